Background: an optimization exercise with open tools, aiming at small area. Do not read the settings as production practice. Where RTL was checked, it was by simulation tests only, not by an equivalence proof against the original. The runs stand in the order in which they began. Some may have run side by side, so a run need not build on the results above it, and the first need not be the original design. Some runs may be left out. An edit can pass the tests and still lose a function that they never use. No functional check of the RTL was part of run 1. The clock cells of runs 14 to 18 and 21 to 23 come from the design's own scripts or RTL, not from TritonCTS. The clock port is modelled as an ideal driver, which makes a skipped or thinned clock tree look cheaper than it is; a real chip needs a root buffer or a tree. Power is estimated from default activity; no workload was simulated.

==> flow/design.v <==
module cardinal_nic(
  input             clk, 
  input             reset, 
  input [1:0]       addr, 
  input [63:0]      d_in,
  input             nicEn, 
  input             nicWrEn, 
  input             net_ro, 
  input             net_polarity, 
  input             net_si, 
  input [63:0]      net_di, 
  output reg        net_ri, 
  output reg        net_so, 
  output reg [63:0] net_do,
  output reg [63:0] d_out
);
parameter INPUT_CHANNEL_BUFFER             = 2'b00;
parameter INPUT_CHANNEL_STATUE_REGISTER    = 2'b01;
parameter OUTPUT_CHANNEL_BUFFER            = 2'b10;
parameter OUTPUT_CHANNEL_STATUE_REGISTER   = 2'b11;
reg input_statue_reg;
reg output_statue_reg;
reg[63:0] input_buffer;
reg[63:0] output_buffer;
always @(posedge clk) begin
  if(reset) begin
    net_do <= 64'b0;
    net_so <= 1'b0;
  end 
  else begin
    if(output_statue_reg == 1'b1 && net_ro == 1'b1 && net_polarity == output_buffer[63]) begin
       net_do <= output_buffer;
       net_so            <= 1'b1;
    end 
    else begin
       net_do <= net_do;
       net_so            <= 1'b0;
    end
  end
end
always @(posedge clk) begin 
  if(reset) begin
    output_buffer <= 64'b0;
  end 
  else begin
    if(nicEn && nicWrEn && addr == OUTPUT_CHANNEL_BUFFER) begin
      output_buffer <= d_in;
    end 
    else begin
      output_buffer <= output_buffer;
    end
  end 
end
always @(posedge clk) begin
  if(reset) begin
    output_statue_reg <= 1'b0;
  end 
  else begin
    if(output_statue_reg == 1'b1 && net_ro == 1'b1 && net_polarity == output_buffer[63]) begin
      output_statue_reg <= 1'b0;
    end 
    else if(nicEn && nicWrEn && addr == OUTPUT_CHANNEL_BUFFER) begin
      output_statue_reg <= 1'b1;
    end 
    else begin
      output_statue_reg <= output_statue_reg;
    end
  end
end 
always @(posedge clk) begin
  if(reset) begin
    input_buffer <= 64'b0;
  end 
  else begin
    if(net_ri == 1'b1 && net_si == 1'b1) begin
      input_buffer <= net_di;
    end 
    else begin
      input_buffer <= input_buffer;
    end 
  end
end
always @(posedge clk) begin
  if(reset) begin
    d_out <= 64'b0;
  end 
  else begin
    if(nicEn && !nicWrEn) begin
      case(addr)
        INPUT_CHANNEL_BUFFER:            d_out <= input_buffer;        
        INPUT_CHANNEL_STATUE_REGISTER:   d_out <= {input_statue_reg, 63'b0};  
        OUTPUT_CHANNEL_STATUE_REGISTER:  d_out <= {output_statue_reg, 63'b0};  
        default:                         d_out <= 64'b0;
      endcase
    end 
    else begin
      d_out <= d_out;
    end
  end
end
always @(posedge clk) begin
  if(reset) begin
    input_statue_reg <= 1'b0;
    net_ri           <= 1'b1;
  end 
  else begin
    if(nicEn && !nicWrEn && addr == INPUT_CHANNEL_BUFFER) begin
      input_statue_reg <= 1'b0;
      net_ri           <= 1'b1;
    end 
    else if(net_ri == 1'b1 && net_si == 1'b1) begin
      input_statue_reg <= 1'b1;
      net_ri           <= 1'b0;
    end 
    else begin
      input_statue_reg <= input_statue_reg;
      net_ri           <= net_ri;
    end
  end
end
endmodule
==> flow/run.sh <==
#!/bin/bash
# synth_recipe.tcl (not shown) runs the flow's synth.tcl, then flattens the netlist and writes it again
# the make line also repeats each setting of config.mk as NAME=value (left out here)
make -C /OpenROAD-flow-scripts/flow DESIGN_CONFIG=/design/flow/config.mk WORK_HOME=/design/flow/orfs CLKGATE_MAP_FILE= SYNTH_SCRIPT=/design/flow/synth_recipe.tcl finish
==> flow/config.mk <==
export PLATFORM = sky130hd
export DESIGN_NAME = cardinal_nic
export DESIGN_NICKNAME = cardinal_nic
export VERILOG_FILES = /design/flow/design.v
export SDC_FILE = /design/flow/constraint.sdc
export NUM_CORES = 4
export LEC_CHECK = 0
export CAP_MARGIN = 20
export CORE_MARGIN = 2
export CORE_UTILIZATION = 40
export SLEW_MARGIN = 20
==> flow/constraint.sdc <==
create_clock -name core_clock -period 3.0 [get_ports {clk}]
set_input_delay 0.6000 -clock core_clock [delete_from_list [all_inputs] [get_ports {clk}]]
set_output_delay 0.6000 -clock core_clock [all_outputs]
set_load 0.01 [all_outputs]
==> flow_summary.toml, run 1 <==
[synthesis]
syn_inst = 931
synth.avg_cell_area_um2 = 9.59
synth.distinct_cells = 27
yosysTopAreaCell = "dfxtp_1"
synth_nets = 1068
ys_ff_latch = 260
yosys_warnings = 1
netlist_area_um2 = 8930
synthFlopType = "dfxtp_1"
synth_top_area_share_pct = 58.3
synthArstFlopShare_pct = 0
synth_area_leaders = "dfxtp_1 58%, nand2_1 11%, a21oi_1 7.2%"
seq_area_frac_synth_pct = 58.3
synth_edf_count = 0

[power]
p_leak_nw = 4.50
p_per_area_nw_per_um2 = 589
vdd_drop_max_mv = 0.419

[job]
drv_cap = 0

[global_route]
grt_pass1_wl_um = 37900
grt_pass1_vias = 7095
overflow = 0
track_usage_pct = 19.5
antenna_found_initial = 1
grt_max_degree = 115

[die]
core_um2 = 21900
dieHeight_um = 153
dieArea_um2 = 23500
initial_core_util_pct = 40.8
ios = 267
core.rowCount = 54
die_w_um = 153

[sta]
fin_crit_sh_pct = 70.0
hold_viol = 0
fin_tns_setup_ps = 0
max_slew.worst_pin.slew_ps = 583
slew_headroom_pct = 61.0
setup_viol = 0
slew_violations = 0
setup_ws_ps = 899
min_period_ps = 2100
worst_clock_skew_ps = 10.9
timing.fmax_ghz = 0.476
rsz0062_at_grt = "false"

[worst_setup_path]
reg2reg_to = "net_do[8]"
path_cells = "clkdlybuf4s50_1"
cp.arrival_ps = 1500
critical_path_depth = 1
slowest_stage = "clkdlybuf4s50_1"
path_buf_inv = 1
crit_type = "reg2out"
start_kind = "flop"
required_ps = 2400
r2r-start = "output_buffer[63]"
cp_top_family = "buffers and inverters"
cp_slowest_stage_delay_ps = 620
ff2ff_path_depth = 4
crit_path_start = "d_out[61]"
endpoint_kind = "output pin"
endpoint = "d_out[61]"
worst-path-max-fanout = 2
regToRegSetupSlack_ps = 1410

[detailed_routing]
first_iter_violations = 346
drt.antenna.violating_nets = 0
dr_total_vias = 7248
drc_errors = 0
finalWirelength_um = 23800
drt_pre_antenna_iters = 5
wl_per_cell_um = 16.2
vias_per_cell = 4.95

[finish]
final_cell_mix = "265 x clkdlybuf4s50_1, 260 x dfxtp_1, 257 x nand2_1"
final_common_cell = "clkdlybuf4s50_1"
instances_no_fill = 1465
drive_gt1_share_pct = 8.70
syn2layout_area_growth_pct = 41.5
final_nets = 1302

[clock_network]
clockBufferDepth = 3
cts_tree = "yes"
cts_buffers = 28
holdBufCountCts = 0
cts_setup_buffers = 0
cts.sinks = 260
path_clk_slew_ps = 60
cts-htree-levels = 1
clk_latency_ps = 520
cts_root_buf = "clkbuf_16"
cts_resized = 0

[status]
status = "complete, no violations"

[placement]
dp_hpwl_um = 15300
preCtsSetupSlack_ps = 644
routabilityCongestion = 0.721
post-place-cells = 1415
portBuffers = 266

[worst_hold_path]
hold_path.class = "reg2reg"
[per-stage QoR]
stage / hold WS [ps] / util, % / power, W / instance area, um2
after floorplan: 436 / - / 0.00387 / 8930
after global placement: 441 / 53.5 / 0.00414 / 11700
after detailed placement: 446 / 53.5 / 0.00415 / 11700
after CTS: 454 / 57.7 / 0.00755 / 12600
after global routing: 468 / 57.7 / 0.00775 / 12600
final: 452 / 57.7 / 0.00744 / 12600
[power breakdown]
| group | switching [W] | internal [W] |
|---|---|---|
| sequential | 0.0000432 | 0.00353 |
| combinational | 0.000240 | 0.000253 |
| clock | 0.00130 | 0.00208 |
| total | 0.00158 | 0.00586 |
[logic make-up (layout without fill, tap and decap cells)]
| logic type | after synthesis | after routing | share of synthesized area [%] |
|---|---|---|---|
| AO/OA/AOI/OAI | 261 | 261 | 21.4 |
| flip-flops | 260 | 260 | 58.3 |
| AND/OR/NAND/NOR | 330 | 330 | 14.4 |
| buffers and inverters | 78 | 331 | 5.63 |
| multiplexers | 1 | 1 | 0.112 |
| other | 0 | 1 | 0 |
| XOR/XNOR | 1 | 1 | 0.0981 |
[worst register-to-register path, stage by stage, from the launching register on]
cell and delay (ps):
dfxtp_1 360, xor2_1 300, o21ba_2 340, buf_12 300, a22o_1 230
[layout make-up]
class / count / area [um2]
Clock inverter: 6 / 80.1
Timing Repair Buffer: 281 / 2910
Fill cell: 2012 / 9260
Sequential cell: 260 / 5200
Clock buffer: 43 / 838
Tap cell: 280 / 350
Multi-Input combinational cell: 593 / 3240
Inverter: 1 / 3.75
Antenna cell: 1 / 2.50
[worst min path at each step]
stage                     startpoint               end  slack, ps  cells after the start
detailed placement  input_buffer[20]  input_buffer[20]        450                      2
finish               input_buffer[9]   input_buffer[9]        450                      2
CTS                 input_buffer[20]  input_buffer[20]        450                      2
global route         input_buffer[1]   input_buffer[1]        470                      2
global placement    input_buffer[14]  input_buffer[14]        440                      2
floorplan            input_buffer[0]   input_buffer[0]        440                      2
[Yosys cell counts (2+ instances only)]
| master | n |
|---|---|
| a22o_1 | 64 |
| nor2_1 | 64 |
| buf_6 | 23 |
| nand3b_1 | 2 |
| a22oi_2 | 39 |
| o21a_1 | 2 |
| a21oi_1 | 128 |
| nand2_1 | 258 |
| buf_2 | 24 |
| buf_4 | 2 |
| dfxtp_1 | 260 |
| a22oi_1 | 24 |
| clkbuf_1 | 27 |
[metal layers]
layer | vias to the layer above | track usage (%) | wire [um]
li1 | 3632 | - | -
met1 | 3338 | 25.8 | 10300
met2 | 242 | 30.6 | 10500
met3 | 34 | 7.26 | 2480
met4 | 2 | 4.46 | 409
met5 | - | 0 | 11
==> run 2, diff against run 1 <==
==> flow/design.v (replaced) <==
module cardinal_nic(
  input             clk,
  input             reset,
  input [1:0]       addr,
  input [63:0]      d_in,
  input             nicEn,
  input             nicWrEn,
  input             net_ro,
  input             net_polarity,
  input             net_si,
  input [63:0]      net_di,
  output reg        net_ri,
  output reg        net_so,
  output [63:0]     net_do,
  output reg [63:0] d_out
);
reg        out_stat;
reg [63:0] out_buf;
reg        ib_valid;
reg [63:0] in_buf;
wire send = out_stat & net_ro & (net_polarity == out_buf[63]);
wire wr_ob = nicEn & nicWrEn & (addr == 2'b10);
wire rd_ib = nicEn & ~nicWrEn & (addr == 2'b00);
wire recv = net_ri & net_si;
assign net_do = out_buf;
always @(posedge clk) begin
  if (wr_ob & ~send)
    out_buf <= d_in;
end
always @(posedge clk) begin
  if (reset) begin
    out_stat <= 1'b0;
    net_so   <= 1'b0;
  end else begin
    net_so   <= send;
    out_stat <= send ? 1'b0 : (wr_ob | out_stat);
  end
end
always @(posedge clk) begin
  if (recv)
    in_buf <= net_di;
end
always @(posedge clk) begin
  if (reset) begin
    ib_valid <= 1'b0;
    net_ri   <= 1'b1;
  end else begin
    ib_valid <= ib_valid | recv;
    net_ri   <= rd_ib | (net_ri & ~net_si);
  end
end
wire sel_ib = (addr == 2'b00) & ib_valid;
always @(posedge clk) begin
  d_out[62:0] <= in_buf[62:0] & {63{sel_ib}};
  case (addr)
    2'b00: d_out[63] <= in_buf[63] & ib_valid;
    2'b01: d_out[63] <= ~net_ri;
    2'b10: d_out[63] <= 1'b0;
    2'b11: d_out[63] <= out_stat;
  endcase
end
endmodule
==> run 2 against run 1 <==
Utilization grew 7.2 points. Register-to-register slack improved by 40 ps. Setup slack gained 120 ps. Clock-buffer cell count fell by 19. Routed wire length down 44%. Die area shrank 34%. Maximum frequency grew 6.1%. Critical path depth unchanged. Highest routed layer is now met4.
==> flow_summary.toml, run 2 <==
[synthesis]
syn_inst = 283
seq_area_frac_synth_pct = 89.2
synthFlopType = "edfxtp_1"
synthArstFlopShare_pct = 0
synth.distinct_cells = 18
synth_top_area_share_pct = 65.9
synth_area_leaders = "edfxtp_1 66%, dfxtp_1 23%, and2_2 6.7%"
yosysTopAreaCell = "edfxtp_1"
synth.most_common_cell = "edfxtp_1"
synth_edf_count = 128
ys_ff_latch = 196
yosys-top-cells-count = "128 x edfxtp_1, 68 x dfxtp_1, 52 x and2_2"
synth_nets = 420
netlist_area_um2 = 5830
synth.avg_cell_area_um2 = 20.6
yosys_warnings = 1

[clock_network]
cts.sinks = 196
holdBufCountCts = 0
path_clk_slew_ps = 60
cts_tree = "yes"
cts_setup_buffers = 0
cts_root_buf = "clkbuf_16"
clk_latency_ps = 420
cts_buffers = 17
cts-htree-levels = 4
clockBufferDepth = 2
cts_resized = 0

[worst_hold_path]
hold_path.class = "reg2reg"

[power]
internal-power_w = 0.00442
p_leak_nw = 3.34
p_sw_share_pct = 19.0
combPwrFrac_pct = 6.3
p_per_area_nw_per_um2 = 585
seq_power_share_pct = 54.9
power.share.clock_pct = 38.8
p_switching_w = 0.00104
vdd_drop_max_mv = 0.386

[global_route]
grt_pass1_wl_um = 19600
grt_pass1_vias = 3376
track_usage_pct = 17.2
antenna_found_initial = 0
grt_max_degree = 65
overflow = 0

[worst_setup_path]
endpoint_kind = "output pin"
start_kind = "flop"
required_ps = 2400
crit_type = "reg2out"
cp_top_family = "buffers and inverters"
path_cells = "clkdlybuf4s50_1"
slowest_stage = "clkdlybuf4s50_1"
cp.arrival_ps = 1380
path_buf_inv = 1
cp_slowest_stage_delay_ps = 570
worst-path-max-fanout = 5

[die]
core.rowCount = 44
die_w_um = 125
initial_core_util_pct = 40.6
dieArea_um2 = 15600
dieHeight_um = 125
ios = 267
core_um2 = 14400

[sta]
timing.fmax_ghz = 0.505
whs_ps = 440
hold_viol = 0
fin_crit_sh_pct = 66.0
rsz0062_at_grt = "false"
max_slew.worst_pin.slew_ps = 509
setup_viol = 0
slew_violations = 0
fin_tns_setup_ps = 0
min_period_ps = 1980
setup_ws_ps = 1020
worst_clock_skew_ps = 9.69
slew_headroom_pct = 66.1

[finish]
insertedDiodeCount = 0
fillers = 1030
largestRegisters = "d_out: 64 flops, in_buf: 64 flops, out_buf: 64 flops"
drive_gt1_share_pct = 15.4
final_cell_mix = "266 x clkdlybuf4s50_1, 128 x edfxtp_1, 68 x dfxtp_1"
final_nets = 703
syn2layout_area_growth_pct = 59.8
final_common_cell = "clkdlybuf4s50_1"

[detailed_routing]
dr_total_vias = 3314
vias_per_cell = 4.34
wl_per_cell_um = 17.4
drt.antenna.violating_nets = 0
first_iter_violations = 165
drt_pre_antenna_iters = 4
finalWirelength_um = 13300
drc_errors = 0

[job]
drv_cap = 0

[placement]
preCtsSetupSlack_ps = 690
routabilityCongestion = 0.757
dp_hpwl_um = 9690
portBuffers = 266

[status]
status = "complete, no violations"
[run 2: cell count changes after synthesis, moves of 39 or more]
cell,delta
a21oi_1,-126
a22o_1,-64
edfxtp_1,+128
dfxtp_1,-192
and2_2,+52
nor2_1,-63
nand2_1,-258
a22oi_2,-39
[run 2: cell type report]
class                      count  area [um2]  area share, %
timing repair buffer         270        2720           29.2
sequential                   196        5200           55.8
clock inverter                 8        75.1          0.805
clock buffer                  24         482           5.17
tap                          184         230           2.47
inverter                       2        7.51         0.0805
multi-input combinational     79         603           6.47
[run 2: logic make-up (layout without fill, tap and decap cells)]
logic type | after synthesis | count (layout) | share of synthesized area (%)
AO/OA/AOI/OAI | 5 | 5 | 0.622
XOR/XNOR | 1 | 1 | 0.150
buffers and inverters | 8 | 304 | 0.644
flip-flops | 196 | 196 | 89.2
AND/OR/NAND/NOR | 73 | 73 | 9.35
[run 2: final timing paths]
path                            startpoint  slack (ps)  cells after the start          to
worst max-delay path                net_ri        1020                      1      net_ri
worst min-delay path            in_buf[38]         440                      1   d_out[38]
worst max register to register      net_ri        1450                      2  in_buf[63]
worst min register to register  in_buf[38]         440                      1   d_out[38]
[run 2: layer usage]
metal  up-vias  GRT usage (%)  routed length (um)
li1       1572              -                   -
met1      1552           19.4                5240
met2       180           28.2                6440
met3        10           8.76                1420
met4         0           6.15                 190
met5         -              0                   0
[run 2: per-stage QoR]
step	total power [W]	cells	instance area, um2	util (%)
3_5_place_dp	0.00340	731	8760	61.0
4_1_cts	0.00552	763	9320	64.9
6_report	0.00545	763	9320	64.9
5_1_grt	0.00564	763	9320	64.9
3_3_place_gp	0.00339	731	8760	61.0
2_1_floorplan	0.00312	283	5840	-
[run 2: power groups by stage]
stage                     Clock [W]  Combinational [W]  Sequential, W
after floorplan                   0          0.0000521        0.00307
after global placement            0           0.000339        0.00305
after detailed placement          0           0.000346        0.00305
after CTS                   0.00217           0.000348        0.00299
after global routing        0.00228           0.000365        0.00300
final                       0.00212           0.000343        0.00299
==> run 3, diff against run 2 <==
==> flow/flow/run.sh (new file) <==
#!/bin/bash
# Standard synthesis and layout; the only change is that the port buffers
# buffer_ports inserts are the smallest buffer (buf_1) instead of its default pick.
set -euo pipefail
bash standard.sh synth > synth.log 2>&1
bash standard.sh BUFFER_PORTS_ARGS="-buffer_cell sky130_fd_sc_hd__buf_1" finish > layout.log 2>&1
==> flow/standard.sh (new file) <==
#!/bin/bash
# synth_recipe.tcl (not shown) runs the flow's synth.tcl, then flattens the netlist and writes it again
# the make line also repeats each setting of config.mk as NAME=value (left out here)
make -C /OpenROAD-flow-scripts/flow DESIGN_CONFIG=/design/flow/config.mk WORK_HOME=/design/flow/orfs CLKGATE_MAP_FILE= SYNTH_SCRIPT=/design/flow/synth_recipe.tcl "${@:-finish}"
removed: flow/run.sh
==> run 3 against run 2 <==
Maximum frequency rose by 25%. Critical path depth did not move. Utilization fell by 11 points. Combinational power fell by 46%. Area after synthesis did not move. Critical path type unchanged. Highest routed layer unchanged.
==> flow_summary.toml, run 3 <==
[clock_network]
clk_latency_ps = 420
cts-htree-levels = 4
cts_resized = 0
cts_buffers = 17
path_clk_slew_ps = 70
cts.sinks = 196
cts_root_buf = "clkbuf_16"
cts_setup_buffers = 0
cts_tree = "yes"
holdBufCountCts = 0
clockBufferDepth = 2

[placement]
post-place-cells = 730
routabilityCongestion = 0.788
portBuffers = 266
dp_hpwl_um = 8300

[worst_setup_path]
endpoint_kind = "output pin"
required_ps = 2400
cp_slowest_stage_delay_ps = 400
path_cells = "buf_1"
cp.arrival_ps = 980
start_kind = "flop"
slowest_stage = "dfxtp_1"
cp_top_family = "flip-flops"
path_buf_inv = 1
crit_type = "reg2out"
worst-path-max-fanout = 5

[synthesis]
synthFlopType = "edfxtp_1"
synth.distinct_cells = 18
synth_edf_count = 128
netlist_area_um2 = 5830
syn_inst = 283
yosys-top-cells-count = "128 x edfxtp_1, 68 x dfxtp_1, 52 x and2_2"
synth_top_area_share_pct = 65.9
synth.most_common_cell = "edfxtp_1"
synth_nets = 420
synth_area_leaders = "edfxtp_1 66%, dfxtp_1 23%, and2_2 6.7%"
synth.avg_cell_area_um2 = 20.6
ys_ff_latch = 196
seq_area_frac_synth_pct = 89.2
yosys_warnings = 1
yosysTopAreaCell = "edfxtp_1"
synthArstFlopShare_pct = 0

[sta]
timing.fmax_ghz = 0.632
slew_headroom_pct = 68.1
rsz0062_at_grt = "false"
whs_ps = 345
max_slew.worst_pin.slew_ps = 479
fin_tns_setup_ps = 0
hold_viol = 0
slew_violations = 0
setup_viol = 0
fin_crit_sh_pct = 52.7
min_period_ps = 1580
worst_clock_skew_ps = 5.53

[detailed_routing]
drc_errors = 0
first_iter_violations = 143
vias_per_cell = 4.35
drt.antenna.violating_nets = 0
finalWirelength_um = 11800
dr_total_vias = 3316
drt_pre_antenna_iters = 4
wl_per_cell_um = 15.4

[power]
vdd_drop_max_mv = 0.363
p_leak_nw = 2.66
p_per_area_nw_per_um2 = 704

[die]
core_um2 = 14400
die_w_um = 125
core.rowCount = 44
dieHeight_um = 125
ios = 267
initial_core_util_pct = 40.6
dieArea_um2 = 15600

[finish]
final_cell_mix = "266 x buf_1, 128 x edfxtp_1, 68 x dfxtp_1"
drive_gt1_share_pct = 15.6
register_area_um2 = 5200
insertedDiodeCount = 0
fillers = 1249
multi_input_area_um2 = 603
final_common_cell = "buf_1"
largestRegisters = "d_out: 64 flops, in_buf: 64 flops, out_buf: 64 flops"
instances_no_fill = 762
syn2layout_area_growth_pct = 31.8
final_nets = 702

[global_route]
overflow = 0
grt_pass1_vias = 3271
grt_max_degree = 65
track_usage_pct = 15.3
grt_pass1_wl_um = 17900
antenna_found_initial = 0

[job]
drv_cap = 0

[worst_hold_path]
hold_path.class = "in2reg"

[status]
status = "complete, no violations"
==> run 3: final cells by class <==
class                           count  area share, %
Tap cell                          184           3.00
Clock buffer                       20           6.23
Multi-Input combinational cell     79           7.85
Timing Repair Buffer              269           13.6
Inverter                            2         0.0977
Clock inverter                     12           1.50
Sequential cell                   196           67.7
==> run 3: power breakdown <==
group          internal, W  leakage, nW  switching (W)  total [W]
clock              0.00126        0.292       0.000972    0.00223
combinational    0.0000769        0.622       0.000108   0.000185
sequential         0.00297         1.74      0.0000200    0.00299
total              0.00431         2.66        0.00110    0.00541
==> run 3: final timing paths <==
| kind | cells past startpoint | start | end | slack [ps] |
|---|---|---|---|---|
| min | 1 | net_di[15] | in_buf[15] | 350 |
| max reg2reg | 3 | out_buf[63] | out_buf[8] | 1530 |
| min reg2reg | 1 | in_buf[11] | d_out[11] | 450 |
| max | 1 | net_ri | net_ri | 1420 |
==> run 3: metrics by stage <==
| step | area [um2] | power [W] | util, % | setup WS [ps] |
|---|---|---|---|---|
| 2_1_floorplan | 5840 | 0.00312 | - | 468 |
| 3_3_place_gp | 7090 | 0.00323 | 49.4 | 1130 |
| 3_5_place_dp | 7090 | 0.00324 | 49.4 | 1060 |
| 4_1_cts | 7690 | 0.00549 | 53.5 | 1380 |
| 5_1_grt | 7690 | 0.00563 | 53.5 | 1350 |
| 6_report | 7690 | 0.00541 | 53.5 | 1420 |
==> run 3: logic make-up after synthesis <==
family / after synthesis / share of synthesized area, %
flops: 196 / 89.2
simple gates: 73 / 9.35
buf+inv: 8 / 0.644
compound gates: 5 / 0.622
xor+xnor: 1 / 0.150
==> run 3: routing by layer <==
layer | GRT usage [%] | vias up | share of wire, % | wire, um
met5 | 0 | - | 0 | 0
met4 | 6.35 | 0 | 1.4 | 170
met3 | 7.22 | 13 | 11 | 1280
met2 | 23.3 | 183 | 48 | 5630
met1 | 18.9 | 1549 | 40 | 4680
li1 | - | 1571 | - | -
==> run 4, diff against run 3 <==
--- a/flow/config.mk
+++ b/flow/config.mk
@@ -7,5 +7,6 @@
 export LEC_CHECK = 0
+export ABC_AREA = 1
 export CAP_MARGIN = 20
 export CORE_MARGIN = 2
-export CORE_UTILIZATION = 40
+export CORE_UTILIZATION = 60
 export SLEW_MARGIN = 20
==> run 4 against run 3 <==
Critical path depth rose by 5. First-iteration DRC count fell by 4.2%. Largest cell class unchanged. Flip-flop and latch count did not move. Power fell by 2.6%. Critical path type is now reg2reg. Cell area fell by 0.75%. Cell count rose by 3.5%.
==> flow_summary.toml, run 4 <==
[worst_setup_path]
reg2reg_to = "out_buf[47]"
worst-path-max-fanout = 21
required_ps = 3220
crit_type = "reg2reg"
regToRegSetupSlack_ps = 1270
ff2ff_path_depth = 6
start_kind = "flop"
cp.arrival_ps = 1950
r2r-start = "out_buf[63]"
endpoint_kind = "flop"

[sta]
whs_ps = 245
worst_clock_skew_ps = 5.04
slew_violations = 0
fin_tns_setup_ps = 0
setup_ws_ps = 1270
slew_headroom_pct = 49.2
rsz0062_at_grt = "false"
hold_viol = 0
min_period_ps = 1730
fin_crit_sh_pct = 57.7
timing.fmax_ghz = 0.577
setup_viol = 0
max_slew.worst_pin.slew_ps = 763

[synthesis]
syn_inst = 360
seq_area_frac_synth_pct = 87.8
yosys_warnings = 1
synth_nets = 497
synthFlopType = "edfxtp_1"
yosys-top-cells-count = "128 x edfxtp_1, 71 x inv_1, 68 x dfxtp_1"
netlist_area_um2 = 5930
synth_edf_count = 128
synth_top_area_share_pct = 64.9
synth.distinct_cells = 13
synth_area_leaders = "edfxtp_1 65%, dfxtp_1 23%, inv_1 4.5%"
ys_ff_latch = 196
synth.most_common_cell = "edfxtp_1"
synthArstFlopShare_pct = 0
yosysTopAreaCell = "edfxtp_1"
synth.avg_cell_area_um2 = 16.5

[clock_network]
cts_root_buf = "clkbuf_8"
cts_buffers = 17
cts_tree = "yes"
cts-htree-levels = 4
cts_setup_buffers = 0
holdBufCountCts = 0
clk_latency_ps = 510
cts_resized = 0
cts.sinks = 196
path_clk_slew_ps = 70
clockBufferDepth = 2

[finish]
final_cell_mix = "266 x buf_1, 128 x edfxtp_1, 69 x inv_1"
final_common_cell = "buf_1"
largestRegisters = "d_out: 64 flops, in_buf: 64 flops, out_buf: 64 flops"
final_util_pct = 78.8
drive_gt1_share_pct = 7.32
insertedDiodeCount = 0
fillers = 625
syn2layout_area_growth_pct = 28.7
final_nets = 780

[placement]
dp_hpwl_um = 8600
portBuffers = 266
preCtsSetupSlack_ps = 902
routabilityCongestion = 0.804

[die]
core.rowCount = 36
core_um2 = 9680
die_w_um = 103
dieHeight_um = 103
ios = 267
dieArea_um2 = 10700
initial_core_util_pct = 61.2

[power]
vdd_drop_max_mv = 0.404
p_per_area_nw_per_um2 = 691
p_leak_nw = 2.92

[worst_hold_path]
hold_path.class = "in2reg"
hold_depth = 1
hp-start = "net_di[57]"
hold_end = "in_buf[57]"

[global_route]
grt_pass1_wl_um = 16400
grt_max_degree = 66
track_usage_pct = 21.7
overflow = 0
antenna_found_initial = 0
grt_pass1_vias = 3316

[detailed_routing]
dr_total_vias = 3527
wl_per_cell_um = 15.1
drt.antenna.violating_nets = 0
vias_per_cell = 4.47
drc_errors = 0
drt_pre_antenna_iters = 4
first_iter_violations = 137
finalWirelength_um = 11900

[job]
drv_cap = 0

[status]
status = "complete, no violations"
## run 4: metal layers
layer / vias to the layer above / GRT usage (%) / routed length (um)
li1: 1722 / - / -
met2: 162 / 38.3 / 6360
met5: - / 0 / 0
met1: 1622 / 23.2 / 4160
met3: 21 / 9.48 / 1160
met4: 0 / 7.89 / 232
## run 4: through the flow
step | power, W | instance area [um2] | std cells
after floorplan | 0.00316 | 5930 | 360
after global placement | 0.00328 | 7080 | 757
after detailed placement | 0.00328 | 7080 | 757
after CTS | 0.00532 | 7630 | 789
after global routing | 0.00547 | 7630 | 789
final | 0.00527 | 7630 | 789
## run 4: worst max path at each step
stage | from | endpoint | slack, ps | cells after the start
after global placement | addr[1] | out_buf[20] | 940 | 6
after floorplan | addr[0] | out_buf[0] | 470 | 5
after CTS | out_buf[63] | out_buf[47] | 1250 | 6
final | out_buf[63] | out_buf[47] | 1270 | 6
after global routing | out_buf[63] | out_buf[47] | 1130 | 6
after detailed placement | addr[1] | out_buf[28] | 900 | 6
## run 4: cell families after synthesis
| logic type | Yosys count | synth area share (%) |
|---|---|---|
| AO/OA/AOI/OAI | 1 | 0.0844 |
| buffers and inverters | 77 | 5.64 |
| flip-flops | 196 | 87.8 |
| AND/OR/NAND/NOR | 86 | 6.46 |
## run 4: where the power goes
part	leakage (nW)	internal (W)	total (W)	switching, W
sequential	1.74	0.00298	0.00301	0.0000267
combinational	0.917	0.0000776	0.000211	0.000134
clock	0.259	0.00117	0.00205	0.000879
## run 4: worst max-delay path, cell delays in order, from the launching register on
cell,delay [ps]
edfxtp_1,420
inv_1,70
nand2_1,50
nand3_1,120
nand2_1,80
inv_2,380
buf_4,300
## run 4: layout make-up
| class | instances | area (um2) | share of cell area [%] |
|---|---|---|---|
| sequential | 196 | 5200 | 68.2 |
| timing repair buffer | 270 | 1050 | 13.8 |
| clock buffer | 24 | 470 | 6.17 |
| multi-input combinational | 87 | 388 | 5.08 |
| inverter | 71 | 267 | 3.49 |
| tap | 133 | 166 | 2.18 |
| clock inverter | 8 | 78.8 | 1.03 |
==> run 5, diff against run 4 <==
--- a/flow/config.mk
+++ b/flow/config.mk
@@ -7,6 +7,6 @@
 export LEC_CHECK = 0
-export ABC_AREA = 1
 export CAP_MARGIN = 20
 export CORE_MARGIN = 2
-export CORE_UTILIZATION = 60
+export CORE_UTILIZATION = 40
+export CTS_BUF_LIST = sky130_fd_sc_hd__clkbuf_8
 export SLEW_MARGIN = 20
==> run 5 against run 4 <==
First-iteration DRC count grew 10%. Sequential share of layout area up 1.1 points. Flip-flop and latch count did not move. Maximum frequency increased by 6.4%. Clock-buffer cell count down 7. Utilization shrank 27 points. Setup slack gained 100 ps. Sequential power is essentially flat.
==> flow_summary.toml, run 5 <==
[worst_setup_path]
critical_path_depth = 1
worst-path-max-fanout = 5
cp_slowest_stage_delay_ps = 410
reg2reg_to = "out_buf[8]"
cp.arrival_ps = 1030
crit_path_start = "net_ri"
path_cells = "buf_1"
crit_type = "reg2out"
endpoint = "net_ri"
slowest_stage = "dfxtp_1"
r2r-start = "out_buf[63]"
regToRegSetupSlack_ps = 1520
required_ps = 2400
endpoint_kind = "output pin"
cp_top_family = "flip-flops"
path_buf_inv = 1
start_kind = "flop"
ff2ff_path_depth = 3

[placement]
routabilityCongestion = 0.788
portBuffers = 266
dp_hpwl_um = 8300
preCtsSetupSlack_ps = 1060

[synthesis]
yosys_warnings = 1
yosys-top-cells-count = "128 x edfxtp_1, 68 x dfxtp_1, 52 x and2_2"
synth_nets = 420
synth.avg_cell_area_um2 = 20.6
synthFlopType = "edfxtp_1"
synth_top_area_share_pct = 65.9
yosysTopAreaCell = "edfxtp_1"
synth_edf_count = 128
netlist_area_um2 = 5830
seq_area_frac_synth_pct = 89.2
synth.most_common_cell = "edfxtp_1"
syn_inst = 283
synth_area_leaders = "edfxtp_1 66%, dfxtp_1 23%, and2_2 6.7%"
synth.distinct_cells = 18
ys_ff_latch = 196
synthArstFlopShare_pct = 0

[die]
die_w_um = 125
initial_core_util_pct = 40.6
dieHeight_um = 125
dieArea_um2 = 15600
core.rowCount = 44
core_um2 = 14400
ios = 267

[clock_network]
clk_latency_ps = 450
cts_root_buf = "clkbuf_8"
cts-htree-levels = 4
holdBufCountCts = 0
cts_resized = 0
cts_setup_buffers = 0
path_clk_slew_ps = 100
cts_tree = "yes"
cts.sinks = 196
cts_buffers = 17
clockBufferDepth = 2

[finish]
largestRegisters = "d_out: 64 flops, in_buf: 64 flops, out_buf: 64 flops"
insertedDiodeCount = 0
final_nets = 702
final_cell_mix = "266 x buf_1, 128 x edfxtp_1, 68 x dfxtp_1"
final_common_cell = "buf_1"
syn2layout_area_growth_pct = 28.7
final_util_pct = 52.2
drive_gt1_share_pct = 15.6

[power]
p_leak_nw = 2.58
p_per_area_nw_per_um2 = 656
vdd_drop_max_mv = 0.403

[sta]
setup_viol = 0
slew_headroom_pct = 67.7
worst_clock_skew_ps = 8.75
timing.fmax_ghz = 0.614
max_slew.worst_pin.slew_ps = 485
min_period_ps = 1630
hold_viol = 0
setup_ws_ps = 1370
slew_violations = 0
rsz0062_at_grt = "false"
fin_crit_sh_pct = 54.3
fin_tns_setup_ps = 0

[worst_hold_path]
hold_path.class = "in2reg"

[detailed_routing]
finalWirelength_um = 11800
first_iter_violations = 151
dr_total_vias = 3293
drt.antenna.violating_nets = 0
drt_pre_antenna_iters = 4
vias_per_cell = 4.32
wl_per_cell_um = 15.5
drc_errors = 0

[global_route]
track_usage_pct = 15.3
antenna_found_initial = 0
overflow = 0
grt_pass1_vias = 3272
grt_max_degree = 65
grt_pass1_wl_um = 17800

[status]
status = "complete, no violations"

[job]
drv_cap = 0
[run 5: cell count changes after synthesis, moves of 2 or more]
cell	change
inv_1	-69
nor2_1	-55
and2_2	+52
and2_1	+13
nor2_2	-13
nand2_1	-9
buf_6	-6
clkbuf_2	+6
nand3_1	-3
nand2b_1	+2
nand3b_1	-2
[run 5: cell families after synthesis]
group / synth area share (%)
DFF: 89.2
and+or+nand+nor: 9.35
AOI/OAI and AO/OA: 0.622
xor gates and xnor gates: 0.150
buffers and inverters: 0.644
[run 5: how the worst min path moves through the flow]
stage	cells after the start	start	end	slack, ps
6_report	1	net_di[29]	in_buf[29]	310
3_5_place_dp	1	in_buf[3]	d_out[3]	430
4_1_cts	1	net_di[21]	in_buf[21]	270
2_1_floorplan	1	in_buf[10]	d_out[10]	420
5_1_grt	1	net_di[14]	in_buf[14]	260
3_3_place_gp	1	in_buf[4]	d_out[4]	420
[run 5: routing by layer]
layer	GRT usage [%]	wire [um]	up-vias
met5	0	0	-
met1	18.7	4620	1521
li1	-	-	1565
met2	23.4	5510	191
met4	6.74	227	0
met3	7.09	1430	16
[run 5: cell type report]
type | count | area [um2]
Sequential cell | 196 | 5200
Tap cell | 184 | 230
Multi-Input combinational cell | 79 | 603
Inverter | 2 | 7.51
Clock buffer | 17 | 234
Timing Repair Buffer | 269 | 1050
Clock inverter | 15 | 179
Fill cell | 1272 | 6860
[run 5: per-stage QoR]
stage	cells	hold slack (ps)	instance area (um2)	total power (W)
floorplan	283	420	5840	0.00312
global placement	730	423	7090	0.00323
detailed placement	730	432	7090	0.00324
CTS	762	265	7500	0.00499
global route	762	260	7500	0.00513
finish	762	308	7500	0.00492
[run 5: report_power, final]
part / leakage (nW) / switching (W) / total (W) / internal (W)
Clock: 0.212 / 0.000911 / 0.00175 / 0.000836
Combinational: 0.622 / 0.000108 / 0.000185 / 0.0000769
Sequential: 1.74 / 0.0000202 / 0.00299 / 0.00297
Total: 2.58 / 0.00104 / 0.00492 / 0.00388
==> run 6, diff against run 5 <==
==> flow/flow/run.sh (replaced) <==
#!/bin/bash
# Standard synthesis and layout with smaller port buffers and a lighter clock tree.
set -euo pipefail
bash standard.sh synth > synth.log 2>&1
bash standard.sh BUFFER_PORTS_ARGS="-buffer_cell sky130_fd_sc_hd__buf_1" \
  CTS_ARGS="-sink_clustering_enable -repair_clock_nets -dont_use_dummy_load -buf_list sky130_fd_sc_hd__clkbuf_16 -sink_clustering_size 100 -sink_clustering_max_diameter 500" finish > layout.log 2>&1
--- a/flow/config.mk
+++ b/flow/config.mk
@@ -10,3 +10,2 @@
 export CORE_UTILIZATION = 40
-export CTS_BUF_LIST = sky130_fd_sc_hd__clkbuf_8
 export SLEW_MARGIN = 20
==> run 6 against run 5 <==
Worst hold slack better by 42 ps. Combinational power is essentially flat. Via count is 1.2% lower. Synthesized cell count is the same. Die area unchanged. Largest power group unchanged.
==> flow_summary.toml, run 6 <==
[placement]
postPlaceCellArea_um2 = 7090
routabilityCongestion = 0.788
portBuffers = 266
dp_hpwl_um = 8300

[global_route]
antenna_found_initial = 0
grt_max_degree = 65
overflow = 0
track_usage_pct = 15.2
grt_pass1_wl_um = 17700
grt_pass1_vias = 3222

[power]
p_leak_nw = 2.57
p_per_area_nw_per_um2 = 662
vdd_drop_max_mv = 0.332
total_power_w = 0.00498

[sta]
hold_viol = 0
min_period_ps = 1570
setup_viol = 0
fin_crit_sh_pct = 52.3
worst_clock_skew_ps = 14.0
max_slew.worst_pin.slew_ps = 487
slew_headroom_pct = 67.5
rsz0062_at_grt = "false"
fin_tns_setup_ps = 0
timing.fmax_ghz = 0.637
slew_violations = 0

[clock_network]
path_clk_slew_ps = 70
cts_buffers = 17
cts_root_buf = "clkbuf_16"
cts-htree-levels = 4
cts_tree = "yes"
holdBufCountCts = 0
clockBufferDepth = 2
cts_setup_buffers = 0
cts.sinks = 196
clk_latency_ps = 410
cts_resized = 0

[synthesis]
netlist_area_um2 = 5830
synth.most_common_cell = "edfxtp_1"
synth_top_area_share_pct = 65.9
synth_edf_count = 128
synthFlopType = "edfxtp_1"
synth_nets = 420
syn_inst = 283
synth.distinct_cells = 18
synthArstFlopShare_pct = 0
yosysTopAreaCell = "edfxtp_1"
synth_area_leaders = "edfxtp_1 66%, dfxtp_1 23%, and2_2 6.7%"
yosys-top-cells-count = "128 x edfxtp_1, 68 x dfxtp_1, 52 x and2_2"
synth.avg_cell_area_um2 = 20.6
ys_ff_latch = 196
seq_area_frac_synth_pct = 89.2
yosys_warnings = 1

[finish]
largestRegisters = "d_out: 64 flops, in_buf: 64 flops, out_buf: 64 flops"
final_common_cell = "buf_1"
postLayoutCellArea_um2 = 7520
drive_gt1_share_pct = 13.7
final_nets = 702
fillers = 1261
final_cell_mix = "266 x buf_1, 128 x edfxtp_1, 68 x dfxtp_1"
final_util_pct = 52.3
insertedDiodeCount = 0
syn2layout_area_growth_pct = 28.9

[die]
dieArea_um2 = 15600
initial_core_util_pct = 40.6
core.rowCount = 44
die_w_um = 125
core_um2 = 14400
dieHeight_um = 125
ios = 267

[worst_setup_path]
required_ps = 2400
cp_top_family = "flip-flops"
cp.arrival_ps = 970
start_kind = "flop"
worst-path-max-fanout = 2
regToRegSetupSlack_ps = 1520
crit_type = "reg2out"
cp_slowest_stage_delay_ps = 410
path_cells = "buf_1"
critical_path_depth = 1
reg2reg_to = "out_buf[9]"
path_buf_inv = 1
endpoint_kind = "output pin"
ff2ff_path_depth = 3
slowest_stage = "edfxtp_1"
r2r-start = "out_buf[63]"

[detailed_routing]
drt.antenna.violating_nets = 0
first_iter_violations = 189
wl_per_cell_um = 15.6
vias_per_cell = 4.36
drt_pre_antenna_iters = 4
dr_total_vias = 3254
drc_errors = 0
finalWirelength_um = 11700

[worst_hold_path]
hp-start = "net_di[29]"
hold_depth = 1
hold_end = "in_buf[29]"
hold_path.class = "in2reg"

[job]
drv_cap = 0

[status]
status = "complete, no violations"
run 6: where the power goes:
group | internal (W) | total [W] | switching, W
clock network | 0.000987 | 0.00180 | 0.000810
logic | 0.0000769 | 0.000185 | 0.000108
registers | 0.00297 | 0.00299 | 0.0000200
total | 0.00404 | 0.00498 | 0.000938
run 6: layout make-up:
class	count	area, um2	area share (%)
Clock buffer	17	425	5.66
Inverter	2	7.51	0.0999
Multi-Input combinational cell	79	603	8.02
Sequential cell	196	5200	69.2
Tap cell	184	230	3.06
Timing Repair Buffer	269	1050	13.9
run 6: kinds of logic (layout without fill, tap and decap cells):
kind of cell              count (synthesis)  in the layout  share of synthesized area, %
xor gates and xnor gates                  1              1                         0.150
AOI/OAI and AO/OA                         5              5                         0.622
buffers and inverters                     8            288                         0.644
DFF                                     196            196                          89.2
and+or+nand+nor                          73             73                          9.35
run 6: through the flow:
stage,hold WS (ps),instances,setup slack (ps)
floorplan,420,283,468
global placement,423,730,1130
detailed placement,432,730,1060
CTS,324,747,1400
global route,317,747,1370
finish,350,747,1430
run 6: how the worst max path moves through the flow:
stage             endpoint  slack (ps)        start
6_report        net_do[63]        1430  out_buf[63]
5_1_grt         net_do[63]        1370  out_buf[63]
4_1_cts             net_ri        1400       net_ri
3_5_place_dp   out_buf[55]        1060      addr[1]
3_3_place_gp   out_buf[52]        1130      addr[1]
2_1_floorplan    in_buf[0]         470       net_si
run 6: per-layer routing:
layer  part of all wire (%)  vias to the layer above  GRT usage, %
met1                     40                     1515          18.8
met2                     48                      176          23.2
li1                       -                     1552             -
met4                    1.4                        0          6.15
met5                      0                        -             0
met3                     11                       11          6.83
==> run 7, diff against run 6 <==
==> flow/flow/run.sh (replaced) <==
#!/bin/bash
# Standard synthesis and layout with smaller port buffers and a lighter clock tree.
set -euo pipefail
bash standard.sh synth > synth.log 2>&1
bash standard.sh BUFFER_PORTS_ARGS="-buffer_cell sky130_fd_sc_hd__buf_1" \
  CTS_ARGS="-sink_clustering_enable -repair_clock_nets -dont_use_dummy_load -buf_list sky130_fd_sc_hd__clkbuf_8 -sink_clustering_size 40" finish > layout.log 2>&1
==> run 7 against run 6 <==
Worst hold slack worse by 39 ps. Maximum frequency down 2.6%. Global-route usage is 0.10 points lower. Register-to-register slack hardly changed. Via count shrank 0.22%. Combinational power barely moved. Sequential share of layout area up 1.8 points. Flip-flop and latch count stayed put. Synthesized cell count did not move. Setup slack lost 42 ps. Cell area down 2.5%. Largest power group unchanged.
==> flow_summary.toml, run 7 <==
[worst_setup_path]
ff2ff_path_depth = 3
regToRegSetupSlack_ps = 1510
cp_top_family = "flip-flops"
endpoint_kind = "output pin"
cp.arrival_ps = 1010
path_cells = "buf_1"
slowest_stage = "edfxtp_1"
worst-path-max-fanout = 2
cp_slowest_stage_delay_ps = 420
reg2reg_to = "out_buf[9]"
path_buf_inv = 1
crit_type = "reg2out"
r2r-start = "out_buf[63]"
start_kind = "flop"
required_ps = 2400

[power]
p_leak_nw = 2.49
seq_power_share_pct = 67.5
internal-power_w = 0.00355
p_sw_share_pct = 19.8
p_per_area_nw_per_um2 = 604
power.share.clock_pct = 28.3
combPwrFrac_pct = 4.2
p_switching_w = 0.000877
vdd_drop_max_mv = 0.400

[worst_hold_path]
hold_end = "in_buf[29]"
hp-start = "net_di[29]"
hold_path.class = "in2reg"
hold_depth = 1

[detailed_routing]
finalWirelength_um = 11600
drt_pre_antenna_iters = 4
dr_total_vias = 3247
first_iter_violations = 141
drc_errors = 0
vias_per_cell = 4.35
wl_per_cell_um = 15.5
drt.antenna.violating_nets = 0

[global_route]
grt_pass1_wl_um = 17600
track_usage_pct = 15.1
antenna_found_initial = 0
grt_pass1_vias = 3228
grt_max_degree = 65
overflow = 0

[status]
status = "complete, no violations"

[synthesis]
synth.most_common_cell = "edfxtp_1"
synth_edf_count = 128
synth_top_area_share_pct = 65.9
yosysTopAreaCell = "edfxtp_1"
netlist_area_um2 = 5830
synth_area_leaders = "edfxtp_1 66%, dfxtp_1 23%, and2_2 6.7%"
synth.distinct_cells = 18
synthFlopType = "edfxtp_1"
synthArstFlopShare_pct = 0
seq_area_frac_synth_pct = 89.2
synth_nets = 420
syn_inst = 283
yosys_warnings = 1
synth.avg_cell_area_um2 = 20.6
ys_ff_latch = 196
yosys-top-cells-count = "128 x edfxtp_1, 68 x dfxtp_1, 52 x and2_2"

[job]
drv_cap = 0

[finish]
syn2layout_area_growth_pct = 25.6
drive_gt1_share_pct = 13.7
final_nets = 702
largestRegisters = "d_out: 64 flops, in_buf: 64 flops, out_buf: 64 flops"
insertedDiodeCount = 0
instances_no_fill = 747
final_cell_mix = "266 x buf_1, 128 x edfxtp_1, 68 x dfxtp_1"
final_common_cell = "buf_1"

[die]
core.rowCount = 44
dieArea_um2 = 15600
initial_core_util_pct = 40.6
core_um2 = 14400
ios = 267
die_w_um = 125
dieHeight_um = 125

[placement]
dp_hpwl_um = 8300
portBuffers = 266
routabilityCongestion = 0.788
post-place-cells = 730

[sta]
fin_tns_setup_ps = 0
rsz0062_at_grt = "false"
hold_viol = 0
max_slew.worst_pin.slew_ps = 478
timing.fmax_ghz = 0.620
min_period_ps = 1610
fin_crit_sh_pct = 53.8
slew_violations = 0
setup_viol = 0
slew_headroom_pct = 68.1
worst_clock_skew_ps = 22.5

[clock_network]
cts_tree = "yes"
cts_resized = 0
cts_root_buf = "clkbuf_8"
path_clk_slew_ps = 100
cts_buffers = 17
cts-htree-levels = 4
clockBufferDepth = 2
holdBufCountCts = 0
cts.sinks = 196
clk_latency_ps = 450
cts_setup_buffers = 0
==> run 7: kinds of logic (layout without fill, tap and decap cells) <==
kind of cell	count (synthesis)	in the layout	share of synthesized area, %
AO/OA/AOI/OAI	5	5	0.622
XOR/XNOR	1	1	0.150
buffers and inverters	8	288	0.644
flip-flops	196	196	89.2
AND/OR/NAND/NOR	73	73	9.35
==> run 7: cell type report <==
class | instances | area [um2]
sequential | 196 | 5200
multi-input combinational | 79 | 603
inverter | 2 | 7.51
tap | 184 | 230
timing repair buffer | 269 | 1050
clock buffer | 17 | 234
fill | 1282 | 7040
==> run 7: worst max-delay path by stage <==
stage,depth (start not counted),start,slack [ps],endpoint
after floorplan,1,net_si,470,in_buf[0]
after global placement,4,addr[1],1130,out_buf[52]
after detailed placement,4,addr[1],1060,out_buf[55]
after CTS,1,out_buf[63],1350,net_do[63]
after global routing,1,out_buf[63],1310,net_do[63]
final,1,out_buf[63],1390,net_do[63]
==> run 7: per-stage QoR <==
step	total power, W	worst slack [ps]	utilization, %	hold WS [ps]	cell area (um2)
after CTS	0.00448	1350	51.0	272	7330
after floorplan	0.00312	468	-	420	5840
after global placement	0.00323	1130	49.4	423	7090
after global routing	0.00461	1310	51.0	263	7330
final	0.00443	1390	51.0	311	7330
after detailed placement	0.00324	1060	49.4	432	7090
==> run 7: routing by layer <==
layer / GRT usage [%] / share of wire (%) / vias up
li1: - / - / 1547
met1: 18.2 / 40 / 1498
met2: 23.2 / 47 / 188
met3: 7.30 / 11 / 14
met4: 6.15 / 1.7 / 0
met5: 0 / 0 / -
==> run 7: power by group through the flow <==
stage / combinational, W / sequential [W] / clock [W]
floorplan: 0.0000521 / 0.00307 / 0
global placement: 0.000183 / 0.00305 / 0
detailed placement: 0.000189 / 0.00305 / 0
CTS: 0.000190 / 0.00299 / 0.00130
global route: 0.000205 / 0.00300 / 0.00141
finish: 0.000184 / 0.00299 / 0.00125
==> run 8, diff against run 7 <==
==> flow/flow/run.sh (replaced) <==
#!/bin/bash
# Standard synthesis and layout with smaller port buffers and a lighter clock tree.
set -euo pipefail
bash standard.sh synth > synth.log 2>&1
bash standard.sh BUFFER_PORTS_ARGS="-buffer_cell sky130_fd_sc_hd__buf_1" \
  CTS_ARGS="-sink_clustering_enable -repair_clock_nets -dont_use_dummy_load -buf_list sky130_fd_sc_hd__clkbuf_8" finish > layout.log 2>&1
==> run 8 against run 7 <==
Still clean. Register-to-register slack about the same. Sequential share of layout area unchanged. Routed wire length unchanged. Sequential power about the same. Via count unchanged. Setup slack unchanged. Non-clock buffer count unchanged. Flip-flop and latch count unchanged. Clock power about the same. Critical path depth unchanged. Die area unchanged. Clock-buffer cell count unchanged. Critical path type unchanged.
==> flow_summary.toml, run 8 <==
[detailed_routing]
wl_met2_um = 5430
finalWirelength_um = 11600
drt_pre_antenna_iters = 4
drc_errors = 0
route.layer.met1.wl_um = 4640
wl_met3_um = 1340
vias_per_cell = 4.35
first_iter_violations = 141
top_layer = "met4"
wl_per_cell_um = 15.5
drt.antenna.violating_nets = 0
dr_total_vias = 3247

[sta]
worst_clock_skew_ps = 22.5
min_period_ps = 1610
fin_tns_setup_ps = 0
max_slew.worst_pin.slew_ps = 478
hold_viol = 0
fin_crit_sh_pct = 53.8
rsz0062_at_grt = "false"
timing.fmax_ghz = 0.620
slew_violations = 0
setup_viol = 0
slew_headroom_pct = 68.1

[synthesis]
synth.most_common_cell = "edfxtp_1"
netlist_area_um2 = 5830
synth_edf_count = 128
ys_ff_latch = 196
synth.distinct_cells = 18
synth_top_area_share_pct = 65.9
synth_area_leaders = "edfxtp_1 66%, dfxtp_1 23%, and2_2 6.7%"
synthArstFlopShare_pct = 0
synth_nets = 420
yosys-top-cells-count = "128 x edfxtp_1, 68 x dfxtp_1, 52 x and2_2"
synthFlopType = "edfxtp_1"
yosysTopAreaCell = "edfxtp_1"
seq_area_frac_synth_pct = 89.2
yosys_warnings = 1
syn_inst = 283
synth.avg_cell_area_um2 = 20.6

[worst_setup_path]
cp_slowest_stage_delay_ps = 420
cp.arrival_ps = 1010
crit_type = "reg2out"
worst-path-max-fanout = 2
required_ps = 2400
slowest_stage = "edfxtp_1"
path_buf_inv = 1
cp_top_family = "flip-flops"
endpoint_kind = "output pin"
start_kind = "flop"
path_cells = "buf_1"

[die]
die_w_um = 125
core.rowCount = 44
dieHeight_um = 125
dieArea_um2 = 15600
ios = 267
initial_core_util_pct = 40.6
core_um2 = 14400

[clock_network]
cts.sinks = 196
cts_buffers = 17
cts_setup_buffers = 0
path_clk_slew_ps = 100
cts_tree = "yes"
cts_resized = 0
clk_latency_ps = 450
clockBufferDepth = 2
cts_root_buf = "clkbuf_8"
holdBufCountCts = 0
cts-htree-levels = 4

[finish]
insertedDiodeCount = 0
drive_gt1_share_pct = 13.7
final_cell_mix = "266 x buf_1, 128 x edfxtp_1, 68 x dfxtp_1"
syn2layout_area_growth_pct = 25.6
largestRegisters = "d_out: 64 flops, in_buf: 64 flops, out_buf: 64 flops"
final_nets = 702
final_common_cell = "buf_1"
instances_no_fill = 747

[global_route]
track_usage_pct = 15.1
antenna_found_initial = 0
grt_max_degree = 65
overflow = 0
grt_pass1_wl_um = 17600
grt_pass1_vias = 3228

[job]
drv_cap = 0

[placement]
portBuffers = 266
post-place-cells = 730
dp_hpwl_um = 8300
routabilityCongestion = 0.788

[power]
p_per_area_nw_per_um2 = 604
p_leak_nw = 2.49
vdd_drop_max_mv = 0.400

[worst_hold_path]
hold_path.class = "in2reg"

[status]
status = "complete, no violations"
[run 8: cell counts after synthesis]
No cell type changed its count.
[run 8: routing by layer]
metal,global-route usage (%),vias up
met2,23.2,188
met4,6.15,0
met5,0,-
met1,18.2,1498
li1,-,1547
met3,7.30,14
[run 8: final cells by class]
type	instances	area (um2)
Clock buffer	17	234
Fill cell	1282	7040
Inverter	2	7.51
Multi-Input combinational cell	79	603
Sequential cell	196	5200
Tap cell	184	230
Timing Repair Buffer	269	1050
[run 8: per-stage QoR]
| stage | setup WS, ps | util (%) | power, W | hold WS, ps | cell area (um2) |
|---|---|---|---|---|---|
| 2_1_floorplan | 468 | - | 0.00312 | 420 | 5840 |
| 3_3_place_gp | 1130 | 49.4 | 0.00323 | 423 | 7090 |
| 3_5_place_dp | 1060 | 49.4 | 0.00324 | 432 | 7090 |
| 4_1_cts | 1350 | 51.0 | 0.00448 | 272 | 7330 |
| 5_1_grt | 1310 | 51.0 | 0.00461 | 263 | 7330 |
| 6_report | 1390 | 51.0 | 0.00443 | 311 | 7330 |
[run 8: logic make-up after synthesis]
family | after synthesis | share of synthesized area, %
AND/OR/NAND/NOR | 73 | 9.35
AO/OA/AOI/OAI | 5 | 0.622
flip-flops | 196 | 89.2
XOR/XNOR | 1 | 0.150
buffers and inverters | 8 | 0.644
[run 8: worst paths after layout]
check,slack [ps],cells after the start,endpoint,startpoint
min,310,1,in_buf[29],net_di[29]
max reg2reg,1510,3,out_buf[9],out_buf[63]
max,1390,1,net_do[63],out_buf[63]
min reg2reg,430,1,d_out[24],in_buf[24]
[run 8: power breakdown]
group          leakage, nW  switching, W  total (W)  internal [W]
combinational        0.622      0.000107   0.000184     0.0000769
sequential            1.74     0.0000198    0.00299       0.00297
clock                0.122      0.000750    0.00125      0.000503
==> run 9, diff against run 8 <==
==> flow/flow/run.sh (replaced) <==
#!/bin/bash
# Standard synthesis and layout with smaller port buffers and a lighter clock tree.
set -euo pipefail
bash standard.sh synth > synth.log 2>&1
bash standard.sh BUFFER_PORTS_ARGS="-buffer_cell sky130_fd_sc_hd__buf_1" \
  CTS_ARGS="-sink_clustering_enable -repair_clock_nets -dont_use_dummy_load -buf_list sky130_fd_sc_hd__clkbuf_8" RECOVER_POWER=100 finish > layout.log 2>&1
--- a/flow/config.mk
+++ b/flow/config.mk
@@ -9,3 +9,3 @@
 export CORE_MARGIN = 2
-export CORE_UTILIZATION = 40
+export CORE_UTILIZATION = 70
 export SLEW_MARGIN = 20
==> run 9 against run 8 <==
Still clean. Cell count down 10%. Register-to-register slack lost 550 ps. Combinational power about the same. Global-route usage increased by 15 points. Sequential share of layout area increased by 1.2 points. Utilization is 38 points higher. Routed wire length increased by 12%. Sequential power barely moved. Synthesized cell count is the same. Clock power fell by 3%. Worst hold slack better by 17 ps. Cell area down 1.6%. Critical endpoint is now in_buf[43]. Highest routed layer unchanged.
==> flow_summary.toml, run 9 <==
[status]
status = "complete, no violations"

[worst_setup_path]
r2r-start = "net_ri"
start_kind = "flop"
required_ps = 3040
reg2reg_to = "in_buf[43]"
crit_path_start = "net_ri"
regToRegSetupSlack_ps = 960
crit_type = "reg2reg"
ff2ff_path_depth = 2
worst-path-max-fanout = 20
endpoint = "in_buf[43]"
endpoint_kind = "flop"
cp.arrival_ps = 2080

[detailed_routing]
drt.antenna.violating_nets = 0
finalWirelength_um = 13000
first_iter_violations = 233
drc_errors = 0
dr_total_vias = 3489
vias_per_cell = 5.22
wl_per_cell_um = 19.5
drt_pre_antenna_iters = 4

[clock_network]
cts_resized = 0
cts_setup_buffers = 0
cts_root_buf = "clkbuf_8"
cts_tree = "yes"
clk_latency_ps = 430
clockBufferDepth = 2
path_clk_slew_ps = 100
cts.sinks = 196
cts_buffers = 17
holdBufCountCts = 0
cts-htree-levels = 4

[sta]
slew_violations = 0
fin_tns_setup_ps = 0
max_slew.worst_pin.slew_ps = 904
rsz0062_at_grt = "false"
timing.fmax_ghz = 0.490
worst_clock_skew_ps = 27.9
hold_viol = 0
slew_headroom_pct = 39.7
min_period_ps = 2040
fin_crit_sh_pct = 68.0
setup_viol = 0

[synthesis]
synth.distinct_cells = 18
synthFlopType = "edfxtp_1"
synth_area_leaders = "edfxtp_1 66%, dfxtp_1 23%, and2_2 6.7%"
yosys_warnings = 1
synth_top_area_share_pct = 65.9
yosysTopAreaCell = "edfxtp_1"
synthArstFlopShare_pct = 0
netlist_area_um2 = 5830
syn_inst = 283
ys_ff_latch = 196
synth_nets = 420
seq_area_frac_synth_pct = 89.2
synth.most_common_cell = "edfxtp_1"
synth_edf_count = 128
yosys-top-cells-count = "128 x edfxtp_1, 68 x dfxtp_1, 52 x and2_2"
synth.avg_cell_area_um2 = 20.6

[global_route]
overflow = 0
grt_max_degree = 65
track_usage_pct = 29.6
antenna_found_initial = 0
grt_pass1_wl_um = 18700
grt_pass1_vias = 3508

[finish]
drive_gt1_share_pct = 13.5
fillers = 337
final_common_cell = "buf_1"
insertedDiodeCount = 0
final_cell_mix = "265 x buf_1, 128 x edfxtp_1, 68 x dfxtp_1"
syn2layout_area_growth_pct = 23.6
final_nets = 703
largestRegisters = "d_out: 64 flops, in_buf: 64 flops, out_buf: 64 flops"

[power]
total_power_w = 0.00439
p_leak_nw = 2.48
p_per_area_nw_per_um2 = 609
vdd_drop_max_mv = 0.406

[die]
dieHeight_um = 95.3
core_um2 = 8130
ios = 267
initial_core_util_pct = 71.7
die_w_um = 95.3
dieArea_um2 = 9080
core.rowCount = 33

[placement]
portBuffers = 266
routabilityCongestion = 0.926
dp_hpwl_um = 10100

[worst_hold_path]
hold_path.class = "in2reg"

[job]
drv_cap = 0
[run 9: area by class of cell]
class	count	area [um2]	share of cell area, %
well taps	105	131	1.82
flip-flops and latches	196	5200	72.2
repair buffers	270	1040	14.4
clock buffers	17	234	3.25
multi-input cells	79	592	8.21
inverters	2	7.51	0.104
[run 9: layer usage]
layer	share of wire, %	GRT usage [%]	vias up
met5	0	0	-
met4	7.0	20.8	0
met3	10	10.9	72
met2	51	49.9	240
met1	31	30.4	1625
li1	-	-	1552
[run 9: worst min path at each step]
stage	start	to	depth (start not counted)
floorplan	in_buf[10]	d_out[10]	1
global placement	in_buf[9]	d_out[9]	1
CTS	d_in[59]	out_buf[59]	1
detailed placement	in_buf[2]	d_out[2]	1
finish	d_in[59]	out_buf[59]	1
global route	net_di[54]	in_buf[54]	1
[run 9: stage by stage]
step / util, % / hold slack, ps / setup WS, ps / cell area [um2] / std cells
after floorplan: - / 420 / 468 / 5840 / 283
after global placement: 85.9 / 425 / 1060 / 6990 / 652
after detailed placement: 85.9 / 437 / 1030 / 6990 / 652
after CTS: 88.8 / 312 / 1320 / 7220 / 669
after global routing: 88.6 / 309 / 852 / 7210 / 669
final: 88.6 / 328 / 960 / 7210 / 669
[run 9: cell families after synthesis]
logic type	Yosys count	share of synthesized area [%]
buffers and inverters	8	0.644
xor gates and xnor gates	1	0.150
AOI/OAI and AO/OA	5	0.622
and+or+nand+nor	73	9.35
DFF	196	89.2
[run 9: worst max-delay path, stage by stage, from the launching register on]
cell	delay [ps]
dfxtp_1	420
and2_2	500
clkbuf_1	740
[run 9: where the power goes]
part	total, W	switching (W)	internal, W	leakage (nW)
combinational	0.000187	0.000113	0.0000742	0.611
sequential	0.00300	0.0000237	0.00297	1.74
clock	0.00121	0.000704	0.000503	0.122
==> run 10, diff against run 9 <==
--- a/flow/config.mk
+++ b/flow/config.mk
@@ -9,3 +9,3 @@
 export CORE_MARGIN = 2
-export CORE_UTILIZATION = 70
+export CORE_UTILIZATION = 40
 export SLEW_MARGIN = 20
==> run 10 against run 9 <==
Utilization decreased by 38 points. Maximum frequency up 21%. Largest power group unchanged. Still clean on timing, DRC and antenna. Clock skew down 5.2 ps. Critical path type unchanged. Clock-buffer cell count unchanged. Critical path depth up 1.
==> flow_summary.toml, run 10 <==
[clock_network]
cts_buffers = 17
clockBufferDepth = 2
cts_setup_buffers = 0
cts_tree = "yes"
path_clk_slew_ps = 100
cts.sinks = 196
cts-htree-levels = 4
holdBufCountCts = 0
cts_resized = 0
clk_latency_ps = 450
cts_root_buf = "clkbuf_8"

[placement]
routabilityCongestion = 0.788
dp_hpwl_um = 8300
portBuffers = 266
postPlaceCellArea_um2 = 7090

[detailed_routing]
wl_per_cell_um = 15.5
dr_total_vias = 3252
drt_pre_antenna_iters = 4
finalWirelength_um = 11600
first_iter_violations = 152
drc_errors = 0
drt.antenna.violating_nets = 0
vias_per_cell = 4.35

[sta]
slew_headroom_pct = 37.6
slew_violations = 0
worst_clock_skew_ps = 22.7
max_slew.worst_pin.slew_ps = 937
min_period_ps = 1680
setup_viol = 0
fin_crit_sh_pct = 56.1
whs_ps = 311
rsz0062_at_grt = "false"
timing.fmax_ghz = 0.594
hold_viol = 0
fin_tns_setup_ps = 0

[worst_setup_path]
cp_top_family = "buffers and inverters"
critical_path_depth = 3
r2r-start = "ib_valid"
path_buf_inv = 1
start_kind = "flop"
worst-path-max-fanout = 63
endpoint_kind = "flop"
crit_type = "reg2reg"
crit_path_start = "ib_valid"
ff2ff_path_depth = 3
path_cells = "nor3b_1 -> clkbuf_2 -> and2_2"
cp.arrival_ps = 2050
slowest_stage = "clkbuf_2"
cp_slowest_stage_delay_ps = 750
required_ps = 3370

[power]
p_per_area_nw_per_um2 = 605
vdd_drop_max_mv = 0.400
p_leak_nw = 2.47
total_power_w = 0.00442

[die]
dieHeight_um = 125
core_um2 = 14400
ios = 267
core.rowCount = 44
dieArea_um2 = 15600
die_w_um = 125
initial_core_util_pct = 40.6

[finish]
syn2layout_area_growth_pct = 25.4
register_area_um2 = 5200
final_common_cell = "buf_1"
final_cell_mix = "265 x buf_1, 128 x edfxtp_1, 68 x dfxtp_1"
drive_gt1_share_pct = 13.5
largestRegisters = "d_out: 64 flops, in_buf: 64 flops, out_buf: 64 flops"
fillers = 1283
postLayoutCellArea_um2 = 7310
final_nets = 702
multi_input_area_um2 = 592
insertedDiodeCount = 0

[synthesis]
yosysTopAreaCell = "edfxtp_1"
synth_nets = 420
netlist_area_um2 = 5830
synthSimpleGateAreaFrac_pct = 9.35
synth_mux_area_share_pct = 0
synth_area_leaders = "edfxtp_1 66%, dfxtp_1 23%, and2_2 6.7%"
synth.most_common_cell = "edfxtp_1"
synth_top_area_share_pct = 65.9
synth_edf_count = 128
synthAdderAreaFrac_pct = 0
synth_compound_area_share_pct = 0.622
synth.avg_cell_area_um2 = 20.6
yosys_warnings = 1
seq_area_frac_synth_pct = 89.2
synth_xor_area_share_pct = 0.150
yosys-top-cells-count = "128 x edfxtp_1, 68 x dfxtp_1, 52 x and2_2"
synthArstFlopShare_pct = 0
ys_ff_latch = 196
syn_inst = 283
synth.distinct_cells = 18
synth_top_family_by_area = "simple AND/OR/NAND/NOR gates"
synthFlopType = "edfxtp_1"

[global_route]
grt_pass1_wl_um = 17600
grt_max_degree = 65
antenna_found_initial = 0
track_usage_pct = 15.1
grt_pass1_vias = 3228
overflow = 0

[job]
drv_cap = 0

[status]
status = "complete, no violations"

[worst_hold_path]
hp-start = "net_di[29]"
hold_path.class = "in2reg"
hold_depth = 1
## run 10: final cells by class
class / count / area share (%)
Multi-Input combinational cell: 79 / 8.09
Tap cell: 184 / 3.15
Clock buffer: 17 / 3.20
Sequential cell: 196 / 71.2
Inverter: 2 / 0.103
Timing Repair Buffer: 269 / 14.3
## run 10: routing by layer
layer / vias up / share of wire, % / track usage [%]
li1: 1547 / - / -
met1: 1503 / 40 / 18.2
met2: 188 / 47 / 23.2
met3: 14 / 11 / 7.30
met4: 0 / 1.7 / 6.15
met5: - / 0 / 0
## run 10: cell families (layout without fill, tap and decap cells)
kind of cell	count (synthesis)	in the layout
flip-flops	196	196
buffers and inverters	8	288
AO/OA/AOI/OAI	5	5
XOR/XNOR	1	1
AND/OR/NAND/NOR	73	73
## run 10: through the flow
stage                     cells  worst slack [ps]  util [%]
after floorplan             283               468         -
after detailed placement    730              1060      49.4
final                       747              1320      50.9
after CTS                   747              1350      51.0
after global routing        747              1110      50.9
after global placement      730              1130      49.4
## run 10: final timing paths
check               endpoint  slack [ps]
setup / recovery   d_out[44]        1320
hold / removal    in_buf[29]         310
setup reg to reg   d_out[44]        1320
hold reg to reg    d_out[24]         430
## run 10: power breakdown
part | internal [W] | switching, W
clock | 0.000503 | 0.000746
sequential | 0.00297 | 0.0000198
combinational | 0.0000757 | 0.000107
==> run 11, diff against run 10 <==
--- a/flow/config.mk
+++ b/flow/config.mk
@@ -7,5 +7,6 @@
 export LEC_CHECK = 0
+export ABC_CLOCK_PERIOD_IN_PS = 20000
 export CAP_MARGIN = 20
 export CORE_MARGIN = 2
-export CORE_UTILIZATION = 40
+export CORE_UTILIZATION = 70
 export SLEW_MARGIN = 20
==> run 11 against run 10 <==
Utilization rose by 38 points. Clock-buffer cell count did not move. Flip-flop and latch count did not move. Setup slack got worse by 360 ps. Sequential share of layout area rose by 1.0 points. Non-clock buffer count rose by 1.
==> flow_summary.toml, run 11 <==
[status]
status = "complete, no violations"

[synthesis]
synth_nets = 420
netlist_area_um2 = 5830
synth_compound_area_share_pct = 0.622
synth_edf_count = 128
synth_mux_area_share_pct = 0
synthFlopType = "edfxtp_1"
syn_inst = 283
synth_top_family_by_area = "simple AND/OR/NAND/NOR gates"
yosys_warnings = 1
synthAdderAreaFrac_pct = 0
yosysTopAreaCell = "edfxtp_1"
synthSimpleGateAreaFrac_pct = 9.35
synth.most_common_cell = "edfxtp_1"
synth_xor_area_share_pct = 0.150
synth_top_area_share_pct = 65.9
synth.avg_cell_area_um2 = 20.6
synth.distinct_cells = 18
ys_ff_latch = 196
synth_area_leaders = "edfxtp_1 66%, dfxtp_1 23%, and2_2 6.7%"
synthArstFlopShare_pct = 0
seq_area_frac_synth_pct = 89.2
yosys-top-cells-count = "128 x edfxtp_1, 68 x dfxtp_1, 52 x and2_2"

[global_route]
grt_pass1_wl_um = 18700
grt_pass1_vias = 3508
grt_max_degree = 65
overflow = 0
antenna_found_initial = 0
track_usage_pct = 29.6

[finish]
final_cell_mix = "265 x buf_1, 128 x edfxtp_1, 68 x dfxtp_1"
drive_gt1_share_pct = 13.5
final_util_pct = 88.6
fillers = 337
final_common_cell = "buf_1"
largestRegisters = "d_out: 64 flops, in_buf: 64 flops, out_buf: 64 flops"
postLayoutCellArea_um2 = 7210
syn2layout_area_growth_pct = 23.6
insertedDiodeCount = 0
final_nets = 703

[worst_setup_path]
regToRegSetupSlack_ps = 960
crit_type = "reg2reg"
reg2reg_to = "in_buf[43]"
r2r-start = "net_ri"
endpoint_kind = "flop"
cp.arrival_ps = 2080
worst-path-max-fanout = 20
start_kind = "flop"
ff2ff_path_depth = 2
required_ps = 3040

[die]
dieArea_um2 = 9080
initial_core_util_pct = 71.7
core_um2 = 8130
dieHeight_um = 95.3
core.rowCount = 33
die_w_um = 95.3
ios = 267

[detailed_routing]
dr_total_vias = 3489
drc_errors = 0
wl_per_cell_um = 19.5
drt.antenna.violating_nets = 0
finalWirelength_um = 13000
drt_pre_antenna_iters = 4
first_iter_violations = 233
vias_per_cell = 5.22

[clock_network]
cts_setup_buffers = 0
cts-htree-levels = 4
clockBufferDepth = 2
holdBufCountCts = 0
cts_resized = 0
clk_latency_ps = 430
cts_root_buf = "clkbuf_8"
cts_buffers = 17
path_clk_slew_ps = 100
cts_tree = "yes"
cts.sinks = 196

[sta]
hold_viol = 0
slew_violations = 0
timing.fmax_ghz = 0.490
worst_clock_skew_ps = 27.9
max_slew.worst_pin.slew_ps = 904
fin_crit_sh_pct = 68.0
fin_tns_setup_ps = 0
min_period_ps = 2040
rsz0062_at_grt = "false"
setup_viol = 0
slew_headroom_pct = 39.7

[power]
p_leak_nw = 2.48
total_power_w = 0.00439
vdd_drop_max_mv = 0.406
p_per_area_nw_per_um2 = 609

[worst_hold_path]
hold_end = "out_buf[59]"
hold_depth = 1
hp-start = "d_in[59]"
hold_path.class = "in2reg"

[placement]
portBuffers = 266
dp_hpwl_um = 10100
routabilityCongestion = 0.926
postPlaceCellArea_um2 = 6990

[job]
drv_cap = 0
## run 11: worst max-delay path, stage by stage (launching register included)
cell and delay (ps):
dfxtp_1 420, and2_2 500, clkbuf_1 740
## run 11: kinds of logic (layout without fill, tap and decap cells)
group / count (synthesis) / after routing
AO/OA/AOI/OAI: 5 / 5
XOR/XNOR: 1 / 1
buffers and inverters: 8 / 289
flip-flops: 196 / 196
AND/OR/NAND/NOR: 73 / 73
## run 11: how the worst max path moves through the flow
stage | startpoint | to | cells past startpoint | slack, ps
6_report | net_ri | in_buf[43] | 2 | 960
5_1_grt | net_ri | in_buf[43] | 2 | 850
4_1_cts | net_ri | in_buf[55] | 2 | 1320
3_5_place_dp | addr[1] | out_buf[30] | 4 | 1030
3_3_place_gp | net_si | in_buf[54] | 3 | 1060
2_1_floorplan | net_si | in_buf[0] | 1 | 470
## run 11: where the power goes
part | internal, W | total, W | switching (W)
clock | 0.000503 | 0.00121 | 0.000704
sequential | 0.00297 | 0.00300 | 0.0000237
combinational | 0.0000742 | 0.000187 | 0.000113
total | 0.00355 | 0.00439 | 0.000840
## run 11: per-stage QoR
step / cells / setup slack (ps) / hold slack (ps)
floorplan: 283 / 468 / 420
global placement: 652 / 1060 / 425
detailed placement: 652 / 1030 / 437
CTS: 669 / 1320 / 312
global route: 669 / 852 / 309
finish: 669 / 960 / 328
## run 11: metal layers
metal | global-route usage [%] | routed length, um | up-vias
li1 | - | - | 1552
met1 | 30.4 | 4080 | 1625
met2 | 49.9 | 6690 | 240
met3 | 10.9 | 1350 | 72
met4 | 20.8 | 918 | 0
met5 | 0 | 0 | -
## run 11: cell type report
type / count / area, um2 / share of cell area, %
clock buffer: 17 / 234 / 3.25
inverter: 2 / 7.51 / 0.104
sequential: 196 / 5200 / 72.2
tap: 105 / 131 / 1.82
timing repair buffer: 270 / 1040 / 14.4
multi-input combinational: 79 / 592 / 8.21
==> run 12, diff against run 11 <==
==> flow/flow/run.sh (replaced) <==
#!/bin/bash
# Standard synthesis, then the standard layout with three changes: combinational
# cells start at their smallest size, the port buffers are buf_1, and the clock
# tree uses clkbuf_8 without dummy loads.
set -euo pipefail
bash standard.sh synth > synth.log 2>&1
bash standard.sh BUFFER_PORTS_ARGS="-buffer_cell sky130_fd_sc_hd__buf_1" \
  PRE_FLOORPLAN_TCL="$PWD/flow/downsize.tcl" \
  CTS_ARGS="-sink_clustering_enable -repair_clock_nets -dont_use_dummy_load -buf_list sky130_fd_sc_hd__clkbuf_8" \
  RECOVER_POWER=100 finish > layout.log 2>&1
==> flow/flow/downsize.tcl (new file) <==
# Run before floorplanning: give every combinational cell of the synthesized
# netlist its smallest drive strength. The flow's repair steps size up again
# wherever timing, slew or capacitance needs it. Registers keep their cells.
set db [ord::get_db]
set block [ord::get_db_block]
set dont_use [split $::env(DONT_USE_CELLS)]
set n 0
foreach inst [$block getInsts] {
  set m [[$inst getMaster] getName]
  if {![regexp {^(sky130_fd_sc_hd__.+)_([0-9]+)$} $m -> base sz]} { continue }
  if {[regexp {__(df|edf|sdf|dl|sdl|tap|fill|decap|conb|clk)} $base]} { continue }
  set best $m
  set bestw [[$inst getMaster] getWidth]
  foreach s {0 1 2 4} {
    set c ${base}_$s
    if {$c eq $m || [lsearch -exact $dont_use $c] >= 0} { continue }
    set mm [$db findMaster $c]
    if {$mm eq "NULL" || $mm eq ""} { continue }
    if {[$mm getWidth] < $bestw} { set best $c; set bestw [$mm getWidth] }
  }
  if {$best ne $m} {
    replace_cell [$inst getName] $best
    incr n
  }
}
puts "downsize: resized $n cells"
--- a/flow/config.mk
+++ b/flow/config.mk
@@ -7,3 +7,2 @@
 export LEC_CHECK = 0
-export ABC_CLOCK_PERIOD_IN_PS = 20000
 export CAP_MARGIN = 20
==> run 12 against run 11 <==
Now fails the layout checks on capacitance limit, slew limit. Utilization fell by 0.43 points. Register-to-register slack got worse by 60 ps. Maximum frequency fell by 2.7%. Critical path depth did not move. Setup slack got worse by 56 ps. Sequential share of layout area rose by 0.72 points. First-iteration DRC count rose by 5.2%. Via count fell by 2.2%. Cell area fell by 0.99%. Critical endpoint is now in_buf[37]. Largest power group unchanged.
==> flow_summary.toml, run 12 <==
[die]
core.rowCount = 33
die_w_um = 94.7
dieHeight_um = 94.7
ios = 267
dieArea_um2 = 8970
core_um2 = 8090
initial_core_util_pct = 71.1

[power]
p_per_area_nw_per_um2 = 617
vdd_drop_max_mv = 0.423
total_power_w = 0.00440
p_leak_nw = 2.38

[worst_setup_path]
start_kind = "flop"
endpoint = "in_buf[37]"
endpoint_kind = "flop"
worst-path-max-fanout = 64
required_ps = 3010
path_cells = "and2_2 -> clkbuf_2"
ff2ff_path_depth = 2
cp.arrival_ps = 2110
r2r-start = "net_ri"
reg2reg_to = "in_buf[37]"
crit_type = "reg2reg"
crit_path_start = "net_ri"
slowest_stage = "clkbuf_2"
cp_slowest_stage_delay_ps = 1090
regToRegSetupSlack_ps = 900

[global_route]
track_usage_pct = 28.8
grt_max_degree = 65
antenna_found_initial = 0
grt_pass1_wl_um = 17900
grt_pass1_vias = 3379
overflow = 0

[clock_network]
cts_buffers = 17
cts_resized = 0
clockBufferDepth = 2
path_clk_slew_ps = 100
cts_tree = "yes"
cts.sinks = 196
cts_root_buf = "clkbuf_8"
holdBufCountCts = 0
cts_setup_buffers = 0
clk_latency_ps = 440
cts-htree-levels = 4

[placement]
routabilityCongestion = 0.850
dp_hpwl_um = 9120
postPlaceCellArea_um2 = 6920
portBuffers = 266

[synthesis]
syn_inst = 283
yosys_warnings = 1
synth_nets = 420

[status]
status = "complete, but fails checks"
so_faults = "capacitance limit, slew limit"

[detailed_routing]
route.layer.met1.wl_um = 4070
dr_total_vias = 3413
drc_errors = 0
drt_pre_antenna_iters = 4
wl_met3_um = 1240
wl_per_cell_um = 19.4
finalWirelength_um = 13000
wl_met2_um = 7050
top_layer = "met4"
vias_per_cell = 5.11
first_iter_violations = 245
drt.antenna.violating_nets = 0

[sta]
min_period_ps = 2100
whs_ps = 324
worst_clock_skew_ps = 32.9
rsz0062_at_grt = "false"
fin_crit_sh_pct = 69.9
max_slew.worst_pin.slew_ps = 1520
setup_viol = 0
timing.fmax_ghz = 0.477
fin_tns_setup_ps = 0
hold_viol = 0
slew_violations = 65
slew_headroom_pct = -1.07

[finish]
final_nets = 702
insertedDiodeCount = 0
fillers = 328
largestRegisters = "d_out: 64 flops, in_buf: 64 flops, out_buf: 64 flops"
drive_gt1_share_pct = 4.26
final_common_cell = "buf_1"
final_cell_mix = "264 x buf_1, 128 x edfxtp_1, 68 x dfxtp_1"
postLayoutCellArea_um2 = 7140

[job]
drv_cap = 1

[worst_hold_path]
hold_path.class = "in2reg"
## run 12: cell types whose count changed in the layout (fill, tap and decap cells not counted)
cell      previous run  this run
nor3b_4              1         0
and2_0               7        58
a21oi_4              0         1
a21oi_1              2         1
buf_1              265       264
clkbuf_2             0         1
nor3b_1              0         1
and2_2              53         1
and2_1               5         6
buf_4                2         1
## run 12: routing by layer
metal  up-vias  track usage (%)
li1       1548                -
met1      1601             27.6
met2       222             51.6
met3        42             11.3
met4         0             16.8
met5         -                0
## run 12: stage by stage
| step | worst slack (ps) | cells | util, % |
|---|---|---|---|
| 2_1_floorplan | 468 | 283 | - |
| 3_3_place_gp | 1190 | 651 | 85.5 |
| 3_5_place_dp | 1070 | 651 | 85.5 |
| 4_1_cts | 1390 | 668 | 88.4 |
| 5_1_grt | 738 | 668 | 88.2 |
| 6_report | 904 | 668 | 88.2 |
## run 12: how the worst min path moves through the flow
stage	end	slack (ps)	cells past startpoint	from
global placement	d_out[24]	420	1	in_buf[24]
detailed placement	d_out[2]	430	1	in_buf[2]
floorplan	d_out[10]	420	1	in_buf[10]
CTS	out_buf[38]	300	1	d_in[38]
finish	out_buf[53]	320	1	d_in[53]
global route	out_buf[57]	300	1	d_in[57]
## run 12: layout make-up
class                           count  area, um2  share of cell area, %
Clock buffer                       17        234                   3.28
Timing Repair Buffer              269       1030                   14.4
Sequential cell                   196       5200                   72.9
Tap cell                          105        131                   1.84
Multi-Input combinational cell     79        527                   7.38
Inverter                            2       7.51                  0.105
## run 12: power by group
group          internal [W]  leakage, nW  switching [W]
Sequential          0.00297         1.74      0.0000241
Combinational     0.0000684        0.513       0.000112
Clock              0.000503        0.122       0.000718
Total               0.00355         2.38       0.000854
## run 12: worst max-delay path: cells and delay by family (launching register included)
family	cells	cell delay [ps]
buffers and inverters	1	1090
flip-flops	1	400
AND/OR/NAND/NOR	1	170
==> run 13, diff against run 12 <==
--- a/flow/flow/run.sh
+++ b/flow/flow/run.sh
@@ -9,2 +9,2 @@
   CTS_ARGS="-sink_clustering_enable -repair_clock_nets -dont_use_dummy_load -buf_list sky130_fd_sc_hd__clkbuf_8" \
-  RECOVER_POWER=100 finish > layout.log 2>&1
+  finish > layout.log 2>&1
==> run 13 against run 12 <==
Clock skew is 0.54 ps lower. Clock power hardly changed. Global-route usage stayed put. Cell count stayed put. The run now finishes clean. Via count hardly changed. Cell area is 0.28% higher. Power hardly changed. Worst hold slack worse by 1.1 ps. Clock-buffer cell count stayed put.
==> flow_summary.toml, run 13 <==
[status]
status = "complete, no violations"

[worst_setup_path]
cp_top_family = "flip-flops"
slowest_stage = "edfxtp_1"
ff2ff_path_depth = 3
required_ps = 2400
crit_type = "reg2out"
start_kind = "flop"
reg2reg_to = "out_buf[14]"
path_buf_inv = 1
r2r-start = "out_buf[63]"
path_cells = "buf_1"
endpoint_kind = "output pin"
cp.arrival_ps = 1010
critical_path_depth = 1
worst-path-max-fanout = 1
cp_slowest_stage_delay_ps = 430
regToRegSetupSlack_ps = 1470

[die]
dieArea_um2 = 8970
core_um2 = 8090
ios = 267
core.rowCount = 33
dieHeight_um = 94.7
die_w_um = 94.7
initial_core_util_pct = 71.1

[power]
vdd_drop_max_mv = 0.422
p_leak_nw = 2.39
p_per_area_nw_per_um2 = 615

[detailed_routing]
drt_pre_antenna_iters = 4
dr_total_vias = 3415
first_iter_violations = 269
drt.antenna.violating_nets = 0
vias_per_cell = 5.11
wl_per_cell_um = 19.4
drc_errors = 0
finalWirelength_um = 12900

[sta]
timing.fmax_ghz = 0.622
whs_ps = 322
min_period_ps = 1610
slew_violations = 0
fin_tns_setup_ps = 0
setup_viol = 0
max_slew.worst_pin.slew_ps = 469
slew_headroom_pct = 68.5
hold_viol = 0
worst_clock_skew_ps = 32.3
fin_crit_sh_pct = 53.6
rsz0062_at_grt = "false"

[placement]
portBuffers = 266
routabilityCongestion = 0.850
dp_hpwl_um = 9120

[clock_network]
cts_root_buf = "clkbuf_8"
cts-htree-levels = 4
clockBufferDepth = 2
holdBufCountCts = 0
clk_latency_ps = 440
cts_resized = 0
path_clk_slew_ps = 100
cts_tree = "yes"
cts.sinks = 196
cts_setup_buffers = 0
cts_buffers = 17

[worst_hold_path]
hold_path.class = "in2reg"
hold_end = "out_buf[53]"
hold_depth = 1
hp-start = "d_in[53]"

[global_route]
grt_pass1_wl_um = 17900
antenna_found_initial = 0
overflow = 0
grt_pass1_vias = 3379
track_usage_pct = 28.8
grt_max_degree = 65

[finish]
insertedDiodeCount = 0
final_common_cell = "buf_1"
fillers = 325
drive_gt1_share_pct = 4.44
multi_input_area_um2 = 532
largestRegisters = "d_out: 64 flops, in_buf: 64 flops, out_buf: 64 flops"
register_area_um2 = 5200
final_nets = 702
final_cell_mix = "266 x buf_1, 128 x edfxtp_1, 68 x dfxtp_1"

[job]
drv_cap = 0

[synthesis]
yosys_warnings = 1
syn_inst = 283
synth_nets = 420
run 13: changes by cell type in the layout (fill, tap and decap cells not counted):
| cell | previous run | this run |
|---|---|---|
| clkbuf_2 | 1 | 0 |
| buf_1 | 264 | 266 |
| buf_12 | 1 | 2 |
| and2_0 | 58 | 52 |
| and2_1 | 6 | 12 |
| clkbuf_1 | 2 | 0 |
| nor3b_2 | 0 | 1 |
| nor3b_1 | 1 | 0 |
run 13: through the flow:
step | setup WS [ps] | std cells | area [um2] | total power (W) | util (%)
final | 1390 | 668 | 7160 | 0.00440 | 88.4
after global routing | 1310 | 668 | 7160 | 0.00453 | 88.4
after CTS | 1390 | 668 | 7160 | 0.00442 | 88.4
after detailed placement | 1070 | 651 | 6920 | 0.00324 | 85.5
after global placement | 1190 | 651 | 6920 | 0.00322 | 85.5
after floorplan | 468 | 283 | 5770 | 0.00312 | -
run 13: area by class of cell:
type,count,area share [%]
Clock buffer,17,3.27
Tap cell,105,1.84
Inverter,2,0.105
Timing Repair Buffer,269,14.6
Sequential cell,196,72.7
Multi-Input combinational cell,79,7.43
run 13: metal layers:
layer / GRT usage (%) / part of all wire, %
met2: 51.6 / 54
met3: 11.3 / 9.9
met1: 27.6 / 31
met5: 0 / 0
met4: 16.8 / 4.4
run 13: worst max path at each step:
stage / start / to / slack (ps)
floorplan: net_si / in_buf[0] / 470
global placement: addr[1] / out_buf[1] / 1190
detailed placement: addr[1] / out_buf[38] / 1070
CTS: out_buf[63] / net_do[63] / 1390
global route: out_buf[15] / net_do[15] / 1310
finish: out_buf[31] / net_do[31] / 1390
run 13: power by group:
part | total (W) | switching (W) | internal, W | leakage [nW]
Combinational | 0.000185 | 0.000113 | 0.0000721 | 0.525
Sequential | 0.00300 | 0.0000242 | 0.00297 | 1.74
Clock | 0.00122 | 0.000719 | 0.000503 | 0.122
Total | 0.00440 | 0.000856 | 0.00355 | 2.39
==> run 14, diff against run 13 <==
==> flow/flow/run.sh (replaced) <==
#!/bin/bash
# Standard synthesis, then the standard layout with three changes: combinational
# cells start at their smallest size, the port buffers are buf_1, and the clock
# tree is a plain two-level buffer tree (flow/cts.tcl) instead of TritonCTS.
set -euo pipefail
bash standard.sh synth > synth.log 2>&1
export CTS_ROOT_CELL=${CTS_ROOT_CELL:-sky130_fd_sc_hd__clkbuf_16}
export CTS_LEAF_CELL=${CTS_LEAF_CELL:-sky130_fd_sc_hd__clkbuf_4}
export CTS_LEAVES=${CTS_LEAVES:-16}
export CTS_CLOCK_NET=clk
bash standard.sh BUFFER_PORTS_ARGS="-buffer_cell sky130_fd_sc_hd__buf_1" \
  PRE_FLOORPLAN_TCL="$PWD/flow/downsize.tcl" \
  PRE_CTS_TCL="$PWD/flow/cts.tcl" \
  finish > layout.log 2>&1
==> flow/flow/cts.tcl (new file) <==
# A two-level clock tree in place of TritonCTS: the register clock pins are
# split by recursive bisection of their placement into CTS_LEAVES groups of
# equal size; each group gets a leaf buffer at its centre, and one root buffer
# at the centre of the leaves drives them all from the clock port. Every
# register sees the same two buffers, so the tree is balanced by construction.
proc my_split {pts k axis} {
  # pts: list of {x y iterm}; returns a list of k groups
  if {$k <= 1} { return [list $pts] }
  set idx [expr {$axis == 0 ? 0 : 1}]
  set pts [lsort -real -index $idx $pts]
  set k1 [expr {$k / 2}]
  set n1 [expr {int(round(double([llength $pts]) * $k1 / $k))}]
  set a [lrange $pts 0 [expr {$n1 - 1}]]
  set b [lrange $pts $n1 end]
  set nax [expr {1 - $axis}]
  return [concat [my_split $a $k1 $nax] [my_split $b [expr {$k - $k1}] $nax]]
}

proc clock_tree_synthesis {args} {
  set db [ord::get_db]
  set block [ord::get_db_block]
  set leaf_master [$db findMaster $::env(CTS_LEAF_CELL)]
  set root_master [$db findMaster $::env(CTS_ROOT_CELL)]
  set k $::env(CTS_LEAVES)
  set clk [$block findNet $::env(CTS_CLOCK_NET)]
  set pts {}
  foreach it [$clk getITerms] {
    set inst [$it getInst]
    set bb [$inst getBBox]
    lappend pts [list [expr {([$bb xMin] + [$bb xMax]) / 2.0}] [expr {([$bb yMin] + [$bb yMax]) / 2.0}] $it]
  }
  set ext [$block getDieArea]
  set axis [expr {([$ext dx] >= [$ext dy]) ? 0 : 1}]
  set groups [my_split $pts $k $axis]
  set root [odb::dbInst_create $block $root_master clkbuf_root]
  set rnet [odb::dbNet_create $block clknet_root]
  $rnet setSigType CLOCK
  [$root findITerm A] connect $clk
  [$root findITerm X] connect $rnet
  set i 0
  set lx {}
  set ly {}
  foreach g $groups {
    set sx 0.0; set sy 0.0
    foreach p $g { set sx [expr {$sx + [lindex $p 0]}]; set sy [expr {$sy + [lindex $p 1]}] }
    set cx [expr {int($sx / [llength $g])}]
    set cy [expr {int($sy / [llength $g])}]
    set buf [odb::dbInst_create $block $leaf_master clkbuf_leaf_$i]
    set net [odb::dbNet_create $block clknet_leaf_$i]
    $net setSigType CLOCK
    [$buf findITerm A] connect $rnet
    [$buf findITerm X] connect $net
    foreach p $g {
      set it [lindex $p 2]
      $it disconnect
      $it connect $net
    }
    $buf setLocation [expr {$cx - [$leaf_master getWidth] / 2}] $cy
    $buf setPlacementStatus PLACED
    lappend lx $cx
    lappend ly $cy
    puts "cts: leaf $i drives [llength $g] registers at ($cx, $cy)"
    incr i
  }
  set sx 0.0; set sy 0.0
  foreach x $lx y $ly { set sx [expr {$sx + $x}]; set sy [expr {$sy + $y}] }
  $root setLocation [expr {int($sx / $k) - [$root_master getWidth] / 2}] [expr {int($sy / $k)}]
  $root setPlacementStatus PLACED
  puts "cts: root buffer and $k leaf buffers inserted"
}
==> run 14 against run 13 <==
Critical path depth is the same. Maximum frequency increased by 2.0%. Setup slack improved by 32 ps. Cell count unchanged. Global-route usage fell by 4.0 points. Sequential power hardly changed. Routed wire length fell by 7.3%. Critical path type unchanged. Largest power group unchanged.
==> flow_summary.toml, run 14 <==
[placement]
routabilityCongestion = 0.850
dp_hpwl_um = 9120
portBuffers = 266
postPlaceCellArea_um2 = 6920
preCtsSetupSlack_ps = 1070

[worst_setup_path]
required_ps = 2400
start_kind = "flop"
worst-path-max-fanout = 2
path_cells = "buf_1"
slowest_stage = "edfxtp_1"
cp.arrival_ps = 970
path_buf_inv = 1
cp_top_family = "flip-flops"
endpoint_kind = "output pin"
cp_slowest_stage_delay_ps = 450
crit_type = "reg2out"

[global_route]
overflow = 0
antenna_found_initial = 0
grt_pass1_wl_um = 16400
track_usage_pct = 24.8
grt_pass1_vias = 3184
grt_max_degree = 65

[clock_network]
holdBufCountCts = 0
cts_setup_buffers = 0
cts_resized = 0
path_clk_slew_ps = 120
clk_latency_ps = 380

[synthesis]
syn_inst = 283
yosys_warnings = 1
synth_nets = 420

[job]
drv_cap = 0

[die]
core.rowCount = 33
dieArea_um2 = 8970
ios = 267
die_w_um = 94.7
dieHeight_um = 94.7
initial_core_util_pct = 71.1
core_um2 = 8090

[sta]
hold_viol = 0
worst_clock_skew_ps = 11.6
fin_tns_setup_ps = 0
slew_headroom_pct = 69.5
fin_crit_sh_pct = 52.5
setup_ws_ps = 1430
max_slew.worst_pin.slew_ps = 454
min_period_ps = 1570
rsz0062_at_grt = "false"
timing.fmax_ghz = 0.635
slew_violations = 0
setup_viol = 0

[finish]
final_util_pct = 87.3
insertedDiodeCount = 0
final_common_cell = "buf_1"
final_cell_mix = "266 x buf_1, 128 x edfxtp_1, 68 x dfxtp_1"
final_nets = 702
drive_gt1_share_pct = 4.44
postLayoutCellArea_um2 = 7070
largestRegisters = "d_out: 64 flops, in_buf: 64 flops, out_buf: 64 flops"

[power]
p_leak_nw = 2.35
p_per_area_nw_per_um2 = 589
vdd_drop_max_mv = 0.488

[detailed_routing]
finalWirelength_um = 12000
dr_total_vias = 3359
drc_errors = 0
vias_per_cell = 5.03
drt_pre_antenna_iters = 4
wl_per_cell_um = 18.0
first_iter_violations = 197
drt.antenna.violating_nets = 0

[status]
status = "complete, no violations"

[worst_hold_path]
hold_path.class = "in2reg"
[run 14: area by class of cell]
class	instances	area, um2
multi-input cells	79	532
repair buffers	269	1050
fillers	373	1030
inverters	2	7.51
well taps	105	131
plain buffers	17	145
flip-flops and latches	196	5200
[run 14: per-stage QoR]
| step | instances | power, W | hold slack (ps) |
|---|---|---|---|
| after detailed placement | 651 | 0.00324 | 429 |
| final | 668 | 0.00416 | 380 |
| after CTS | 668 | 0.00398 | 429 |
| after floorplan | 283 | 0.00312 | 420 |
| after global placement | 651 | 0.00322 | 423 |
| after global routing | 668 | 0.00431 | 362 |
[run 14: metal layers]
metal / GRT usage (%) / wire length, um
met1: 26.3 / 3870
met2: 45.0 / 6270
met3: 6.23 / 1190
met4: 13.4 / 665
met5: 0 / 0
[run 14: final timing paths]
kind / from / endpoint / slack [ps] / cells past startpoint
worst max-delay path: out_buf[63] / net_do[63] / 1430 / 1
worst min-delay path: d_in[52] / out_buf[52] / 380 / 1
worst max register to register: out_buf[63] / out_buf[49] / 1470 / 3
worst min register to register: in_buf[2] / d_out[2] / 450 / 1
[run 14: power breakdown]
group / total, W / switching [W] / leakage, nW / internal [W]
registers: 0.00299 / 0.0000225 / 1.74 / 0.00297
clock network: 0.000990 / 0.000678 / 0.0859 / 0.000311
logic: 0.000181 / 0.000109 / 0.525 / 0.0000721
==> run 15, diff against run 14 <==
--- a/flow/flow/cts.tcl
+++ b/flow/flow/cts.tcl
@@ -4,3 +4,3 @@
 # at the centre of the leaves drives them all from the clock port. Every
-# register sees the same two buffers, so the tree is balanced by construction.
+# register sees the same two cells (two buffers, or two inverters), so the tree is balanced by construction.
 proc my_split {pts k axis} {
@@ -16,2 +16,11 @@
   return [concat [my_split $a $k1 $nax] [my_split $b [expr {$k - $k1}] $nax]]
+}
+
+proc my_pin {inst out} {
+  foreach it [$inst getITerms] {
+    if {[$it getSigType] ne "SIGNAL"} { continue }
+    if {$out && [$it isOutputSignal]} { return $it }
+    if {!$out && [$it isInputSignal]} { return $it }
+  }
+  error "cts: no [expr {$out ? {output} : {input}}] pin on [$inst getName]"
 }
@@ -37,4 +46,4 @@
   $rnet setSigType CLOCK
-  [$root findITerm A] connect $clk
-  [$root findITerm X] connect $rnet
+  [my_pin $root 0] connect $clk
+  [my_pin $root 1] connect $rnet
   set i 0
@@ -50,4 +59,4 @@
     $net setSigType CLOCK
-    [$buf findITerm A] connect $rnet
-    [$buf findITerm X] connect $net
+    [my_pin $buf 0] connect $rnet
+    [my_pin $buf 1] connect $net
     foreach p $g {
--- a/flow/config.mk
+++ b/flow/config.mk
@@ -7,5 +7,5 @@
 export LEC_CHECK = 0
-export CAP_MARGIN = 20
+export CAP_MARGIN = 0
 export CORE_MARGIN = 2
 export CORE_UTILIZATION = 70
-export SLEW_MARGIN = 20
+export SLEW_MARGIN = 0
==> run 15 against run 14 <==
Maximum frequency unchanged. Register-to-register slack hardly changed. Cell area unchanged. Power unchanged. Sequential share of layout area is the same. Die area stayed put. Combinational power about the same. Synthesized cell count unchanged. Critical path depth unchanged. Critical path type unchanged. Critical endpoint unchanged. Largest cell class unchanged.
==> flow_summary.toml, run 15 <==
[placement]
dp_hpwl_um = 9120
portBuffers = 266
routabilityCongestion = 0.850
post-place-cells = 651

[die]
dieArea_um2 = 8970
core.rowCount = 33
ios = 267
initial_core_util_pct = 71.1
core_um2 = 8090
die_w_um = 94.7
dieHeight_um = 94.7

[sta]
slew_violations = 0
fin_tns_setup_ps = 0
fin_crit_sh_pct = 52.5
min_period_ps = 1570
timing.fmax_ghz = 0.635
rsz0062_at_grt = "false"
max_slew.worst_pin.slew_ps = 454
worst_clock_skew_ps = 11.6
setup_viol = 0
hold_viol = 0
slew_headroom_pct = 69.5

[detailed_routing]
wl_per_cell_um = 18.0
dr_total_vias = 3359
drt.antenna.violating_nets = 0
drc_errors = 0
finalWirelength_um = 12000
drt_pre_antenna_iters = 4
first_iter_violations = 197
route.layer.met1.wl_um = 3870
top_layer = "met4"
vias_per_cell = 5.03
wl_met2_um = 6270
wl_met3_um = 1190

[clock_network]
clk_latency_ps = 380
cts_resized = 0
holdBufCountCts = 0
cts_setup_buffers = 0
path_clk_slew_ps = 120

[worst_setup_path]
worst-path-max-fanout = 2
path_buf_inv = 1
cp.arrival_ps = 970
slowest_stage = "edfxtp_1"
required_ps = 2400
cp_slowest_stage_delay_ps = 450
crit_type = "reg2out"
start_kind = "flop"
cp_top_family = "flip-flops"
path_cells = "buf_1"
endpoint_kind = "output pin"

[global_route]
overflow = 0
grt_max_degree = 65
grt_pass1_wl_um = 16400
grt_pass1_vias = 3184
track_usage_pct = 24.8
antenna_found_initial = 0

[finish]
final_cell_mix = "266 x buf_1, 128 x edfxtp_1, 68 x dfxtp_1"
insertedDiodeCount = 0
largestRegisters = "d_out: 64 flops, in_buf: 64 flops, out_buf: 64 flops"
instances_no_fill = 668
multi_input_area_um2 = 532
final_nets = 702
drive_gt1_share_pct = 4.44
final_common_cell = "buf_1"
register_area_um2 = 5200
fillers = 373

[worst_hold_path]
hold_path.class = "in2reg"

[power]
p_per_area_nw_per_um2 = 589
p_leak_nw = 2.35
vdd_drop_max_mv = 0.488

[status]
status = "complete, no violations"

[synthesis]
yosys_warnings = 1
synth_nets = 420
syn_inst = 283

[job]
drv_cap = 0
==> run 15: area by class of cell <==
| cell class | count | share of cell area (%) |
|---|---|---|
| Sequential cell | 196 | 73.7 |
| Multi-Input combinational cell | 79 | 7.52 |
| Timing Repair Buffer | 269 | 14.8 |
| Tap cell | 105 | 1.86 |
| Inverter | 2 | 0.106 |
| Buffer | 17 | 2.05 |
==> run 15: per-stage QoR <==
step / power [W] / instance area, um2 / setup slack [ps] / hold slack, ps / util [%]
after detailed placement: 0.00324 / 6920 / 1070 / 429 / 85.5
after floorplan: 0.00312 / 5770 / 468 / 420 / -
final: 0.00416 / 7070 / 1430 / 380 / 87.3
after global routing: 0.00431 / 7070 / 1370 / 362 / 87.3
after global placement: 0.00322 / 6920 / 1190 / 423 / 85.5
after CTS: 0.00398 / 7070 / 1070 / 429 / 87.3
==> run 15: worst reg2reg max path: stages (launching register included) <==
cell and delay [ps]:
edfxtp_1 450, xnor2_1 240, a21oi_4 190, buf_12 320
==> run 15: worst paths after layout <==
path                                   from     endpoint  slack, ps  cells past startpoint
worst min register to register    in_buf[2]     d_out[2]        450                      1
worst min-delay path               d_in[52]  out_buf[52]        380                      1
worst max register to register  out_buf[63]  out_buf[49]       1470                      3
worst max-delay path            out_buf[63]   net_do[63]       1430                      1
==> run 15: where the power goes <==
part / internal [W] / total [W] / switching, W
Sequential: 0.00297 / 0.00299 / 0.0000225
Clock: 0.000311 / 0.000990 / 0.000678
Combinational: 0.0000721 / 0.000181 / 0.000109
==> run 15: routing by layer <==
layer	vias up	GRT usage, %
met5	-	0
met4	0	13.4
li1	1558	-
met2	193	45.0
met3	44	6.23
met1	1564	26.3
==> run 16, diff against run 15 <==
--- a/flow/flow/run.sh
+++ b/flow/flow/run.sh
@@ -6,4 +6,4 @@
 bash standard.sh synth > synth.log 2>&1
-export CTS_ROOT_CELL=${CTS_ROOT_CELL:-sky130_fd_sc_hd__clkbuf_16}
-export CTS_LEAF_CELL=${CTS_LEAF_CELL:-sky130_fd_sc_hd__clkbuf_4}
+export CTS_ROOT_CELL=${CTS_ROOT_CELL:-sky130_fd_sc_hd__inv_8}
+export CTS_LEAF_CELL=${CTS_LEAF_CELL:-sky130_fd_sc_hd__inv_4}
 export CTS_LEAVES=${CTS_LEAVES:-16}
--- a/flow/config.mk
+++ b/flow/config.mk
@@ -7,5 +7,5 @@
 export LEC_CHECK = 0
-export CAP_MARGIN = 0
+export CAP_MARGIN = 20
 export CORE_MARGIN = 2
 export CORE_UTILIZATION = 70
-export SLEW_MARGIN = 0
+export SLEW_MARGIN = 20
==> run 16 against run 15 <==
Largest cell class unchanged. Utilization shrank 0.42 points. Setup slack lost 140 ps. Power shrank 1.9%.
==> flow_summary.toml, run 16 <==
[status]
status = "complete, no violations"

[die]
dieArea_um2 = 8970
core_um2 = 8090
ios = 267
initial_core_util_pct = 71.1
core.rowCount = 33
dieHeight_um = 94.7
die_w_um = 94.7

[detailed_routing]
drt.antenna.violating_nets = 0
dr_total_vias = 3351
first_iter_violations = 179
drt_pre_antenna_iters = 4
wl_per_cell_um = 18.1
finalWirelength_um = 12100
vias_per_cell = 5.02
drc_errors = 0

[finish]
fillers = 384
final_util_pct = 86.9
final_nets = 702
postLayoutCellArea_um2 = 7030
register_area_um2 = 5200
final_common_cell = "buf_1"
largestRegisters = "d_out: 64 flops, in_buf: 64 flops, out_buf: 64 flops"
final_cell_mix = "266 x buf_1, 128 x edfxtp_1, 68 x dfxtp_1"
insertedDiodeCount = 0
drive_gt1_share_pct = 4.44
instances_no_fill = 668
multi_input_area_um2 = 532

[global_route]
grt_pass1_vias = 3192
grt_pass1_wl_um = 16600
grt_max_degree = 65
track_usage_pct = 25.0
overflow = 0
antenna_found_initial = 0

[sta]
hold_viol = 0
rsz0062_at_grt = "false"
worst_clock_skew_ps = 11.3
setup_viol = 0
min_period_ps = 1710
slew_violations = 0
fin_tns_setup_ps = 0
fin_crit_sh_pct = 57.1
slew_headroom_pct = 69.2
timing.fmax_ghz = 0.584
max_slew.worst_pin.slew_ps = 459

[worst_setup_path]
ff2ff_path_depth = 3
crit_type = "in2reg"
endpoint_kind = "flop"
regToRegSetupSlack_ps = 1460
start_kind = "input pin"
cp.arrival_ps = 1610
worst-path-max-fanout = 64
reg2reg_to = "out_buf[27]"
r2r-start = "out_buf[63]"
required_ps = 2900

[synthesis]
synth_nets = 420
syn_inst = 283
yosys_warnings = 1

[placement]
routabilityCongestion = 0.850
post-place-cells = 651
dp_hpwl_um = 9120
portBuffers = 266
postPlaceCellArea_um2 = 6920

[power]
p_leak_nw = 2.35
vdd_drop_max_mv = 0.473
p_per_area_nw_per_um2 = 581

[worst_hold_path]
hp-start = "in_buf[2]"
hold_end = "d_out[2]"
hold_path.class = "reg2reg"
hold_depth = 1

[clock_network]
holdBufCountCts = 0
clk_latency_ps = 230
cts_setup_buffers = 0
cts_resized = 0
path_clk_slew_ps = 100

[job]
drv_cap = 0
==> run 16: cell count changes in the layout (fill, tap and decap cells not counted), sizes merged <==
cell	previous run	this run
inv	2	19
clkbuf	17	0
==> run 16: worst max-delay path by stage <==
stage	startpoint	endpoint	slack, ps	depth (start not counted)
global route	addr[1]	out_buf[45]	1230	4
CTS	addr[1]	out_buf[38]	1070	4
floorplan	net_si	in_buf[0]	470	1
detailed placement	addr[1]	out_buf[38]	1070	4
global placement	addr[1]	out_buf[1]	1190	4
finish	addr[1]	out_buf[27]	1290	4
==> run 16: layout make-up <==
class / count / share of cell area, %
Sequential cell: 196 / 74.0
Timing Repair Buffer: 269 / 14.9
Multi-Input combinational cell: 79 / 7.56
Tap cell: 105 / 1.87
Inverter: 19 / 1.69
==> run 16: layer usage <==
| metal | GRT usage [%] | vias to the layer above | part of all wire [%] |
|---|---|---|---|
| li1 | - | 1557 | - |
| met2 | 46.0 | 197 | 53 |
| met3 | 6.46 | 48 | 10 |
| met4 | 12.2 | 0 | 5.4 |
| met5 | 0 | - | 0 |
| met1 | 26.3 | 1549 | 32 |
==> run 16: report_power, final <==
part | internal (W) | leakage (nW) | switching, W | total, W
Combinational | 0.0000721 | 0.525 | 0.000110 | 0.000182
Sequential | 0.00297 | 1.74 | 0.0000228 | 0.00299
Clock | 0.000105 | 0.0775 | 0.000805 | 0.000910
Total | 0.00315 | 2.35 | 0.000938 | 0.00409
==> run 16: metrics by stage <==
stage	total power [W]	hold slack (ps)	setup WS, ps
2_1_floorplan	0.00312	420	468
3_3_place_gp	0.00322	423	1190
3_5_place_dp	0.00324	429	1070
4_1_cts	0.00393	429	1070
5_1_grt	0.00423	465	1230
6_report	0.00409	451	1290
==> run 16: critical path, stage by stage <==
cell	delay [ps]
buf_1	230
nand4b_1	240
a21oi_4	200
buf_12	330
==> run 17, diff against run 16 <==
--- a/flow/flow/run.sh
+++ b/flow/flow/run.sh
@@ -7,4 +7,4 @@
 export CTS_ROOT_CELL=${CTS_ROOT_CELL:-sky130_fd_sc_hd__inv_8}
-export CTS_LEAF_CELL=${CTS_LEAF_CELL:-sky130_fd_sc_hd__inv_4}
-export CTS_LEAVES=${CTS_LEAVES:-16}
+export CTS_LEAF_CELL=${CTS_LEAF_CELL:-sky130_fd_sc_hd__inv_2}
+export CTS_LEAVES=${CTS_LEAVES:-24}
 export CTS_CLOCK_NET=clk
==> run 17 against run 16 <==
Flip-flop and latch count is the same. Clock power shrank 5.9%. Critical path depth is the same. Routed wire length grew 0.19%. Largest power group unchanged. Highest routed layer unchanged.
==> flow_summary.toml, run 17 <==
[worst_setup_path]
start_kind = "input pin"
required_ps = 2890
crit_type = "in2reg"
slowest_stage = "buf_12"
endpoint_kind = "flop"
path_buf_inv = 2
cp_top_family = "buffers and inverters"
cp.arrival_ps = 1600
cp_slowest_stage_delay_ps = 320
worst-path-max-fanout = 64
path_cells = "buf_1 -> nand4b_1 -> a21oi_4 -> buf_12"

[detailed_routing]
drt.antenna.violating_nets = 0
vias_per_cell = 5.04
drt_pre_antenna_iters = 4
wl_per_cell_um = 17.9
dr_total_vias = 3407
finalWirelength_um = 12100
first_iter_violations = 219
drc_errors = 0

[power]
seq_power_share_pct = 74.3
p_per_area_nw_per_um2 = 574
combPwrFrac_pct = 4.5
p_switching_w = 0.000908
vdd_drop_max_mv = 0.443
p_sw_share_pct = 22.5
p_leak_nw = 2.38
power.share.clock_pct = 21.2
internal-power_w = 0.00312

[sta]
setup_viol = 0
setup_ws_ps = 1290
min_period_ps = 1710
max_slew.worst_pin.slew_ps = 461
fin_tns_setup_ps = 0
fin_crit_sh_pct = 57.1
worst_clock_skew_ps = 13.2
hold_viol = 0
slew_headroom_pct = 69.1
timing.fmax_ghz = 0.584
rsz0062_at_grt = "false"
slew_violations = 0

[finish]
drive_gt1_share_pct = 5.78
largestRegisters = "d_out: 64 flops, in_buf: 64 flops, out_buf: 64 flops"
final_cell_mix = "266 x buf_1, 128 x edfxtp_1, 68 x dfxtp_1"
final_nets = 710
insertedDiodeCount = 0
final_common_cell = "buf_1"

[synthesis]
synth_nets = 420
yosys_warnings = 1
syn_inst = 283

[global_route]
grt_pass1_vias = 3275
grt_max_degree = 65
antenna_found_initial = 0
track_usage_pct = 25.0
overflow = 0
grt_pass1_wl_um = 16700

[placement]
dp_hpwl_um = 9120
preCtsSetupSlack_ps = 1070
portBuffers = 266
routabilityCongestion = 0.850

[die]
core_um2 = 8090
dieArea_um2 = 8970
dieHeight_um = 94.7
die_w_um = 94.7
ios = 267
initial_core_util_pct = 71.1
core.rowCount = 33

[clock_network]
clk_latency_ps = 220
path_clk_slew_ps = 120
holdBufCountCts = 0
cts_setup_buffers = 0
cts_resized = 0

[job]
drv_cap = 0

[status]
status = "complete, no violations"

[worst_hold_path]
hold_path.class = "reg2reg"
## run 17: routing by layer
layer | GRT usage [%] | vias up | wire length, um
li1 | - | 1569 | -
met4 | 11.8 | 0 | 574
met5 | 0 | - | 0
met3 | 6.94 | 39 | 1170
met2 | 46.7 | 208 | 6520
met1 | 25.7 | 1591 | 3870
## run 17: worst paths after layout
kind	end	slack, ps	start	depth (start not counted)
worst max-delay path	out_buf[40]	1290	addr[1]	4
worst min-delay path	d_out[14]	450	in_buf[14]	1
worst max register to register	out_buf[40]	1480	out_buf[63]	3
worst min register to register	d_out[14]	450	in_buf[14]	1
## run 17: per-stage QoR
step / instance area (um2) / hold WS (ps) / total power, W / util, % / cells
2_1_floorplan: 5770 / 420 / 0.00312 / - / 283
3_3_place_gp: 6920 / 423 / 0.00322 / 85.5 / 651
3_5_place_dp: 6920 / 429 / 0.00324 / 85.5 / 651
4_1_cts: 7020 / 429 / 0.00385 / 86.8 / 676
5_1_grt: 7020 / 465 / 0.00418 / 86.8 / 676
6_report: 7020 / 451 / 0.00403 / 86.8 / 676
## run 17: power groups by stage
stage / Combinational (W) / Clock [W] / Sequential [W]
2_1_floorplan: 0.0000475 / 0 / 0.00307
3_3_place_gp: 0.000171 / 0 / 0.00305
3_5_place_dp: 0.000182 / 0 / 0.00305
4_1_cts: 0.000183 / 0.000613 / 0.00306
5_1_grt: 0.000198 / 0.000982 / 0.00300
6_report: 0.000182 / 0.000856 / 0.00299
## run 17: area by class of cell
| cell class | count | area (um2) |
|---|---|---|
| flip-flops and latches | 196 | 5200 |
| inverters | 27 | 109 |
| fillers | 388 | 1070 |
| repair buffers | 269 | 1050 |
| multi-input cells | 79 | 532 |
| well taps | 105 | 131 |
==> run 18, diff against run 17 <==
--- a/flow/flow/run.sh
+++ b/flow/flow/run.sh
@@ -6,5 +6,5 @@
 bash standard.sh synth > synth.log 2>&1
-export CTS_ROOT_CELL=${CTS_ROOT_CELL:-sky130_fd_sc_hd__inv_8}
-export CTS_LEAF_CELL=${CTS_LEAF_CELL:-sky130_fd_sc_hd__inv_2}
-export CTS_LEAVES=${CTS_LEAVES:-24}
+export CTS_ROOT_CELL=${CTS_ROOT_CELL:-sky130_fd_sc_hd__inv_6}
+export CTS_LEAF_CELL=${CTS_LEAF_CELL:-sky130_fd_sc_hd__inv_4}
+export CTS_LEAVES=${CTS_LEAVES:-14}
 export CTS_CLOCK_NET=clk
==> run 18 against run 17 <==
Still clean on timing, DRC and antenna. Clock power is 1% higher. First-iteration DRC count increased by 0.46%. Synthesized cell count did not move. Critical path depth unchanged. Worst hold slack gained 2.7 ps. Utilization fell by 0.062 points. Largest cell class unchanged. Largest power group unchanged.
==> flow_summary.toml, run 18 <==
[die]
dieArea_um2 = 8970
core_um2 = 8090
initial_core_util_pct = 71.1
ios = 267
dieHeight_um = 94.7
core.rowCount = 33
die_w_um = 94.7

[sta]
hold_viol = 0
worst_clock_skew_ps = 10.3
fin_crit_sh_pct = 55.8
setup_ws_ps = 1320
timing.fmax_ghz = 0.597
slew_violations = 0
rsz0062_at_grt = "false"
max_slew.worst_pin.slew_ps = 474
slew_headroom_pct = 68.2
fin_tns_setup_ps = 0
setup_viol = 0
min_period_ps = 1680

[detailed_routing]
wl_met2_um = 6340
dr_total_vias = 3349
drt.antenna.violating_nets = 0
vias_per_cell = 5.03
top_layer = "met4"
drt_pre_antenna_iters = 4
finalWirelength_um = 11900
wl_met3_um = 1210
route.layer.met1.wl_um = 3800
wl_per_cell_um = 17.9
drc_errors = 0
first_iter_violations = 220

[finish]
final_nets = 700
fillers = 377
final_cell_mix = "266 x buf_1, 128 x edfxtp_1, 68 x dfxtp_1"
final_common_cell = "buf_1"
final_util_pct = 86.7
largestRegisters = "d_out: 64 flops, in_buf: 64 flops, out_buf: 64 flops"
insertedDiodeCount = 0
instances_no_fill = 666
drive_gt1_share_pct = 4.10

[worst_hold_path]
hold_path.class = "reg2reg"
hold_depth = 1
hold_end = "d_out[60]"
hp-start = "in_buf[60]"

[clock_network]
cts_setup_buffers = 0
cts_resized = 0
holdBufCountCts = 0
clk_latency_ps = 260
path_clk_slew_ps = 110

[synthesis]
syn_inst = 283
yosys_warnings = 1
synth_nets = 420

[power]
p_per_area_nw_per_um2 = 576
p_leak_nw = 2.34
vdd_drop_max_mv = 0.434

[placement]
portBuffers = 266
dp_hpwl_um = 9120
preCtsSetupSlack_ps = 1070
post-place-cells = 651
routabilityCongestion = 0.850

[worst_setup_path]
worst-path-max-fanout = 64
start_kind = "input pin"
cp_top_family = "buffers and inverters"
crit_type = "in2reg"
path_cells = "buf_1 -> nand4b_1 -> a21oi_4 -> buf_12"
required_ps = 2940
crit_path_start = "addr[1]"
cp_slowest_stage_delay_ps = 320
endpoint_kind = "flop"
reg2reg_to = "out_buf[40]"
ff2ff_path_depth = 3
r2r-start = "out_buf[63]"
regToRegSetupSlack_ps = 1460
path_buf_inv = 2
cp.arrival_ps = 1620
slowest_stage = "buf_12"

[global_route]
grt_pass1_wl_um = 16300
track_usage_pct = 24.5
overflow = 0
grt_pass1_vias = 3143
grt_max_degree = 65
antenna_found_initial = 0

[job]
drv_cap = 0

[status]
status = "complete, no violations"
==> run 18: area by class of cell <==
| type | count | area (um2) | share of cell area [%] |
|---|---|---|---|
| sequential | 196 | 5200 | 74.2 |
| tap | 105 | 131 | 1.87 |
| multi-input combinational | 79 | 532 | 7.58 |
| timing repair buffer | 269 | 1050 | 14.9 |
| inverter | 17 | 104 | 1.48 |
==> run 18: worst max path at each step <==
stage | end | slack, ps | cells after the start
finish | out_buf[40] | 1320 | 4
global route | out_buf[3] | 1260 | 4
CTS | out_buf[38] | 1070 | 4
detailed placement | out_buf[38] | 1070 | 4
global placement | out_buf[1] | 1190 | 4
floorplan | in_buf[0] | 470 | 1
==> run 18: metal layers <==
| metal | vias up | GRT usage, % |
|---|---|---|
| met2 | 198 | 45.8 |
| met1 | 1555 | 25.8 |
| met4 | 0 | 11.4 |
| li1 | 1551 | - |
| met5 | - | 0 |
| met3 | 45 | 5.83 |
==> run 18: where the power goes <==
group	internal (W)	switching, W
Sequential	0.00297	0.0000222
Combinational	0.0000721	0.000110
Clock	0.0000897	0.000777
==> run 18: through the flow <==
stage | cell area (um2) | hold slack (ps) | power, W
after global placement | 6920 | 423 | 0.00322
after detailed placement | 6920 | 429 | 0.00324
after floorplan | 5770 | 420 | 0.00312
after CTS | 7020 | 429 | 0.00389
final | 7020 | 454 | 0.00404
after global routing | 7020 | 468 | 0.00417
==> run 19, diff against run 18 <==
--- a/flow/config.mk
+++ b/flow/config.mk
@@ -9,3 +9,3 @@
 export CORE_MARGIN = 2
-export CORE_UTILIZATION = 70
+export CORE_UTILIZATION = 85
 export SLEW_MARGIN = 20
==> run 19 against run 18 <==
The flow now stops in 3_3_place_gp. Synthesized cell count unchanged.
==> flow_summary.toml, run 19 <==
[status]
status = "aborted with a tool error"
stop_stage = "3_3_place_gp"
error = "[ERROR GPL-0301] Utilization 101.451 % exceeds 100%."

[die]
core.rowCount = 29
initial_core_util_pct = 89.1
die_w_um = 86.3
dieHeight_um = 86.3
ios = 267

[synthesis]
syn_inst = 283
synth_nets = 420
yosys_warnings = 1

[placement]
portBuffers = 266
==> run 20, diff against run 19 <==
--- a/flow/flow/run.sh
+++ b/flow/flow/run.sh
@@ -6,5 +6,5 @@
 bash standard.sh synth > synth.log 2>&1
-export CTS_ROOT_CELL=${CTS_ROOT_CELL:-sky130_fd_sc_hd__inv_6}
+export CTS_ROOT_CELL=${CTS_ROOT_CELL:-sky130_fd_sc_hd__inv_8}
 export CTS_LEAF_CELL=${CTS_LEAF_CELL:-sky130_fd_sc_hd__inv_4}
-export CTS_LEAVES=${CTS_LEAVES:-14}
+export CTS_LEAVES=${CTS_LEAVES:-16}
 export CTS_CLOCK_NET=clk
==> run 20 against run 19 <==
The run again fails in 3_3_place_gp. Synthesized cell count unchanged.
==> flow_summary.toml, run 20 <==
[die]
die_w_um = 86.3
dieHeight_um = 86.3
initial_core_util_pct = 89.1
core.rowCount = 29
ios = 267

[status]
stop_stage = "3_3_place_gp"
status = "aborted with a tool error"
error = "[ERROR GPL-0301] Utilization 101.451 % exceeds 100%."

[placement]
portBuffers = 266

[synthesis]
syn_inst = 283
yosys_warnings = 1
synth_nets = 420
==> run 21, diff against run 20 <==
--- a/flow/flow/run.sh
+++ b/flow/flow/run.sh
@@ -3,3 +3,4 @@
 # cells start at their smallest size, the port buffers are buf_1, and the clock
-# tree is a plain two-level buffer tree (flow/cts.tcl) instead of TritonCTS.
+# tree is a plain two-level inverter tree (flow/cts.tcl) instead of TritonCTS;
+# before it, flow/shrink.tcl sizes combinational cells down where timing allows.
 set -euo pipefail
@@ -10,2 +11,3 @@
 export CTS_CLOCK_NET=clk
+export FLOW_FLOW_DIR="$PWD/flow"
 bash standard.sh BUFFER_PORTS_ARGS="-buffer_cell sky130_fd_sc_hd__buf_1" \
--- a/flow/flow/cts.tcl
+++ b/flow/flow/cts.tcl
@@ -5,2 +5,4 @@
 # register sees the same two cells (two buffers, or two inverters), so the tree is balanced by construction.
+source $::env(FLOW_FLOW_DIR)/shrink.tcl
+
 proc my_split {pts k axis} {
==> flow/flow/shrink.tcl (new file) <==
# Run before clock tree synthesis, on the placed design: try each combinational
# cell larger than the smallest size of its kind at smaller sizes, smallest
# first, and keep a size if setup slack stays above 0.3 ns and no pin's slew
# goes above 1.1 ns (the library's limit is 1.5 ns). Registers keep their cells.
set db [ord::get_db]
set block [ord::get_db_block]
set dont_use [split $::env(DONT_USE_CELLS)]
estimate_parasitics -placement

proc shrink_ok {inst} {
  if {[sta::worst_slack_cmd max] < 0.3} { return 0 }
  if {[sta::max_slew_violation_count] > 0 || [sta::max_capacitance_violation_count] > 0} { return 0 }
  foreach it [$inst getITerms] {
    set net [$it getNet]
    if {$net eq "NULL" || $net eq ""} { continue }
    foreach it2 [$net getITerms] {
      set pin [get_pins -quiet "[[$it2 getInst] getName]/[[$it2 getMTerm] getName]"]
      if {$pin eq ""} { continue }
      if {[get_property $pin slew_max] > 1.1} { return 0 }
    }
  }
  return 1
}

set n 0
foreach inst [$block getInsts] {
  set m [[$inst getMaster] getName]
  if {![regexp {^(sky130_fd_sc_hd__.+)_([0-9]+)$} $m -> base sz]} { continue }
  if {[regexp {__(df|edf|sdf|dl|sdl|tap|fill|decap|conb|clk)} $base]} { continue }
  set w [[$inst getMaster] getWidth]
  set cands {}
  foreach s {0 1 2 3 4 6 8 12} {
    set c ${base}_$s
    if {$c eq $m || [lsearch -exact $dont_use $c] >= 0} { continue }
    set mm [$db findMaster $c]
    if {$mm eq "NULL" || $mm eq ""} { continue }
    if {[$mm getWidth] < $w} { lappend cands [list [$mm getWidth] $c] }
  }
  foreach c [lsort -integer -index 0 $cands] {
    set c [lindex $c 1]
    replace_cell [$inst getName] $c
    estimate_parasitics -placement
    if {[shrink_ok $inst]} {
      puts "shrink: [$inst getName] $m -> $c"
      incr n
      break
    }
    replace_cell [$inst getName] $m
    estimate_parasitics -placement
  }
}
puts "shrink: resized $n cells, worst setup slack [sta::worst_slack_cmd max]"
--- a/flow/config.mk
+++ b/flow/config.mk
@@ -9,3 +9,3 @@
 export CORE_MARGIN = 2
-export CORE_UTILIZATION = 85
+export CORE_UTILIZATION = 70
 export SLEW_MARGIN = 20
==> run 21 against run 20 <==
Now clean on timing, DRC and antenna. Synthesized cell count is the same.
==> flow_summary.toml, run 21 <==
[finish]
postLayoutCellArea_um2 = 7030
largestRegisters = "d_out: 64 flops, in_buf: 64 flops, out_buf: 64 flops"
drive_gt1_share_pct = 4.44
instances_no_fill = 668
final_common_cell = "buf_1"
final_nets = 702
final_cell_mix = "266 x buf_1, 128 x edfxtp_1, 68 x dfxtp_1"
final_util_pct = 86.9
insertedDiodeCount = 0

[sta]
timing.fmax_ghz = 0.584
slew_headroom_pct = 69.2
fin_tns_setup_ps = 0
rsz0062_at_grt = "false"
hold_viol = 0
slew_violations = 0
whs_ps = 451
max_slew.worst_pin.slew_ps = 459
min_period_ps = 1710
fin_crit_sh_pct = 57.1
worst_clock_skew_ps = 11.3
setup_viol = 0

[power]
p_leak_nw = 2.35
p_per_area_nw_per_um2 = 581
vdd_drop_max_mv = 0.473

[worst_setup_path]
ff2ff_path_depth = 3
path_cells = "buf_1 -> nand4b_1 -> a21oi_4 -> buf_12"
cp.arrival_ps = 1610
cp_top_family = "buffers and inverters"
crit_type = "in2reg"
required_ps = 2900
regToRegSetupSlack_ps = 1460
cp_slowest_stage_delay_ps = 330
reg2reg_to = "out_buf[27]"
endpoint_kind = "flop"
r2r-start = "out_buf[63]"
start_kind = "input pin"
worst-path-max-fanout = 64
slowest_stage = "buf_12"
path_buf_inv = 2

[global_route]
grt_pass1_vias = 3192
grt_max_degree = 65
overflow = 0
track_usage_pct = 25.0
grt_pass1_wl_um = 16600
antenna_found_initial = 0

[placement]
portBuffers = 266
dp_hpwl_um = 9120
post-place-cells = 651
routabilityCongestion = 0.850
postPlaceCellArea_um2 = 6920

[synthesis]
synth_nets = 420
syn_inst = 283
yosys_warnings = 1

[detailed_routing]
drt_pre_antenna_iters = 4
wl_per_cell_um = 18.1
first_iter_violations = 179
drt.antenna.violating_nets = 0
drc_errors = 0
vias_per_cell = 5.02
dr_total_vias = 3351
finalWirelength_um = 12100

[clock_network]
holdBufCountCts = 0
cts_resized = 0
cts_setup_buffers = 0
clk_latency_ps = 230
path_clk_slew_ps = 100

[status]
status = "complete, no violations"

[job]
drv_cap = 0

[die]
ios = 267
initial_core_util_pct = 71.1
dieHeight_um = 94.7
core.rowCount = 33
core_um2 = 8090
die_w_um = 94.7
dieArea_um2 = 8970

[worst_hold_path]
hold_end = "d_out[2]"
hold_depth = 1
hp-start = "in_buf[2]"
hold_path.class = "reg2reg"
[run 21: worst reg2reg max path, cell delays in order (launching register included)]
cell and delay, ps:
edfxtp_1 440, xnor2_1 240, a21oi_4 190, buf_12 330
[run 21: final cells by class]
class                      count  area (um2)
sequential                   196        5200
fill                         384        1060
timing repair buffer         269        1050
multi-input combinational     79         532
tap                          105         131
inverter                      19         119
[run 21: worst max-delay path by stage]
stage	start	endpoint	slack [ps]	depth (start not counted)
CTS	addr[1]	out_buf[38]	1070	4
finish	addr[1]	out_buf[27]	1290	4
global route	addr[1]	out_buf[45]	1230	4
global placement	addr[1]	out_buf[1]	1190	4
floorplan	net_si	in_buf[0]	470	1
detailed placement	addr[1]	out_buf[38]	1070	4
[run 21: metrics by stage]
step,setup slack [ps],total power [W]
6_report,1290,0.00409
2_1_floorplan,468,0.00312
3_5_place_dp,1070,0.00324
3_3_place_gp,1190,0.00322
5_1_grt,1230,0.00423
4_1_cts,1070,0.00393
[run 21: report_power, final]
part	internal (W)	leakage, nW	switching, W
logic	0.0000721	0.525	0.000110
clock network	0.000105	0.0775	0.000805
registers	0.00297	1.74	0.0000228
[run 21: layer usage]
layer	GRT usage [%]	vias up	wire, um
li1	-	1557	-
met1	26.3	1549	3850
met2	46.0	197	6370
met3	6.46	48	1230
met4	12.2	0	651
met5	0	-	0
==> run 22, diff against run 21 <==
--- a/flow/flow/shrink.tcl
+++ b/flow/flow/shrink.tcl
@@ -10,3 +10,3 @@
 proc shrink_ok {inst} {
-  if {[sta::worst_slack_cmd max] < 0.3} { return 0 }
+  if {[worst_slack -max] < 0.3} { return 0 }
   if {[sta::max_slew_violation_count] > 0 || [sta::max_capacitance_violation_count] > 0} { return 0 }
@@ -51,2 +51,2 @@
 }
-puts "shrink: resized $n cells, worst setup slack [sta::worst_slack_cmd max]"
+puts "shrink: resized $n cells, worst setup slack [worst_slack -max]"
==> run 22 against run 21 <==
Via count rose by 0.84%. Clock skew is 2.6 ps higher. Setup slack got worse by 250 ps. Global-route usage about the same. Clock power down 0.7%. Routed wire length about the same. Die area did not move. Power is 0.28% lower. Highest routed layer unchanged.
==> flow_summary.toml, run 22 <==
[status]
status = "complete, no violations"

[sta]
setup_viol = 0
timing.fmax_ghz = 0.509
slew_violations = 0
setup_ws_ps = 1030
fin_tns_setup_ps = 0
fin_crit_sh_pct = 65.5
hold_viol = 0
max_slew.worst_pin.slew_ps = 804
worst_clock_skew_ps = 13.9
min_period_ps = 1970
slew_headroom_pct = 46.4
rsz0062_at_grt = "false"

[die]
core.rowCount = 33
ios = 267
dieHeight_um = 94.7
initial_core_util_pct = 71.1
dieArea_um2 = 8970
core_um2 = 8090
die_w_um = 94.7

[detailed_routing]
vias_per_cell = 5.06
drt.antenna.violating_nets = 0
first_iter_violations = 182
dr_total_vias = 3379
drt_pre_antenna_iters = 4
drc_errors = 0
wl_per_cell_um = 18.1
finalWirelength_um = 12100

[clock_network]
cts_setup_buffers = 0
path_clk_slew_ps = 100
clk_latency_ps = 230
cts_resized = 0
holdBufCountCts = 0

[placement]
preCtsSetupSlack_ps = 1070
routabilityCongestion = 0.850
portBuffers = 266
dp_hpwl_um = 9120

[power]
vdd_drop_max_mv = 0.468
p_leak_nw = 2.33
p_per_area_nw_per_um2 = 583
total_power_w = 0.00407

[worst_setup_path]
ff2ff_path_depth = 3
cp.arrival_ps = 1820
crit_path_start = "addr[1]"
regToRegSetupSlack_ps = 1160
start_kind = "input pin"
endpoint_kind = "flop"
crit_type = "in2reg"
worst-path-max-fanout = 64
r2r-start = "out_buf[63]"
required_ps = 2860

[finish]
final_nets = 702
final_common_cell = "buf_1"
drive_gt1_share_pct = 3.91
largestRegisters = "d_out: 64 flops, in_buf: 64 flops, out_buf: 64 flops"
multi_input_area_um2 = 514
insertedDiodeCount = 0
register_area_um2 = 5200
fillers = 392
final_cell_mix = "266 x buf_1, 128 x edfxtp_1, 68 x dfxtp_1"

[synthesis]
syn_inst = 283
synth_nets = 420
yosys_warnings = 1

[global_route]
grt_pass1_vias = 3204
grt_max_degree = 65
track_usage_pct = 24.9
antenna_found_initial = 0
overflow = 0
grt_pass1_wl_um = 16600

[worst_hold_path]
hold_path.class = "reg2reg"
hold_depth = 1
hp-start = "in_buf[2]"

[job]
drv_cap = 0
[run 22: cell count changes in the layout (fill, tap and decap cells not counted)]
cell     before  now
buf_12        2    0
nor3b_1       0    1
and2_0       52   53
buf_4         1    2
a21oi_4       1    0
a21oi_1       1    2
buf_2         0    1
nor3b_2       1    0
and2_2        1    0
[run 22: final cells by class]
cell class	count	share of cell area (%)
Tap cell	105	1.88
Multi-Input combinational cell	79	7.36
Sequential cell	196	74.5
Inverter	19	1.70
Timing Repair Buffer	269	14.6
[run 22: power breakdown]
group / switching, W / leakage (nW) / internal [W] / total [W]
logic: 0.000108 / 0.515 / 0.0000674 / 0.000176
clock network: 0.000799 / 0.0775 / 0.000105 / 0.000904
registers: 0.0000229 / 1.74 / 0.00297 / 0.00299
[run 22: stage by stage]
| stage | hold WS (ps) | std cells | area, um2 | utilization (%) |
|---|---|---|---|---|
| after floorplan | 420 | 283 | 5770 | - |
| final | 451 | 668 | 6990 | 86.3 |
| after detailed placement | 429 | 651 | 6920 | 85.5 |
| after global routing | 465 | 668 | 6990 | 86.3 |
| after CTS | 429 | 668 | 6990 | 86.3 |
| after global placement | 423 | 651 | 6920 | 85.5 |
[run 22: per-layer routing]
metal	global-route usage, %	wire, um	vias to the layer above
met5	0	0	-
met4	12.1	622	0
met3	6.54	1260	43
met2	45.9	6390	209
met1	26.3	3820	1569
li1	-	-	1558
[run 22: worst max-delay path: stages]
cell      delay, ps
buf_1           210
nand4b_1        180
a21oi_1         170
buf_4           650
[run 22: worst paths after layout]
kind,endpoint
worst max-delay path,out_buf[17]
worst min-delay path,d_out[2]
worst max register to register,out_buf[17]
worst min register to register,d_out[2]
==> run 23, diff against run 22 <==
--- a/flow/flow/run.sh
+++ b/flow/flow/run.sh
@@ -8,4 +8,4 @@
 export CTS_ROOT_CELL=${CTS_ROOT_CELL:-sky130_fd_sc_hd__inv_8}
-export CTS_LEAF_CELL=${CTS_LEAF_CELL:-sky130_fd_sc_hd__inv_4}
-export CTS_LEAVES=${CTS_LEAVES:-16}
+export CTS_LEAF_CELL=${CTS_LEAF_CELL:-sky130_fd_sc_hd__inv_12}
+export CTS_LEAVES=${CTS_LEAVES:-6}
 export CTS_CLOCK_NET=clk
==> run 23 against run 22 <==
Still clean. Sequential power about the same. Register-to-register slack is essentially flat. Combinational power barely moved. Cell count decreased by 1.5%. Power up 0.31%. Die area stayed put. Routed wire length hardly changed. First-iteration DRC count is 24% higher. Setup slack lost 1.4 ps. Via count fell by 1.5%. Cell area barely moved. Largest power group unchanged.
==> flow_summary.toml, run 23 <==
[detailed_routing]
wl_met3_um = 1060
finalWirelength_um = 12100
wl_per_cell_um = 18.4
drt_pre_antenna_iters = 4
wl_met2_um = 6380
dr_total_vias = 3329
drt.antenna.violating_nets = 0
first_iter_violations = 226
route.layer.met1.wl_um = 3990
top_layer = "met4"
vias_per_cell = 5.06
drc_errors = 0

[status]
status = "complete, no violations"

[placement]
dp_hpwl_um = 9120
portBuffers = 266
routabilityCongestion = 0.850

[power]
p_per_area_nw_per_um2 = 585
vdd_drop_max_mv = 0.525
p_sw_share_pct = 22.8
seq_power_share_pct = 73.3
internal-power_w = 0.00316
combPwrFrac_pct = 4.3
power.share.clock_pct = 22.4
p_leak_nw = 2.31
total_power_w = 0.00409
p_switching_w = 0.000931

[finish]
final_nets = 692
drive_gt1_share_pct = 2.17
insertedDiodeCount = 0
final_cell_mix = "266 x buf_1, 128 x edfxtp_1, 68 x dfxtp_1"
register_area_um2 = 5200
largestRegisters = "d_out: 64 flops, in_buf: 64 flops, out_buf: 64 flops"
fillers = 392
final_common_cell = "buf_1"
multi_input_area_um2 = 514

[global_route]
antenna_found_initial = 0
grt_pass1_vias = 3158
track_usage_pct = 24.9
overflow = 0
grt_max_degree = 65
grt_pass1_wl_um = 16500

[die]
core.rowCount = 33
dieHeight_um = 94.7
dieArea_um2 = 8970
core_um2 = 8090
ios = 267
initial_core_util_pct = 71.1
die_w_um = 94.7

[clock_network]
cts_setup_buffers = 0
path_clk_slew_ps = 110
holdBufCountCts = 0
clk_latency_ps = 230
cts_resized = 0

[synthesis]
synth_nets = 420
syn_inst = 283
yosys_warnings = 1

[worst_setup_path]
cp.arrival_ps = 1840
slowest_stage = "buf_4"
required_ps = 2870
worst-path-max-fanout = 64
endpoint_kind = "flop"
cp_slowest_stage_delay_ps = 640
crit_type = "in2reg"
path_cells = "buf_1 -> nand4b_1 -> a21oi_1 -> buf_4"
start_kind = "input pin"

[sta]
min_period_ps = 1970
worst_clock_skew_ps = 6.82
slew_headroom_pct = 45.7
fin_tns_setup_ps = 0
setup_viol = 0
max_slew.worst_pin.slew_ps = 814
hold_viol = 0
timing.fmax_ghz = 0.508
fin_crit_sh_pct = 65.6
slew_violations = 0
rsz0062_at_grt = "false"

[job]
drv_cap = 0

[worst_hold_path]
hold_path.class = "reg2reg"
## run 23: area by class of cell
class,count,area share (%)
Timing Repair Buffer,269,14.6
Inverter,9,1.67
Sequential cell,196,74.5
Multi-Input combinational cell,79,7.36
Tap cell,105,1.88
## run 23: power groups by stage
stage	clock, W	combinational, W	sequential [W]
5_1_grt	0.00102	0.000192	0.00300
2_1_floorplan	0	0.0000475	0.00307
4_1_cts	0.000721	0.000176	0.00306
3_5_place_dp	0	0.000182	0.00305
3_3_place_gp	0	0.000171	0.00305
6_report	0.000916	0.000175	0.00299
## run 23: worst max-delay path: cells and delay by family
kind                   cells  cell delay [ps]
buffers and inverters      2              850
and+or+nand+nor            1              180
AOI/OAI and AO/OA          1              170
## run 23: worst paths after layout
path	start	cells past startpoint	endpoint	slack, ps
min	in_buf[2]	1	d_out[2]	450
min reg2reg	in_buf[2]	1	d_out[2]	450
max	addr[1]	4	out_buf[13]	1030
max reg2reg	out_buf[63]	3	out_buf[13]	1150
## run 23: through the flow
step	std cells	utilization (%)	hold WS, ps	worst slack, ps	instance area (um2)
global route	658	86.3	471	925	6990
detailed placement	651	85.5	429	1070	6920
global placement	651	85.5	423	1190	6920
floorplan	283	-	420	468	5770
CTS	658	86.3	429	815	6990
finish	658	86.3	453	1030	6990
## run 23: routing by layer
metal,track usage [%],vias to the layer above
met2,46.3,179
met4,12.4,0
li1,-,1534
met1,26.5,1571
met5,0,-
met3,5.51,45

[re-timing with driven ports]
How much do the figures lean on ideal ports? The routed layouts below were timed once more, with nothing changed but the port constraints.
Step 1, drivers: a clkbuf_16 drives clk and a buf_2 each remaining input, both assumed.
Step 2 adds t to the input delays and takes it off the output delays; t is the mean of the earliest and latest rising clock arrival at the registers after step 1. Input paths then give back, and output paths get back, about the clock's delay inside the block.
Three values: ideal, step 1, step 2; two values: the first two.
run	t, ns	setup WS [ns]	worst hold slack (ns)	latest minus earliest clock arrival (ns)
run 1	0.558	0.899 / 0.852 / 0.648	0.452 / 0.452 / 0.452	0.014 / 0.014
run 2	0.455	1.020 / 0.980 / 0.620	0.440 / 0.440 / 0.440	0.012 / 0.012
run 3	0.455	1.418 / 1.377 / 1.041	0.345 / 0.327 / 0.448	0.009 / 0.008
run 4	0.549	1.268 / 1.268 / 0.903	0.245 / 0.233 / 0.459	0.006 / 0.006
run 5	0.481	1.372 / 1.339 / 1.046	0.308 / 0.297 / 0.452	0.011 / 0.011
run 6	0.445	1.430 / 1.388 / 1.032	0.350 / 0.331 / 0.438	0.021 / 0.021
run 7	0.467	1.387 / 1.354 / 1.032	0.311 / 0.302 / 0.433	0.030 / 0.030
run 8	0.467	1.387 / 1.354 / 1.032	0.311 / 0.302 / 0.433	0.030 / 0.030
run 9	0.448	0.960 / 0.960 / 0.661	0.328 / 0.327 / 0.434	0.030 / 0.030
run 10	0.467	1.316 / 1.316 / 0.903	0.311 / 0.302 / 0.433	0.030 / 0.030
run 11	0.448	0.960 / 0.960 / 0.661	0.328 / 0.327 / 0.434	0.030 / 0.030
run 12	0.450	0.904 / 0.904 / 0.548	0.324 / 0.325 / 0.441	0.035 / 0.035
run 13	0.450	1.393 / 1.362 / 0.992	0.322 / 0.325 / 0.438	0.035 / 0.035
run 14	0.408	1.425 / 1.387 / 1.030	0.380 / 0.368 / 0.453	0.012 / 0.012
run 15	0.408	1.425 / 1.387 / 1.030	0.380 / 0.368 / 0.453	0.012 / 0.012
run 16	0.274	1.287 / 1.288 / 1.014	0.451 / 0.451 / 0.451	0.014 / 0.014
run 17	0.262	1.288 / 1.286 / 1.025	0.451 / 0.451 / 0.451	0.015 / 0.015
run 18	0.297	1.325 / 1.321 / 1.024	0.454 / 0.454 / 0.454	0.015 / 0.015
run 21	0.274	1.287 / 1.288 / 1.014	0.451 / 0.451 / 0.451	0.014 / 0.014
run 22	0.271	1.034 / 1.036 / 0.765	0.451 / 0.451 / 0.451	0.017 / 0.016
run 23	0.277	1.032 / 1.038 / 0.762	0.453 / 0.453 / 0.453	0.009 / 0.009
For run 10, which loses most, drivers alone change the setup slack by 0.000 ns; drivers and shift together by -0.413 ns.
